What follows belongs to an exercise in optimizing a design on an open flow for small area; a production flow would make more cautious choices.
RTL that was checked went through simulation tests only; none was proved equivalent to the original.
Runs are listed by start time; runs that overlapped did not see each other's results, and the first one shown may already differ from the original design.
Some runs may be left out. An edit can pass the tests and still lose a function that they never use.
No functional check of the RTL was part of runs 2 to 9.
Power is estimated from default activity; no workload was simulated.

==> flow/design.v <==
module half_clock(
    input logic oldclk,
    input logic rst,
    output logic newclk
);
logic count;
always_ff @(posedge oldclk)
    if (rst)
        begin
            newclk <= 0;
            count <= 0;
        end
    else if (count == 1)
        begin
            newclk <= 1;
            count <= 0;
        end
    else
        begin
            newclk <= 0;
            count <= count + 1;
        end
endmodule
module XYCounter(
    input logic clk,
    input logic rst,
    input logic en,
    output logic vs, hs,
    output logic[9:0] x, y
);
logic[9:0] xpos;
logic[9:0] ypos;
always_ff @(posedge clk)
    if (rst)
        begin
            hs <= 1;
            vs <= 1;
            xpos <= 0;
            ypos <= 0;
        end
    else if (en)
    begin
        hs <= ~((xpos >= 640 + 16) && (xpos < 640 + 16 + 96));
        vs <= ~((ypos >= 480 + 10) && (ypos < 480 + 10 + 2));
        if(xpos == 800 && ypos == 525)   
            begin
                ypos <= 0;
                xpos <= 0;
            end
        else if(xpos == 800)   
            begin
                ypos <= ypos + 1;
                xpos <= 0;
            end
        else   
            xpos <= xpos + 1;
    end
assign x = xpos;
assign y = ypos;
endmodule
module ps2 #(parameter
    UP = 8'h1D, DOWN = 8'h1B, LEFT = 8'h1C, RIGHT = 8'h23   
)(
    input logic sysclk, rst,
    input logic clk, data,
    output logic[1:0] dir_x, dir_y
);
logic[1:0] clk_sync;
logic[1:0] data_sync;
logic clk_prev;
logic fall;
logic bit_in;
always_ff @(posedge sysclk)
    if (rst)
        begin
            clk_sync <= 2'b11;
            data_sync <= 2'b11;
            clk_prev <= 1;
        end
    else
        begin
            clk_sync <= {clk_sync[0], clk};
            data_sync <= {data_sync[0], data};
            clk_prev <= clk_sync[1];
        end
assign fall = clk_prev & ~clk_sync[1];
assign bit_in = data_sync[1];
logic[7:0] bits;
logic[3:0] count;
logic[3:0] even_odd;
logic[1:0] x;
logic[1:0] y;
logic valid;
logic fo;
always_ff @(posedge sysclk)
    if (rst)
        begin
            bits <= 8'b0;
            count <= 0;
            even_odd <= 0;
            x <= 2;
            y <= 2;
            valid <= 0;
            fo <= 0;
        end
    else if (fall)
    begin
        if (count == 10)  
            begin
                if (valid)
                    begin
                        if (~fo && y == 2 && bits == UP) y <= 0;
                        else if (fo && y == 0 && bits == UP) y <= 2;
                        else if (~fo && y == 2 && bits == DOWN) y <= 1;
                        else if (fo && y == 1 && bits == DOWN) y <= 2;
                        if (~fo && x == 2 && bits == LEFT) x <= 0;
                        else if (fo && x == 0 && bits == LEFT) x <= 2;
                        else if (~fo && x == 2 && bits == RIGHT) x <= 1;
                        else if (fo && x == 1 && bits == RIGHT) x <= 2;
                        if (bits == 8'hF0) fo <= 1;
                        else fo <= 0;
                    end
                even_odd <= 0;
                count <= 0;
                bits <= 8'd0;
                valid <= 0;
            end
        else if (count == 9)   
            begin
                count <= count + 1;
                valid <= even_odd[0] == ~bit_in;
            end
        else if (count == 0)   
            count <= count + 1;
        else
            begin
                even_odd <= even_odd + bit_in;
                count <= count + 1;
                bits <= (bits >> 1) + (bit_in * 128);
            end
    end
assign dir_x = x;
assign dir_y = y;
endmodule
module box_controller #(parameter
    SIZE = 40
)(
    input logic clk,
    input logic rst,
    input logic vs,
    input logic[1:0] dir_x, dir_y,
    output logic[3:0] box_r, box_g, box_b,
    output logic[9:0] box_x, box_y, box_size
);
logic[9:0] xpos;
logic[9:0] ypos;
logic[3:0] r;
logic[3:0] g;
logic[3:0] b;
logic vs_q;
always_ff @(posedge clk)
    if (rst) vs_q <= 1;
    else vs_q <= vs;
always_ff @(posedge clk)
    if (rst)
    begin
        xpos <= 300;
        ypos <= 220;
        r <= 4'b1111;
        g <= 4'b0;
        b <= 4'b0;
    end
    else if (vs && ~vs_q)
    begin
        if(~(dir_x == 0 && xpos == 0) && ~(dir_x == 1 && xpos == 640 - SIZE))   
            begin
                if((xpos - 1 == 0 && dir_x == 0) || (xpos + 1 == 640 - SIZE && dir_x == 1))   
                    begin
                        r <= g;
                        g <= b;
                        b <= r;
                    end
                case(dir_x)
                    0: xpos <= xpos - 1;
                    1: xpos <= xpos + 1;
                endcase
            end
        if(~(dir_y == 0 && ypos == 0) && ~(dir_y == 1 && ypos == 480 - SIZE))   
            begin
                if((ypos - 1 == 0 && dir_y == 0) || (ypos + 1 == 480 - SIZE && dir_y == 1))   
                    begin
                        r <= g;
                        g <= b;
                        b <= r;
                    end
                case(dir_y)
                    0: ypos <= ypos - 1;
                    1: ypos <= ypos + 1;
                endcase
            end
    end
assign box_x = xpos;
assign box_y = ypos;
assign box_size = SIZE;
assign box_r = r;
assign box_g = g;
assign box_b = b;
endmodule
module Drawer(
    input logic clk,
    input logic rst,
    input logic en,
    input logic[3:0] box_r, box_g, box_b,
    input logic[9:0] x, y, box_x, box_y, box_size,
    output logic[3:0] r, g, b
);
always_ff @(posedge clk)
    if (rst)
        begin
            r <= 4'b0;
            g <= 4'b0;
            b <= 4'b0;
        end
    else if (en)
    if (x > 640 || y > 480 || x < box_x || y < box_y || x > box_x + box_size || y > box_y + box_size)
        begin
            r <= 4'b0;
            g <= 4'b0;
            b <= 4'b0;
        end
    else   
        begin
            r <= box_r;
            g <= box_g;
            b <= box_b;
        end
endmodule
module ps2_top_level(
    input logic clk, rst, psClk, data,
    output logic vs, hs,
    output logic[3:0] r, g, b
);
logic[9:0] xpos, ypos;
logic slowclk;
logic[1:0] dir_x, dir_y;
logic[3:0] box_r, box_g, box_b;
logic[9:0] box_x, box_y, box_size;
half_clock hc (
    .oldclk(clk),
    .rst(rst),
    .newclk(slowclk)
);
XYCounter c (
    .clk(clk),
    .rst(rst),
    .en(slowclk),
    .vs(vs),
    .hs(hs),
    .x(xpos),
    .y(ypos)
);
ps2 P (
    .sysclk(clk),
    .rst(rst),
    .clk(psClk),
    .data(data),
    .dir_x(dir_x),
    .dir_y(dir_y)
);
box_controller box (
    .clk(clk),
    .rst(rst),
    .vs(vs),
    .dir_x(dir_x),
    .dir_y(dir_y),
    .box_r(box_r),
    .box_g(box_g),
    .box_b(box_b),
    .box_x(box_x),
    .box_y(box_y),
    .box_size(box_size)
);
Drawer d (
    .clk(clk),
    .rst(rst),
    .en(slowclk),
    .box_r(box_r),
    .box_g(box_g),
    .box_b(box_b),
    .x(xpos),
    .y(ypos),
    .box_x(box_x),
    .box_y(box_y),
    .box_size(box_size),
    .r(r),
    .g(g),
    .b(b)
);
endmodule
==> flow/run.sh <==
#!/bin/bash
# synth_recipe.tcl (not shown) runs the flow's synth.tcl, then flattens the netlist and writes it again
# the make line also repeats each setting of config.mk as NAME=value (left out here)
make -C /OpenROAD-flow-scripts/flow DESIGN_CONFIG=/design/flow/config.mk WORK_HOME=/design/flow/orfs CLKGATE_MAP_FILE= SYNTH_SCRIPT=/design/flow/synth_recipe.tcl finish
==> flow/config.mk <==
export PLATFORM = sky130hd
export DESIGN_NAME = ps2_top_level
export DESIGN_NICKNAME = ps2_top_level
export VERILOG_FILES = /design/flow/design.v
export SDC_FILE = /design/flow/constraint.sdc
export NUM_CORES = 4
export LEC_CHECK = 0
export CAP_MARGIN = 20
export CORE_MARGIN = 2
export CORE_UTILIZATION = 40
export SLEW_MARGIN = 20
==> flow/constraint.sdc <==
create_clock -name core_clock -period 20.0 [get_ports {clk}]
set_input_delay 4.0000 -clock core_clock [delete_from_list [all_inputs] [get_ports {clk}]]
set_output_delay 4.0000 -clock core_clock [all_outputs]
set_load 0.01 [all_outputs]
==> results of run 1 <==
## through the flow
stage          instance area (sq um)   util  hold slack (ns)
3_5_place_dp                    6270  0.417            0.395
4_1_cts                         6560  0.436            0.409
5_1_grt                         6570  0.437            0.435
3_3_place_gp                    6270  0.417            0.392
2_1_floorplan                   6070      -            0.385
6_report                        6570  0.437            0.409
## cell families (layout without fill, tap and decap cells)
| logic type | after synthesis | count (layout) | share of synthesized area |
|---|---|---|---|
| buf+inv | 74 | 68 | 0.0559 |
| xor+xnor | 47 | 47 | 0.0678 |
| compound gates | 145 | 145 | 0.153 |
| simple gates | 321 | 321 | 0.283 |
| flops | 93 | 93 | 0.307 |
| mux | 15 | 15 | 0.0254 |
| fa+ha+maj | 52 | 52 | 0.107 |
## power by group
group	switching (uW)	internal [uW]
clock network	83.1	87.3
registers	1.45	186
logic	5.86	3.46
total	90.4	277
## synth_stat cells (2+ instances only)
cell type,instances
inv_1,28
a21oi_1,59
nand4_1,30
or4_1,2
clkbuf_1,26
mux2_2,3
nor4_1,9
nor4b_1,3
o32ai_1,2
or4b_1,2
a21o_1,6
nand2b_1,26
or3_1,10
nor3_2,2
xnor2_1,31
dfxtp_1,93
buf_6,3
o21bai_1,4
a211oi_1,2
or2_2,11
nand4b_1,3
nor3_1,19
a2111oi_0,2
nand3_1,32
and3_1,10
ha_1,52
a211o_1,5
o211ai_1,4
nand2_1,54
a31oi_1,6
o2111ai_1,6
nor2b_1,16
a22oi_1,3
mux2i_1,12
nor4b_2,2
o21ai_0,28
buf_4,5
buf_2,8
xor2_1,16
nor2_1,70
nand3b_1,4
o21a_1,3
nor3b_1,8
## sequential cells by signal, summed over array words and instances, names as in the netlist, 2 cells and up
| name | cells |
|---|---|
| P.bits | 8 |
| P.clk_sync | 2 |
| P.count | 4 |
| P.data_sync | 2 |
| P.x | 2 |
| P.y | 2 |
| box.b | 4 |
| box.g | 4 |
| box.r | 4 |
| box.xpos | 10 |
| box.ypos | 10 |
| c.xpos | 10 |
| c.ypos | 10 |
| d.b | 4 |
| d.g | 4 |
| d.r | 4 |
## worst max path at each step
stage          from           to  slack (ns)  depth (start not counted)
2_1_floorplan   rst  box.xpos[2]       15.29                          2
3_5_place_dp    rst    c.ypos[9]       14.44                          5
3_3_place_gp    rst    c.ypos[3]       14.52                          5
5_1_grt        c.vs           vs       14.63                          1
4_1_cts        c.vs           vs       14.66                          1
6_report       c.vs           vs       14.67                          1
## area by class of cell
class | instances | area share
multi-input cells | 580 | 0.589
flip-flops and latches | 93 | 0.283
well taps | 188 | 0.0358
clock buffers | 9 | 0.0343
repair buffers | 22 | 0.0309
inverters | 30 | 0.0171
clock inverters | 7 | 0.00990
## per-layer routing
layer,share of wire,wire length (um)
met1,0.49,6870
met3,0.025,358
met4,0.020,289
met2,0.47,6630
met5,0,0
## cells in the final DEF, fill, tap and decap left out, types with 12 or more instances in the layout
cell type         n
nand2_1          54
nand2b_1         26
ha_1             52
mux2i_1          12
nor2b_1          16
nand4_1          30
clkdlybuf4s50_1  16
xnor2_1          31
nor3_1           19
inv_1            28
o21ai_0          28
nand3_1          32
dfxtp_1          93
xor2_1           16
nor2_1           70
a21oi_1          59
==> flow_summary_export.csv, run 1 <==
group,metric,value,unit
outcome,outcome,"no timing/DRC/antenna violations",
logic_synthesis,syn_nets,803,
clock_network,post_cts_resized,0,
worst_setup_path,arrival,1.33,ns
worst_setup_path,worst_setup_path_end_kind,"primary output",
place,globalplace.congestion,0.878,
global_routing,gr-total-overflow,0,
timing,finalWorstSetupSlack,14.67,ns
power,power_density,55.9,nW/um^2
clock_network,post_cts_buffers,0,
cells_and_area,syn_to_final_growth,8.27,%
worst_setup_path,crit_chain,"clkdlybuf4s50_1",
min_path,min_from,"hc.count",
worst_setup_path,r2r_cells,11,
worst_setup_path,r2r_start,"box.ypos[3]",
timing,fin_crit,5.33,ns
global_routing,grt_pass1_wl,24000,um
place,dpl.cell_count,912,
cells_and_area,layout-drive-gt1-share,0.0648,
global_routing,top_usage_layer,"met2",
logic_synthesis,synth.avg_cell_area,8.12,sq um
floorplan,die_x,127,um
power,power.leakage,0.00241,uW
logic_synthesis,syn-cell-area,6070,sq um
drt,wirelength,14100,um
cells_and_area,num-fill-cells,1468,
floorplan,die_h,127,um
logic_synthesis,synthFlopType,"dfxtp_1",
cells_and_area,fin_cells,929,
logic_synthesis,yosysTopAreaCell,"dfxtp_1",
drt,drt_iter0_markers,295,
drt,dr.pass1.iters,4,
clock_network,clockBufferDepth,2,
logic_synthesis,synthCells,747,
global_routing,use_met2,0.299,
clock_network,h-tree-depth,3,
drt,post_drt_wl_per_cell,15.2,um
logic_synthesis,synth.top_cell.area_share,0.307,
global_routing,met3_usage,0.0402,
drt,via_per_inst,5.58,
worst_setup_path,cp_num_buf_inv,1,
drt,drc,0,
timing,max_slew_margin,0.433,
place,dp.final_hpwl,10100,um
timing,fmax,187,MHz
timing,rsz0062_at_grt,"false",
global_routing,grtUsageTotal,0.180,
clock_network,cts_tree,"yes",
drt,final_antenna_net_count,0,
worst_setup_path,crit_required,16.00,ns
timing,finalCritPeriodShare,0.267,
timing,setup_violations,0,
global_routing,antenna_found_initial,0,
global_routing,grt_max_degree,77,
worst_setup_path,crit_type,"flip-flop to primary output",
clock_network,numCtsBuffers,9,
cells_and_area,n_antenna_cell,0,
worst_setup_path,critPathLaunchType,"flip-flop",
cells_and_area,multi_input_area,3870,sq um
min_path,hold_path_depth,1,
worst_setup_path,crit_family,"buffers and inverters",
worst_setup_path,rr_endpoint,"d.b[0]",
clock_network,ctsHoldBuffers,0,
place,portBuffers,17,
drt,vias,5185,
cells_and_area,regArea,1860,sq um
timing,finalSetupTns,0,ns
clock_network,cts_root_buffer,"clkbuf_16",
clock_network,clock-sinks,93,
floorplan,pin_count,18,
global_routing,grt_pass1_vias,5009,
floorplan,num_rows,45,
min_path,min_path_type,"flip-flop to flip-flop",
job,cap_violations,0,
worst_setup_path,cp_max_fo,4,
power,ir_worst_vdd,0.0000410,V
logic_synthesis,synth-edff-count,0,
cells_and_area,fin_nets,792,
timing,worst_pin_slew,0.848,ns
logic_synthesis,synthArstFlopShare,0,
timing,finalMaxSlewViolations,0,
logic_synthesis,ys_ff_latch,93,
global_routing,gr-usage-met1,0.229,
power,power,367,uW
timing,hold_viol_final,0,
worst_setup_path,slowest_delay,0.57,ns
worst_setup_path,crit_slowest_cell,"clkdlybuf4s50_1",
clock_network,clk_pin_slew,0.07,ns
place,pre_cts_slack,14.44,ns
floorplan,start_util,0.404,
floorplan,die_area,16200,sq um
logic_synthesis,synthTopCellsByArea,"dfxtp_1 31%, ha_1 11%, a21oi_1 4.9%, xnor2_1 4.5%, nor2_1 4.3%",
worst_setup_path,r2r_slack,16.54,ns
logic_synthesis,synthDistinctLibCells,70,
clock_network,insertion_delay,0.35,ns
timing,finClkSkew,0.0120,ns
logic_synthesis,yosysSeqAreaShare,0.307,
min_path,holdPathEnd,"hc.count",
floorplan,core,15000,sq um
logic_synthesis,yosysWarnings,5,
==> run 2, diff against run 1 <==
==> flow/design.v (replaced) <==
module half_clock(
    input  logic oldclk,
    input  logic rst,
    output logic newclk,    
    output logic odd        
);
always_ff @(posedge oldclk) begin
    odd    <= ~rst & ~odd;
    newclk <= ~rst & odd;
end
endmodule
module XYCounter(
    input  logic clk,
    input  logic rst,
    input  logic en,
    output logic vs, hs,
    output logic yinc,      
    output logic upd,       
    output logic[9:0] x, y
);
wire xend = x[9] & x[8] & x[5];                   
wire yend = y[9] & y[3] & y[2] & y[0];            
assign yinc = en & xend;
wire clrx = rst | yinc;
wire clry = rst | (yinc & yend);
wire[10:0] cx, cy;
assign cx[0] = en;
assign cy[0] = yinc;
genvar i;
for (i = 0; i < 10; i++) begin : g
    assign cx[i+1] = cx[i] & x[i];
    assign cy[i+1] = cy[i] & y[i];
    always_ff @(posedge clk) begin
        x[i] <= ~clrx & (x[i] ^ cx[i]);
        y[i] <= ~clry & (y[i] ^ cy[i]);
    end
end
wire hsl = x[9] & ~x[8] & x[7] & ~(x[6] & x[5] & x[4]) & (x[6] | x[5] | x[4]);
wire vsl = y[8] & y[7] & y[6] & y[5] & ~y[4] & y[3] & ~y[2] & y[1];
logic vs_q;
always_ff @(posedge clk) begin
    vs_q <= rst | vs;
    if (rst | en) begin
        hs <= rst | ~hsl;
        vs <= rst | ~vsl;
    end
end
assign upd = vs & ~vs_q;
endmodule
module ps2 #(parameter
    UP = 8'h1D, DOWN = 8'h1B, LEFT = 8'h1C, RIGHT = 8'h23
)(
    input  logic sysclk, rst,
    input  logic clk, data,
    output logic L, R, U, D      
);
logic[1:0] lo;
always_ff @(posedge sysclk) begin
    lo[1] <= ~(rst | clk) & (lo[1] | lo[0]);
    lo[0] <= ~(rst | clk) & (lo[1] | ~lo[0]);
end
wire fall = lo[1] & ~lo[0];
logic[3:0] count;        
logic[7:0] bits;
logic par;
logic fo;
wire c0  = ~(count[3] | count[2] | count[1] | count[0]);
wire c9  = count[3] & count[0];
wire c10 = count[3] & count[1];
wire clrc = rst | (fall & c10);
wire[4:0] cc;
assign cc[0] = fall;
genvar i;
for (i = 0; i < 4; i++) begin : g
    assign cc[i+1] = cc[i] & count[i];
    always_ff @(posedge sysclk) count[i] <= ~clrc & (count[i] ^ cc[i]);
end
always_ff @(posedge sysclk)
    if (fall & ~c9) bits <= {data, bits[7:1]};
always_ff @(posedge sysclk)
    if (fall) par <= ~c0 & (par ^ data);
wire act = fall & c10 & par;
wire isU = bits == UP, isD = bits == DOWN, isL = bits == LEFT, isR = bits == RIGHT;
always_ff @(posedge sysclk)
    if (rst | act) begin
        U  <= ~rst & (U ? ~(fo & isU) : (~D & ~fo & isU));
        D  <= ~rst & (D ? ~(fo & isD) : (~U & ~fo & isD));
        L  <= ~rst & (L ? ~(fo & isL) : (~R & ~fo & isL));
        R  <= ~rst & (R ? ~(fo & isR) : (~L & ~fo & isR));
        fo <= ~rst & (bits == 8'hF0);
    end
endmodule
module box_controller(
    input  logic clk,
    input  logic rst,
    input  logic odd,
    input  logic yinc,
    input  logic upd,
    input  logic L, R, U, D,
    output logic[9:0] u, v,
    output logic[1:0] col      
);
wire bx0   = u[9] & u[7] & u[6];                                         
wire bx1   = u[9] & u[7] & u[5] & u[4] & u[3] & u[2] & u[1] & u[0];      
wire ulo   = ~u[9] & ~u[8] & ~u[7] & ~u[4] & ~u[2] & ~u[1];
wire bx600 = ulo & ~u[0];                                                
wire bx599 = ulo & u[0];                                                 
wire vhi   = v[8] & v[7] & v[6] & v[5] & v[3];
wire by0   = vhi & v[2];                                                 
wire by1   = vhi & v[1] & v[0];                                          
wire vlo   = ~v[9] & ~v[8] & ~v[7] & ~v[6] & ~v[3] & ~v[1];
wire by440 = vlo & ~v[0];                                                
wire by439 = vlo & v[0];                                                 
wire mvl = L & ~bx0, mvr = R & ~bx600;
wire mvu = U & ~by0, mvd = D & ~by440;
wire rot = upd & ((L & bx1) | (R & bx599) | (U & by1) | (D & by439));
wire uwrap = u[9] & u[8] & u[5];             
wire vwrap = v[9] & v[3] & v[2] & v[1];      
localparam logic[9:0] U0 = 10'd403, V0 = 10'd307;
wire ua0 = odd & ~(upd & (mvl | mvr));
wire ua1 = upd & mvl;
wire va0 = yinc | (upd & ~(mvu | mvd));
wire va1 = upd & mvu;
wire clru = odd & uwrap;
wire clrv = yinc & vwrap;
wire[10:0] cu, cv;
assign cu[0] = ua0;
assign cv[0] = va0;
assign cu[1] = (u[0] & ua0) | ua1;
assign cv[1] = (v[0] & va0) | va1;
genvar i;
for (i = 0; i < 10; i++) begin : g
    if (i > 0) begin : c
        assign cu[i+1] = cu[i] & u[i];
        assign cv[i+1] = cv[i] & v[i];
    end
    always_ff @(posedge clk) begin
        u[i] <= rst ? U0[i] : ~clru & (u[i] ^ cu[i]);
        v[i] <= rst ? V0[i] : ~clrv & (v[i] ^ cv[i]);
    end
end
always_ff @(posedge clk)
    if (rst | rot) col <= {~rst & col[0], ~rst & ~col[1] & ~col[0]};
endmodule
module Drawer(
    input  logic clk,
    input  logic rst,
    input  logic en,
    input  logic[9:0] u, v,
    input  logic[1:0] col,
    output logic[3:0] r, g, b
);
wire inx = u[9] & u[7] & u[6] & (~u[5] | (~u[4] & (~u[3] | ~(u[2] | u[1] | u[0]))));
wire iny = ~(v[9] | v[8] | v[7] | v[6]) & (~v[5] | (~v[4] & (~v[3] | ~(v[2] | v[1] | v[0]))));
logic on;
always_ff @(posedge clk)
    if (rst | en) on <= ~rst & inx & iny;
assign r = {4{on & ~col[1] & ~col[0]}};
assign g = {4{on & col[1]}};
assign b = {4{on & col[0]}};
endmodule
module ps2_top_level(
    input logic clk, rst, psClk, data,
    output logic vs, hs,
    output logic[3:0] r, g, b
);
logic en, odd, yinc, upd;
logic[9:0] x, y, u, v;
logic L, R, U, D;
logic[1:0] col;
half_clock hc (.oldclk(clk), .rst(rst), .newclk(en), .odd(odd));
XYCounter c (.clk(clk), .rst(rst), .en(en), .vs(vs), .hs(hs),
             .yinc(yinc), .upd(upd), .x(x), .y(y));
ps2 P (.sysclk(clk), .rst(rst), .clk(psClk), .data(data),
       .L(L), .R(R), .U(U), .D(D));
box_controller box (.clk(clk), .rst(rst), .odd(odd), .yinc(yinc), .upd(upd),
                    .L(L), .R(R), .U(U), .D(D), .u(u), .v(v), .col(col));
Drawer d (.clk(clk), .rst(rst), .en(en), .u(u), .v(v), .col(col),
          .r(r), .g(g), .b(b));
endmodule
==> run 2 against run 1 <==
  * Cell count decreased by 58%
  * Via count decreased by 61%
  * Sequential power decreased by 22%
  * Flip-flop and latch count decreased by 25
  * Maximum frequency decreased by 8.3%
  * Critical path type is now primary input to flip-flop
  * Synthesized cell count decreased by 63%
  * Worst hold slack improved by 0.071 ns
  * Die area decreased by 49%
  * Worst setup slack got worse by 0.49 ns
  * Total power decreased by 31%
==> flow_summary_export.csv, run 2 <==
group,metric,value,unit
min_path,min_from,"P.bits[3]",
drt,wirelength,5000,um
logic_synthesis,synthFlopType,"dfxtp_1",
place,globalplace.congestion,0.804,
clock_network,post_cts_buffers,0,
worst_setup_path,r2r_cells,14,
drt,final_antenna_net_count,0,
cells_and_area,num-fill-cells,722,
clock_network,clk_pin_slew,0.07,ns
drt,drc,0,
logic_synthesis,synth-edff-count,19,
clock_network,clock-sinks,68,
power,ir_worst_vdd,0.0000334,V
timing,setup_violations,0,
global_routing,antenna_found_initial,0,
logic_synthesis,synthTopCellsByArea,"dfxtp_1 32%, edfxtp_1 19%, ha_1 16%, and3_1 3.9%, nand2_1 3.3%",
cells_and_area,postLayoutCellArea,3420,sq um
cells_and_area,syn_to_final_growth,12.3,%
logic_synthesis,yosys.cell_count.top_type,"dfxtp_1",
place,dpl.cell_count,375,
floorplan,core,7290,sq um
job,cap_violations,0,
logic_synthesis,synthArstFlopShare,0,
floorplan,num_rows,31,
clock_network,insertion_delay,0.34,ns
place,dp.final_hpwl,3620,um
logic_synthesis,ys_ff_latch,68,
timing,worst_pin_slew,0.814,ns
power,swShare,0.226,
logic_synthesis,synthCells,274,
worst_setup_path,crit_family,"buffers and inverters",
worst_setup_path,cp_num_buf_inv,2,
timing,fin_crit,5.82,ns
clock_network,post_cts_resized,0,
floorplan,die_h,91.2,um
worst_setup_path,crit_required,20.16,ns
place,place_area,3250,sq um
drt,via_per_inst,5.15,
power,combinationalPowerShare,0.040,
worst_setup_path,path_depth,4,
global_routing,grt_pass1_wl,8840,um
global_routing,grtUsageTotal,0.135,
worst_setup_path,r2r_start,"c.x[5]",
timing,rsz0062_at_grt,"false",
timing,hold_viol_final,0,
worst_setup_path,crit_chain,"clkdlybuf4s50_1 > inv_1 > nand4_1 > nor4_1",
timing,finalCritPeriodShare,0.291,
logic_synthesis,synth.avg_cell_area,11.1,sq um
worst_setup_path,worst_setup_path_end_kind,"flip-flop",
clock_network,cts_root_buffer,"clkbuf_8",
worst_setup_path,crit_path_start,"rst",
clock_network,cts_tree,"yes",
cells_and_area,layout_common_cells,"49 x dfxtp_1, 39 x ha_1, 27 x nand2_1",
drt,vias,2013,
power,internal_power,197,uW
power,switchingPower,57.4,uW
floorplan,die_area,8320,sq um
timing,finalMaxSlewViolations,0,
drt,drt_iter0_markers,88,
worst_setup_path,crit_type,"primary input to flip-flop",
cells_and_area,layout_commonest_cell,"dfxtp_1",
global_routing,grt_pass1_vias,1882,
global_routing,gr-total-overflow,0,
cells_and_area,layout-drive-gt1-share,0.0788,
clock_network,clockBufferDepth,2,
logic_synthesis,yosysSeqAreaShare,0.510,
cells_and_area,fin_cells,391,
logic_synthesis,yosysWarnings,5,
cells_and_area,n_antenna_cell,0,
min_path,hold_path_depth,0,
clock_network,ctsHoldBuffers,0,
logic_synthesis,yosysTopAreaCell,"dfxtp_1",
timing,fmax,172,MHz
worst_setup_path,critPathLaunchType,"primary input",
timing,finalSetupTns,0,ns
worst_setup_path,crit_slowest_cell,"inv_1",
floorplan,start_util,0.417,
power,power.leakage,0.00154,uW
floorplan,die_x,91.2,um
timing,finClkSkew,0.00969,ns
logic_synthesis,syn_nets,317,
logic_synthesis,synth_common_cells,"49 x dfxtp_1, 39 x ha_1, 27 x nand2_1",
power,power_density,74.4,nW/um^2
drt,dr.pass1.iters,4,
cells_and_area,fin_nets,330,
worst_setup_path,slowest_delay,0.79,ns
drt,post_drt_wl_per_cell,12.8,um
floorplan,pin_count,18,
logic_synthesis,synthDistinctLibCells,40,
worst_setup_path,arrival,5.98,ns
logic_synthesis,synth.top_cell.area_share,0.322,
place,portBuffers,17,
outcome,outcome,"no timing/DRC/antenna violations",
worst_setup_path,cp_max_fo,31,
logic_synthesis,syn-cell-area,3040,sq um
clock_network,numCtsBuffers,9,
clock_network,h-tree-depth,3,
power,p_clk_frac,0.382,
global_routing,grt_max_degree,32,
power,p_seq_frac,0.579,
timing,max_slew_margin,0.457,
min_path,min_path_type,"flip-flop to flip-flop",
[run 2: cell type report]
cell class              instances  area [sq um]  share of cell area
well taps                      99           124              0.0363
clock inverters                 3          15.0             0.00440
flip-flops and latches         68          1550               0.454
inverters                       7          26.3             0.00769
multi-input cells             184          1380               0.404
clock buffers                  13           149              0.0436
repair buffers                 17           170              0.0498
[run 2: final timing paths]
kind                             endpoint  slack [ns]
worst max-delay path                 P.fo       14.18
worst min-delay path            P.bits[2]        0.48
worst max register to register   box.v[9]       16.81
worst min register to register  P.bits[2]        0.48
[run 2: through the flow]
stage	setup slack (ns)	power, uW	hold WS [ns]	util
after floorplan	14.79	157	0.402	-
after global placement	13.86	160	0.451	0.445
after detailed placement	13.81	161	0.461	0.445
after CTS	14.14	257	0.484	0.468
after global routing	14.00	264	0.501	0.468
final	14.18	254	0.479	0.468
[run 2: power groups by stage]
| stage | combinational, uW | sequential (uW) | clock (uW) |
|---|---|---|---|
| after global routing | 11.7 | 148 | 105 |
| after CTS | 10.3 | 147 | 99.3 |
| after global placement | 9.98 | 150 | 0 |
| after floorplan | 7.42 | 149 | 0 |
| after detailed placement | 10.3 | 150 | 0 |
| final | 10.1 | 147 | 97.0 |
[run 2: routing by layer]
metal / track usage / share of wire / up-vias
met5: 0 / 0 / -
met4: 0.0909 / 0.033 / 0
met3: 0.0299 / 0.033 / 13
met2: 0.199 / 0.43 / 37
met1: 0.178 / 0.50 / 946
li1: - / - / 1017
[run 2: cells by family (layout without fill, tap and decap cells)]
logic type      Yosys count  after routing  share of synthesized area
compound gates           21             21                     0.0514
buf+inv                  22             40                     0.0382
simple gates            118            118                      0.223
fa+ha+maj                39             39                      0.160
xor+xnor                  6              6                     0.0173
flops                    68             68                      0.510
==> run 3, diff against run 2 <==
--- a/flow/config.mk
+++ b/flow/config.mk
@@ -10,2 +10,3 @@
 export CORE_UTILIZATION = 40
+export CTS_BUF_LIST = sky130_fd_sc_hd__clkbuf_4
 export SLEW_MARGIN = 20
==> run 3 against run 2 <==
  * First-iteration DRC count increased by 28%
  * Synthesized cell count unchanged
  * Worst setup slack lost 0.045 ns
  * Maximum frequency fell by 0.76%
  * Via count down 0.75%
  * Clock skew grew 0.0082 ns
  * Critical endpoint is now r[0]
==> flow_summary_export.csv, run 3 <==
group,metric,value,unit
clock_network,post_cts_buffers,0,
global_routing,gr-total-overflow,0,
logic_synthesis,yosys.cell_count.top_type,"dfxtp_1",
logic_synthesis,syn_nets,317,
cells_and_area,layout_commonest_cell,"dfxtp_1",
min_path,min_path_type,"flip-flop to flip-flop",
clock_network,ctsHoldBuffers,0,
cells_and_area,syn_to_final_growth,10.4,%
worst_setup_path,slowest_delay,0.63,ns
timing,max_slew_margin,0.459,
global_routing,grtUsageTotal,0.133,
clock_network,clockBufferDepth,2,
worst_setup_path,crit_type,"flip-flop to primary output",
cells_and_area,layout_common_cells,"49 x dfxtp_1, 39 x ha_1, 27 x nand2_1",
timing,rsz0062_at_grt,"false",
drt,vias,1998,
drt,drt_iter0_markers,113,
logic_synthesis,yosysTopAreaCell,"dfxtp_1",
timing,finalMaxSlewViolations,0,
global_routing,grt_pass1_wl,8820,um
worst_setup_path,cp_max_fo,4,
power,power_density,68.8,nW/um^2
cells_and_area,fin_cells,391,
place,portBuffers,17,
logic_synthesis,synthDistinctLibCells,40,
clock_network,cts_tree,"yes",
outcome,outcome,"no timing/DRC/antenna violations",
floorplan,die_h,91.2,um
logic_synthesis,synth-edff-count,19,
power,switchingPower,53.6,uW
logic_synthesis,synthArstFlopShare,0,
timing,fmax,171,MHz
power,p_seq_frac,0.636,
worst_setup_path,crit_required,16.00,ns
floorplan,die_area,8320,sq um
floorplan,start_util,0.417,
power,power.leakage,0.00152,uW
cells_and_area,n_antenna_cell,0,
drt,dr.pass1.iters,4,
clock_network,clk_pin_slew,0.10,ns
logic_synthesis,synth.avg_cell_area,11.1,sq um
logic_synthesis,synthCells,274,
worst_setup_path,critPathLaunchType,"flip-flop",
timing,fin_crit,5.86,ns
timing,worst_pin_slew,0.810,ns
clock_network,numCtsBuffers,9,
cells_and_area,layout-drive-gt1-share,0.0856,
clock_network,post_cts_resized,0,
logic_synthesis,synthTopCellsByArea,"dfxtp_1 32%, edfxtp_1 19%, ha_1 16%, and3_1 3.9%, nand2_1 3.3%",
timing,finClkSkew,0.0179,ns
floorplan,core,7290,sq um
floorplan,num_rows,31,
timing,hold_viol_final,0,
timing,setup_violations,0,
power,ir_worst_vdd,0.0000338,V
timing,finalCritPeriodShare,0.293,
worst_setup_path,crit_slowest_cell,"clkdlybuf4s50_1",
logic_synthesis,ys_ff_latch,68,
worst_setup_path,r2r_start,"c.x[5]",
cells_and_area,utilization,0.461,
drt,via_per_inst,5.11,
logic_synthesis,synth_common_cells,"49 x dfxtp_1, 39 x ha_1, 27 x nand2_1",
logic_synthesis,synth.top_cell.area_share,0.322,
power,internal_power,178,uW
drt,wirelength,4950,um
logic_synthesis,yosysSeqAreaShare,0.510,
place,dp.final_hpwl,3620,um
power,p_clk_frac,0.321,
job,cap_violations,0,
min_path,holdPathEnd,"P.bits[2]",
min_path,hold_path_depth,0,
global_routing,antenna_found_initial,0,
clock_network,insertion_delay,0.40,ns
worst_setup_path,r2r_cells,14,
drt,drc,0,
worst_setup_path,arrival,1.86,ns
logic_synthesis,yosysWarnings,5,
floorplan,die_x,91.2,um
worst_setup_path,r2r_slack,16.81,ns
global_routing,grt_max_degree,32,
clock_network,clock-sinks,68,
worst_setup_path,worst_setup_path_end_kind,"primary output",
timing,finalSetupTns,0,ns
place,dpl.cell_count,375,
worst_setup_path,rr_endpoint,"box.v[9]",
min_path,min_from,"P.bits[3]",
worst_setup_path,crit_chain,"nor3b_1 > clkdlybuf4s50_1",
drt,post_drt_wl_per_cell,12.6,um
cells_and_area,fin_nets,330,
floorplan,pin_count,18,
logic_synthesis,syn-cell-area,3040,sq um
place,globalplace.congestion,0.804,
global_routing,grt_pass1_vias,1888,
drt,final_antenna_net_count,0,
logic_synthesis,synthFlopType,"dfxtp_1",
clock_network,cts_root_buffer,"clkbuf_4",
cells_and_area,num-fill-cells,735,
clock_network,h-tree-depth,3,
power,swShare,0.232,
power,combinationalPowerShare,0.044,
## run 3: per-layer routing
metal	GRT usage	part of all wire	up-vias
met3	0.0274	0.037	9
met2	0.201	0.44	41
met5	0	0	-
li1	-	-	1016
met4	0.0720	0.022	0
met1	0.178	0.50	932
## run 3: area by class of cell
class | count | area [sq um] | share of cell area
Clock buffer | 12 | 90.1 | 0.0268
Clock inverter | 4 | 18.8 | 0.00558
Inverter | 7 | 26.3 | 0.00782
Multi-Input combinational cell | 184 | 1380 | 0.411
Sequential cell | 68 | 1550 | 0.462
Tap cell | 99 | 124 | 0.0369
Timing Repair Buffer | 17 | 170 | 0.0506
## run 3: logic make-up after synthesis
group,count (synthesis),share of synthesized area
buffers and inverters,22,0.0382
flip-flops,68,0.510
AO/OA/AOI/OAI,21,0.0514
AND/OR/NAND/NOR,118,0.223
XOR/XNOR,6,0.0173
adder cells (fa/ha/maj),39,0.160
## run 3: critical path, delay by kind of cell, from the launching register on
kind                   cells  cell delay (ns)
DFF                        1             0.43
and+or+nand+nor            1             0.41
buffers and inverters      1             0.63
## run 3: worst max path at each step
stage | from | end | slack (ns) | depth (start not counted)
floorplan | rst | P.D | 14.79 | 4
global placement | rst | box.col[0] | 13.86 | 3
detailed placement | rst | box.col[0] | 13.81 | 3
CTS | box.col[0] | r[0] | 14.08 | 2
global route | box.col[0] | r[0] | 13.92 | 2
finish | box.col[0] | r[0] | 14.14 | 2
## run 3: metrics by stage
stage / area, sq um / setup slack (ns) / hold WS, ns / total power, uW
after floorplan: 3040 / 14.79 / 0.402 / 157
after global placement: 3250 / 13.86 / 0.451 / 160
after detailed placement: 3250 / 13.81 / 0.461 / 161
after CTS: 3360 / 14.08 / 0.491 / 234
after global routing: 3360 / 13.92 / 0.512 / 242
final: 3360 / 14.14 / 0.485 / 231
## run 3: power by group through the flow
stage	clock network, uW	registers [uW]	logic, uW
detailed placement	0	150	10.3
CTS	76.6	147	10.3
global route	82.5	148	11.7
floorplan	0	149	7.42
finish	74.2	147	10.1
global placement	0	150	9.98
==> run 4, diff against run 3 <==
--- a/flow/design.v
+++ b/flow/design.v
@@ -15,5 +15,6 @@
     input  logic en,
+    input  logic odd,
     output logic vs, hs,
     output logic yinc,      
-    output logic upd,       
+    output logic upd,
     output logic[9:0] x, y
@@ -25,2 +26,3 @@
 wire clry = rst | (yinc & yend);
+localparam logic[9:0] Y0 = 10'd22;
 wire[10:0] cx, cy;
@@ -34,16 +36,13 @@
         x[i] <= ~clrx & (x[i] ^ cx[i]);
-        y[i] <= ~clry & (y[i] ^ cy[i]);
+        y[i] <= rst ? Y0[i] : ~clry & (y[i] ^ cy[i]);
     end
 end
-wire hsl = x[9] & ~x[8] & x[7] & ~(x[6] & x[5] & x[4]) & (x[6] | x[5] | x[4]);
-wire vsl = y[8] & y[7] & y[6] & y[5] & ~y[4] & y[3] & ~y[2] & y[1];
-logic vs_q;
-always_ff @(posedge clk) begin
-    vs_q <= rst | vs;
-    if (rst | en) begin
-        hs <= rst | ~hsl;
-        vs <= rst | ~vsl;
-    end
-end
-assign upd = vs & ~vs_q;
+wire x01 = ~(x[9] | x[8] | x[7] | x[6] | x[5] | x[4] | x[3] | x[2] | x[1]);    
+wire nz  = x[3] | x[2] | x[1] | x[0];
+wire hsl = x[9] & ~x[8] & x[7] & (x[6] | x[5] | (x[4] & nz)) & ~(x[6] & x[5] & x[4] & nz);
+wire y51x = y[9] & ~y[3] & ~y[2];
+wire vsl = (x01 & ~x[0]) ? y51x & (y[1] ^ y[0]) : y51x & ~y[1];
+assign hs  = ~hsl;
+assign vs  = ~vsl;
+assign upd = odd & x01 & x[0] & y51x & y[1] & ~y[0];
 endmodule
@@ -171,3 +170,3 @@
 half_clock hc (.oldclk(clk), .rst(rst), .newclk(en), .odd(odd));
-XYCounter c (.clk(clk), .rst(rst), .en(en), .vs(vs), .hs(hs),
+XYCounter c (.clk(clk), .rst(rst), .en(en), .odd(odd), .vs(vs), .hs(hs),
              .yinc(yinc), .upd(upd), .x(x), .y(y));
--- a/flow/config.mk
+++ b/flow/config.mk
@@ -10,3 +10,5 @@
 export CORE_UTILIZATION = 40
-export CTS_BUF_LIST = sky130_fd_sc_hd__clkbuf_4
+export CTS_BUF_LIST = sky130_fd_sc_hd__clkbuf_8
+export CTS_CLUSTER_DIAMETER = 200
+export CTS_CLUSTER_SIZE = 35
 export SLEW_MARGIN = 20
==> run 4 against run 3 <==
  * Still clean on timing, DRC and antenna
  * Die area decreased by 1.3%
  * Combinational power up 12%
  * Core utilization is 0.57 points higher
  * Synthesized area shrank 1.3%
  * Maximum frequency shrank 5.3%
  * Worst hold slack got worse by 0.022 ns
  * Wire length grew 7.4%
  * Cell count down 0.51%
  * Register-to-register slack got worse by 0.74 ns
  * Via count up 1.3%
  * Sequential power decreased by 5%
  * Clock-buffer cell count fell by 2
  * Largest power group unchanged
  * Highest routed layer unchanged
==> flow_summary_export.csv, run 4 <==
group,metric,value,unit
outcome,outcome,"no timing/DRC/antenna violations",
power,power,245,uW
worst_setup_path,slowest_delay,0.57,ns
power,ir_worst_vdd,0.0000291,V
place,globalplace.congestion,0.767,
timing,finalSetupTns,0,ns
clock_network,clk_pin_slew,0.07,ns
logic_synthesis,synth-edff-count,17,
clock_network,post_cts_buffers,0,
worst_setup_path,r2r_start,"c.y[0]",
worst_setup_path,cp_num_buf_inv,1,
global_routing,gr-total-overflow,0,
logic_synthesis,synthTopCellsByArea,"dfxtp_1 32%, edfxtp_1 17%, ha_1 16%, and3_1 5.8%, buf_4 2.3%",
floorplan,die_x,90.6,um
worst_setup_path,crit_type,"flip-flop to primary output",
drt,vias,2023,
logic_synthesis,synth.top_cell.area_share,0.320,
clock_network,numCtsBuffers,9,
floorplan,core,7250,sq um
drt,drc,0,
clock_network,cts_tree,"yes",
cells_and_area,n_antenna_cell,0,
place,portBuffers,17,
global_routing,antenna_found_initial,0,
worst_setup_path,critPathLaunchType,"flip-flop",
drt,dr.pass1.iters,4,
floorplan,start_util,0.414,
floorplan,pin_count,18,
min_path,hold_path_depth,0,
clock_network,cts_root_buffer,"clkbuf_8",
logic_synthesis,yosysSeqAreaShare,0.490,
drt,drt_iter0_markers,78,
worst_setup_path,crit_family,"simple AND/OR/NAND/NOR gates",
place,dp.final_hpwl,3770,um
worst_setup_path,worst_setup_path_end_kind,"primary output",
logic_synthesis,synth_common_cells,"48 x dfxtp_1, 39 x ha_1, 28 x and3_1",
drt,wirelength,5310,um
clock_network,clock-sinks,65,
timing,rsz0062_at_grt,"false",
logic_synthesis,syn-cell-area,3000,sq um
global_routing,grt_max_degree,34,
logic_synthesis,yosysTopAreaCell,"dfxtp_1",
timing,max_slew_margin,0.425,
worst_setup_path,crit_path_start,"c.y[0]",
timing,hold_viol_final,0,
job,cap_violations,0,
worst_setup_path,r2r_slack,16.07,ns
power,power_density,72.4,nW/um^2
timing,finalCritPeriodShare,0.310,
place,dpl.cell_count,373,
drt,via_per_inst,5.20,
timing,fin_crit,6.19,ns
timing,setup_violations,0,
floorplan,num_rows,31,
min_path,holdPathEnd,"P.bits[4]",
cells_and_area,fin_cells,389,
drt,final_antenna_net_count,0,
global_routing,grt_pass1_wl,9240,um
worst_setup_path,crit_slowest_cell,"or4_4",
timing,hold_ws,0.463,ns
timing,fmax,161,MHz
timing,finalMaxSlewViolations,0,
global_routing,grtUsageTotal,0.142,
timing,finClkSkew,0.0114,ns
power,power.leakage,0.00156,uW
logic_synthesis,synthCells,271,
drt,post_drt_wl_per_cell,13.7,um
floorplan,die_area,8220,sq um
logic_synthesis,yosysWarnings,5,
worst_setup_path,crit_required,16.00,ns
worst_setup_path,crit_chain,"or4_4 > nor4_4 > xnor2_1 > nand3_1 > clkdlybuf4s50_1",
clock_network,h-tree-depth,3,
logic_synthesis,synthArstFlopShare,0,
logic_synthesis,synthFlopType,"dfxtp_1",
logic_synthesis,yosys.cell_count.top_type,"dfxtp_1",
logic_synthesis,synth.avg_cell_area,11.1,sq um
clock_network,clockBufferDepth,2,
min_path,min_from,"P.bits[5]",
logic_synthesis,ys_ff_latch,65,
cells_and_area,fin_nets,328,
logic_synthesis,syn_nets,314,
worst_setup_path,rr_endpoint,"box.u[9]",
global_routing,grt_pass1_vias,1944,
cells_and_area,layout-drive-gt1-share,0.0862,
floorplan,die_h,90.6,um
clock_network,ctsHoldBuffers,0,
worst_setup_path,arrival,2.19,ns
clock_network,post_cts_resized,0,
clock_network,insertion_delay,0.33,ns
cells_and_area,syn_to_final_growth,12.7,%
cells_and_area,layout_common_cells,"48 x dfxtp_1, 39 x ha_1, 28 x and3_1",
timing,worst_pin_slew,0.861,ns
min_path,min_path_type,"flip-flop to flip-flop",
logic_synthesis,synthDistinctLibCells,48,
worst_setup_path,r2r_cells,16,
cells_and_area,layout_commonest_cell,"dfxtp_1",
worst_setup_path,cp_max_fo,3,
run 4: changes by cell type in the layout (fill, tap and decap cells not counted), sizes merged, moves of 3 or more:
cell   change
a21o       +8
and2       -9
and3       +9
nand2      -9
o21ai      +3
run 4: routing by layer:
metal | track usage | routed length [um] | up-vias
met5 | 0 | 0 | -
met4 | 0.0615 | 91 | 0
met3 | 0.0417 | 176 | 7
met2 | 0.215 | 2360 | 26
met1 | 0.189 | 2690 | 959
li1 | - | - | 1031
run 4: cell type report:
cell class              count  area (sq um)
well taps                  99           124
inverters                   7          26.3
flip-flops and latches     65          1470
multi-input cells         184          1420
fillers                   699          3870
clock inverters             6          27.5
clock buffers              10           138
repair buffers             18           178
run 4: how the worst max path moves through the flow:
stage,endpoint,cells after the start
final,vs,5
after global routing,vs,5
after CTS,vs,5
after detailed placement,box.col[0],4
after global placement,vs,5
after floorplan,vs,4
run 4: stage by stage:
step | setup WS [ns] | util | instance area (sq um)
after global placement | 14.14 | 0.443 | 3210
after floorplan | 14.64 | - | 3000
final | 13.81 | 0.467 | 3380
after detailed placement | 14.10 | 0.443 | 3210
after global routing | 13.67 | 0.467 | 3380
after CTS | 13.76 | 0.466 | 3380
run 4: power breakdown:
group / switching, uW / total [uW] / internal, uW
registers: 2.61 / 140 / 138
logic: 5.85 / 11.3 / 5.47
clock network: 46.8 / 93.3 / 46.6
run 4: cell families (layout without fill, tap and decap cells):
| kind of cell | count (synthesis) | in the layout | synth area share |
|---|---|---|---|
| compound gates | 33 | 33 | 0.0783 |
| simple gates | 105 | 105 | 0.210 |
| buf+inv | 22 | 41 | 0.0387 |
| flops | 65 | 65 | 0.490 |
| fa+ha+maj | 39 | 39 | 0.163 |
| xor+xnor | 7 | 7 | 0.0204 |
==> run 5, diff against run 4 <==
--- a/flow/config.mk
+++ b/flow/config.mk
@@ -10,5 +10,5 @@
 export CORE_UTILIZATION = 40
-export CTS_BUF_LIST = sky130_fd_sc_hd__clkbuf_8
+export CTS_BUF_LIST = sky130_fd_sc_hd__clkbuf_4
 export CTS_CLUSTER_DIAMETER = 200
-export CTS_CLUSTER_SIZE = 35
+export CTS_CLUSTER_SIZE = 25
 export SLEW_MARGIN = 20
==> run 5 against run 4 <==
  * Critical path depth stayed put
  * Still clean on timing, DRC and antenna
  * Maximum frequency is 1.3% lower
  * Core utilization is 0.78 points lower
  * Clock-buffer cell count is 1 higher
  * Sequential share of layout area is 0.74 points higher
  * Die area stayed put
  * Critical path type unchanged
  * Synthesized cell count stayed put
  * Clock skew is 0.0036 ns higher
  * Worst setup slack worse by 0.081 ns
==> flow_summary_export.csv, run 5 <==
group,metric,value,unit
clock_network,post_cts_buffers,0,
clock_network,clk_pin_slew,0.11,ns
timing,rsz0062_at_grt,"false",
global_routing,grt_max_degree,34,
worst_setup_path,endpoint,"vs",
drt,drt_iter0_markers,111,
global_routing,grt_pass1_vias,1965,
place,globalplace.congestion,0.767,
worst_setup_path,critPathLaunchType,"flip-flop",
drt,post_drt_wl_per_cell,13.7,um
logic_synthesis,synth-edff-count,17,
clock_network,numCtsBuffers,9,
logic_synthesis,synthArstFlopShare,0,
worst_setup_path,worst_setup_path_end_kind,"primary output",
logic_synthesis,ys_ff_latch,65,
timing,finalMaxSlewViolations,0,
power,power_density,67.1,nW/um^2
place,dp.final_hpwl,3770,um
logic_synthesis,synthCells,271,
clock_network,clockBufferDepth,2,
logic_synthesis,synth_compound_area_frac,0.0783,
floorplan,num_rows,31,
drt,vias,2035,
floorplan,start_util,0.414,
logic_synthesis,syn-cell-area,3000,sq um
logic_synthesis,yosysSeqAreaShare,0.490,
logic_synthesis,synthMuxAreaShare,0,
min_path,min_path_type,"flip-flop to flip-flop",
clock_network,ctsHoldBuffers,0,
global_routing,gr-total-overflow,0,
logic_synthesis,synth_common_cells,"48 x dfxtp_1, 39 x ha_1, 28 x and3_1",
clock_network,clock-sinks,65,
drt,dr.pass1.iters,4,
logic_synthesis,yosysTopAreaCell,"dfxtp_1",
logic_synthesis,synthTopCellsByArea,"dfxtp_1 32%, edfxtp_1 17%, ha_1 16%, and3_1 5.8%, buf_4 2.3%",
floorplan,die_x,90.6,um
floorplan,die_area,8220,sq um
job,cap_violations,0,
timing,hold_viol_final,0,
timing,max_slew_margin,0.418,
worst_setup_path,crit_chain,"or4_4 > nor4_4 > xnor2_1 > nand3_1 > clkdlybuf4s50_1",
logic_synthesis,synth-xor-area-share,0.0204,
global_routing,grt_pass1_wl,9250,um
drt,via_per_inst,5.22,
floorplan,pin_count,18,
cells_and_area,fin_cells,390,
worst_setup_path,cp_num_buf_inv,1,
global_routing,antenna_found_initial,1,
worst_setup_path,crit_type,"flip-flop to primary output",
power,ir_worst_vdd,0.0000224,V
place,portBuffers,17,
clock_network,h-tree-depth,3,
worst_setup_path,arrival,2.28,ns
worst_setup_path,crit_family,"simple AND/OR/NAND/NOR gates",
logic_synthesis,yosysWarnings,5,
worst_setup_path,crit_required,16.00,ns
worst_setup_path,path_depth,5,
logic_synthesis,yosys.cell_count.top_type,"dfxtp_1",
logic_synthesis,synth.top_cell.area_share,0.320,
clock_network,cts_tree,"yes",
clock_network,post_cts_resized,0,
global_routing,grtUsageTotal,0.143,
clock_network,cts_root_buffer,"clkbuf_4",
worst_setup_path,cp_max_fo,3,
drt,drc,0,
worst_setup_path,rr_endpoint,"box.u[9]",
worst_setup_path,slowest_delay,0.58,ns
outcome,outcome,"no timing/DRC/antenna violations",
logic_synthesis,synth_top_family_by_area,"simple AND/OR/NAND/NOR gates",
worst_setup_path,r2r_cells,16,
cells_and_area,syn_to_final_growth,10.8,%
cells_and_area,layout_common_cells,"48 x dfxtp_1, 39 x ha_1, 28 x and3_1",
drt,final_antenna_net_count,0,
cells_and_area,fin_nets,328,
timing,fmax,159,MHz
cells_and_area,layout-drive-gt1-share,0.0897,
worst_setup_path,crit_path_start,"c.y[0]",
worst_setup_path,crit_slowest_cell,"or4_4",
logic_synthesis,synth_fa_ha_area_frac,0.163,
cells_and_area,layout_commonest_cell,"dfxtp_1",
logic_synthesis,yosys.area_share.simple,0.210,
logic_synthesis,syn_nets,314,
place,dpl.cell_count,373,
timing,finalSetupTns,0,ns
logic_synthesis,synthFlopType,"dfxtp_1",
worst_setup_path,r2r_slack,16.06,ns
timing,worst_pin_slew,0.872,ns
floorplan,core,7250,sq um
worst_setup_path,r2r_start,"c.y[0]",
logic_synthesis,synthDistinctLibCells,48,
timing,setup_violations,0,
drt,wirelength,5330,um
clock_network,insertion_delay,0.40,ns
timing,fin_crit,6.28,ns
floorplan,die_h,90.6,um
timing,finalCritPeriodShare,0.314,
timing,hold_ws,0.471,ns
timing,finClkSkew,0.0149,ns
power,power.leakage,0.00153,uW
logic_synthesis,synth.avg_cell_area,11.1,sq um
==> run 5: cell counts after synthesis <==
No cell type changed its count.
==> run 5: final cells by class <==
class / count / area (sq um)
inverter: 7 / 26.3
antenna: 1 / 2.50
clock buffer: 11 / 82.6
fill: 712 / 3930
tap: 99 / 124
timing repair buffer: 18 / 178
sequential: 65 / 1470
multi-input combinational: 184 / 1420
clock inverter: 5 / 23.8
==> run 5: routing by layer <==
metal / vias to the layer above / GRT usage / routed length, um
met5: - / 0 / 0
met1: 965 / 0.188 / 2570
li1: 1030 / - / -
met2: 36 / 0.216 / 2470
met4: 0 / 0.0731 / 65
met3: 4 / 0.0392 / 219
==> run 5: kinds of logic after synthesis <==
kind of cell	after synthesis
simple gates	105
compound gates	33
fa+ha+maj	39
buf+inv	22
xor+xnor	7
flops	65
==> run 5: power breakdown <==
group          switching (uW)  internal [uW]
Clock                    44.5           27.2
Sequential               2.61            138
Combinational            5.89           5.48
Total                    53.0            170
==> run 5: how the worst min path moves through the flow <==
stage / to / cells after the start / startpoint / slack (ns)
global route: P.bits[4] / 0 / P.bits[5] / 0.49
floorplan: hc.odd / 1 / hc.odd / 0.41
global placement: P.bits[4] / 0 / P.bits[5] / 0.45
finish: P.bits[4] / 0 / P.bits[5] / 0.47
CTS: P.bits[4] / 0 / P.bits[5] / 0.47
detailed placement: P.bits[4] / 0 / P.bits[5] / 0.45
==> run 5: per-stage QoR <==
step                      instance area (sq um)  total power [uW]  setup slack, ns  utilization
after floorplan                            3000               151            14.64            -
after global placement                     3210               154            14.14        0.443
after detailed placement                   3210               155            14.10        0.443
after CTS                                  3320               226            13.67        0.458
after global routing                       3330               234            13.59        0.459
final                                      3330               223            13.72        0.459
==> run 5: worst reg2reg max path: cells and delay by family, from the launching register on <==
| kind | cells | cell delay [ns] |
|---|---|---|
| AOI/OAI and AO/OA | 2 | 0.43 |
| xor gates and xnor gates | 1 | 0.14 |
| adders and majority gates | 9 | 1.78 |
| DFF | 1 | 0.34 |
| and+or+nand+nor | 4 | 1.15 |
==> run 6, diff against run 5 <==
--- a/flow/design.v
+++ b/flow/design.v
@@ -48,5 +48,3 @@
 endmodule
-module ps2 #(parameter
-    UP = 8'h1D, DOWN = 8'h1B, LEFT = 8'h1C, RIGHT = 8'h23
-)(
+module ps2(
     input  logic sysclk, rst,
@@ -62,3 +60,2 @@
 logic[3:0] count;        
-logic[7:0] bits;
 logic par;
@@ -66,4 +63,4 @@
 wire c0  = ~(count[3] | count[2] | count[1] | count[0]);
+wire c10 = count[3] & count[1];
 wire c9  = count[3] & count[0];
-wire c10 = count[3] & count[1];
 wire clrc = rst | (fall & c10);
@@ -77,7 +74,21 @@
 always_ff @(posedge sysclk)
-    if (fall & ~c9) bits <= {data, bits[7:1]};
+    if (fall) par <= ~c0 & (par ^ data);
+logic[2:0] s;
+logic e;             
+logic[2:0] alt;      
+always_comb
+    case (count[2:0])
+        3'd1: begin e = 1'b1;                        alt = 3'b110; end
+        3'd2: begin e = 1'b0;                        alt = s[0] ? 3'b101 : 3'b000; end
+        3'd3: begin e = s[1];                        alt = ~s[0] ? 3'b100 : 3'b000; end
+        3'd4: begin e = s[1] | s[0];                 alt = (~s[1] & s[0]) ? 3'b001 : 3'b000; end
+        3'd5: begin e = s[2];                        alt = 3'b000; end
+        3'd6: begin e = s[2] ? ~(s[1] | s[0]) : s[0]; alt = 3'b000; end
+        default: begin e = s[2] & ~s[1] & ~s[0];     alt = 3'b000; end    
+    endcase
 always_ff @(posedge sysclk)
-    if (fall) par <= ~c0 & (par ^ data);
+    if (fall & ~c9 & ~c10) s <= c0 ? 3'b111 : (data == e) ? s : alt;
+wire isU = s == 3'b111, isD = s == 3'b101, isL = s == 3'b110, isF = s == 3'b100;
+wire isR = ~s[2] & s[0];
 wire act = fall & c10 & par;
-wire isU = bits == UP, isD = bits == DOWN, isL = bits == LEFT, isR = bits == RIGHT;
 always_ff @(posedge sysclk)
@@ -88,3 +99,3 @@
         R  <= ~rst & (R ? ~(fo & isR) : (~L & ~fo & isR));
-        fo <= ~rst & (bits == 8'hF0);
+        fo <= ~rst & isF;
     end
==> flow/flow/run.sh (new file) <==
#!/bin/bash
# Layout flow: the standard flow (standard.sh), with two changes:
#  - synthesis maps the logic with an area-oriented ABC script and lets ABC
#    map the adders too (no separate half-adder mapping); the registers are
#    the standard synthesis's, as dfflibmap makes them before ABC runs;
#  - the port buffers are sky130_fd_sc_hd__buf_1.
# Each step's full output goes to a log file in the work folder.
set -euo pipefail
W=$PWD
cp -r "$FLOW_HOME/scripts" "$W/scripts_area"
printf '&get -n\n&st\n&dch -f\n&nf -a\n&put\ntopo\n' > "$W/scripts_area/abc_speed.script"
bash standard.sh SCRIPTS_DIR="$W/scripts_area" ADDER_MAP_FILE= synth > "$W/flow_synth.log" 2>&1
bash standard.sh BUFFER_PORTS_ARGS="-buffer_cell sky130_fd_sc_hd__buf_1" finish > "$W/flow_layout.log" 2>&1
==> flow/standard.sh (new file) <==
#!/bin/bash
# synth_recipe.tcl (not shown) runs the flow's synth.tcl, then flattens the netlist and writes it again
# the make line also repeats each setting of config.mk as NAME=value (left out here)
make -C /OpenROAD-flow-scripts/flow DESIGN_CONFIG=/design/flow/config.mk WORK_HOME=/design/flow/orfs CLKGATE_MAP_FILE= SYNTH_SCRIPT=/design/flow/synth_recipe.tcl "${@:-finish}"
removed: flow/run.sh
==> run 6 against run 5 <==
  * Critical path depth is 1 higher
  * Sequential share of layout area about the same
  * Non-clock buffer count decreased by 1
  * Worst hold slack got worse by 0.028 ns
  * Clock skew decreased by 0.0029 ns
  * Sequential power decreased by 7%
  * Critical path type unchanged
  * Largest cell class is now multi-input combinational cells
  * Largest power group unchanged
==> flow_summary_export.csv, run 6 <==
group,metric,value,unit
cells_and_area,fin_cells,412,
floorplan,start_util,0.409,
job,cap_violations,0,
cells_and_area,postLayoutCellArea,2990,sq um
timing,finalSetupTns,0,ns
cells_and_area,layout-drive-gt1-share,0.0361,
drt,drc,0,
power,power_density,73.7,nW/um^2
logic_synthesis,synthDistinctLibCells,43,
floorplan,core,6760,sq um
cells_and_area,utilization,0.442,
logic_synthesis,yosysWarnings,5,
timing,worst_pin_slew,0.895,ns
place,dp.final_hpwl,3740,um
global_routing,grtUsageTotal,0.158,
floorplan,pin_count,18,
power,internal_power,170,uW
timing,hold_viol_final,0,
timing,setup_violations,0,
logic_synthesis,yosysSeqAreaShare,0.478,
clock_network,post_cts_resized,0,
drt,final_antenna_net_count,0,
global_routing,antenna_found_initial,0,
clock_network,h-tree-depth,3,
worst_setup_path,rr_endpoint,"box.v[9]",
worst_setup_path,r2r_slack,16.50,ns
floorplan,die_area,7590,sq um
logic_synthesis,synth.top_cell.area_share,0.348,
cells_and_area,syn_to_final_growth,7.96,%
outcome,outcome,"no timing/DRC/antenna violations",
logic_synthesis,synth.avg_cell_area,8.95,sq um
timing,finClkSkew,0.0121,ns
cells_and_area,fin_nets,332,
logic_synthesis,syn_nets,313,
global_routing,grt_pass1_wl,9540,um
clock_network,cts_tree,"yes",
logic_synthesis,synth_common_cells,"48 x dfxtp_1, 35 x nor2_1, 26 x nor3_1",
worst_setup_path,cp_max_fo,6,
worst_setup_path,slowest_delay,0.69,ns
global_routing,gr-total-overflow,0,
clock_network,clockBufferDepth,2,
clock_network,numCtsBuffers,9,
logic_synthesis,synth_top_family_by_area,"simple AND/OR/NAND/NOR gates",
place,place_area,2860,sq um
power,p_seq_frac,0.590,
logic_synthesis,synthCells,309,
min_path,min_path_type,"flip-flop to flip-flop",
cells_and_area,regArea,1320,sq um
logic_synthesis,syn-cell-area,2770,sq um
clock_network,post_cts_buffers,0,
timing,finalMaxSlewViolations,0,
logic_synthesis,yosys.area_share.simple,0.252,
cells_and_area,n_antenna_cell,0,
power,p_clk_frac,0.361,
worst_setup_path,r2r_cells,8,
logic_synthesis,synth-edff-count,12,
drt,via_per_inst,5.51,
worst_setup_path,arrival,2.63,ns
worst_setup_path,crit_chain,"or4_1 > nor4_1 > nor3b_1 > xnor2_1 > nand2_1 > buf_1",
cells_and_area,layout_commonest_cell,"dfxtp_1",
logic_synthesis,synth-xor-area-share,0.0570,
cells_and_area,num-fill-cells,688,
timing,max_slew_margin,0.398,
logic_synthesis,synth_compound_area_frac,0.173,
clock_network,cts_root_buffer,"clkbuf_4",
worst_setup_path,endpoint,"vs",
floorplan,num_rows,30,
power,power.leakage,0.00100,uW
place,dpl.cell_count,397,
cells_and_area,layout_common_cells,"48 x dfxtp_1, 35 x nor2_1, 26 x nor3_1",
worst_setup_path,crit_required,16.00,ns
power,swShare,0.229,
drt,wirelength,5230,um
power,combinationalPowerShare,0.049,
logic_synthesis,ys_ff_latch,60,
drt,post_drt_wl_per_cell,12.7,um
timing,finalCritPeriodShare,0.332,
floorplan,die_x,87.1,um
clock_network,clock-sinks,60,
timing,fin_crit,6.63,ns
logic_synthesis,yosys.cell_count.top_type,"dfxtp_1",
place,globalplace.congestion,0.776,
cells_and_area,multi_input_area,1340,sq um
power,switchingPower,50.3,uW
worst_setup_path,r2r_start,"c.x[8]",
worst_setup_path,crit_type,"flip-flop to primary output",
drt,vias,2271,
clock_network,clk_pin_slew,0.10,ns
clock_network,ctsHoldBuffers,0,
logic_synthesis,yosysTopAreaCell,"dfxtp_1",
timing,fmax,151,MHz
power,ir_worst_vdd,0.0000232,V
drt,dr.pass1.iters,4,
logic_synthesis,synthFlopType,"dfxtp_1",
logic_synthesis,synthArstFlopShare,0,
drt,drt_iter0_markers,73,
worst_setup_path,worst_setup_path_end_kind,"primary output",
place,portBuffers,17,
logic_synthesis,synthMuxAreaShare,0,
logic_synthesis,synthTopCellsByArea,"dfxtp_1 35%, edfxtp_1 13%, nor2_1 4.8%, nor3_1 4.7%, xnor2_1 4.4%",
clock_network,insertion_delay,0.40,ns
logic_synthesis,synth_fa_ha_area_frac,0,
worst_setup_path,critPathLaunchType,"flip-flop",
worst_setup_path,crit_slowest_cell,"nor4_1",
timing,rsz0062_at_grt,"false",
global_routing,grt_pass1_vias,2076,
global_routing,grt_max_degree,22,
worst_setup_path,crit_path_start,"c.x[8]",
floorplan,die_h,87.1,um
[run 6: routing by layer]
layer | routed length [um] | part of all wire | track usage
met1 | 2640 | 0.50 | 0.211
met2 | 2320 | 0.44 | 0.242
met3 | 132 | 0.025 | 0.0341
met4 | 132 | 0.025 | 0.0797
met5 | 0 | 0 | 0
[run 6: power by group through the flow]
stage | logic [uW] | clock network [uW] | registers, uW
detailed placement | 10.9 | 0 | 133
global placement | 10.7 | 0 | 132
floorplan | 8.86 | 0 | 132
CTS | 11.0 | 82.8 | 130
global route | 12.7 | 87.7 | 130
finish | 10.7 | 79.5 | 130
[run 6: cells by family (layout without fill, tap and decap cells)]
| family | count (synthesis) | in the layout |
|---|---|---|
| buf+inv | 20 | 43 |
| flops | 60 | 60 |
| xor+xnor | 18 | 18 |
| compound gates | 75 | 75 |
| simple gates | 136 | 136 |
[run 6: stage by stage]
| stage | power (uW) | hold slack (ns) | worst slack (ns) |
|---|---|---|---|
| 5_1_grt | 231 | 0.488 | 13.13 |
| 6_report | 220 | 0.443 | 13.37 |
| 2_1_floorplan | 140 | 0.402 | 14.23 |
| 3_3_place_gp | 143 | 0.412 | 13.76 |
| 4_1_cts | 223 | 0.448 | 13.29 |
| 3_5_place_dp | 143 | 0.424 | 13.70 |
[run 6: worst min path at each step]
stage	startpoint	cells past startpoint	slack [ns]	to
floorplan	hc.odd	1	0.40	hc.odd
global placement	hc.odd	1	0.41	hc.odd
detailed placement	hc.odd	1	0.42	hc.odd
CTS	hc.odd	1	0.45	hc.odd
global route	hc.odd	1	0.49	hc.odd
finish	hc.odd	1	0.44	hc.odd
[run 6: area by class of cell]
cell class | instances | share of cell area
Clock buffer | 11 | 0.0277
Clock inverter | 4 | 0.0138
Tap cell | 80 | 0.0335
Inverter | 11 | 0.0138
Timing Repair Buffer | 17 | 0.0214
Sequential cell | 60 | 0.443
Multi-Input combinational cell | 229 | 0.447
[run 6: worst max-delay path: cells and delay by family (launching register included)]
family,cells,cell delay [ns]
XOR/XNOR,1,0.14
flip-flops,1,0.37
buffers and inverters,1,0.13
AND/OR/NAND/NOR,4,1.58
==> run 7, diff against run 6 <==
--- a/flow/flow/run.sh
+++ b/flow/flow/run.sh
@@ -12,2 +12,2 @@
 bash standard.sh SCRIPTS_DIR="$W/scripts_area" ADDER_MAP_FILE= synth > "$W/flow_synth.log" 2>&1
-bash standard.sh BUFFER_PORTS_ARGS="-buffer_cell sky130_fd_sc_hd__buf_1" finish > "$W/flow_layout.log" 2>&1
+bash standard.sh BUFFER_PORTS_ARGS="-buffer_cell sky130_fd_sc_hd__buf_1" CTS_ARGS="-sink_clustering_enable -repair_clock_nets -buf_list sky130_fd_sc_hd__clkbuf_4 -sink_clustering_size 25 -sink_clustering_max_diameter 200 -dont_use_dummy_load" finish > "$W/flow_layout.log" 2>&1
==> run 7 against run 6 <==
  * Still clean on timing, DRC and antenna
  * Clock-buffer cell count decreased by 2
  * Design area decreased by 1.9%
  * Die area unchanged
  * Global-route usage increased by 0.22 points
  * Wire length increased by 0.61%
  * Combinational power about the same
  * Clock skew increased by 0.014 ns
  * Critical endpoint unchanged
  * Largest cell class unchanged
==> flow_summary_export.csv, run 7 <==
group,metric,value,unit
power,internal_power,151,uW
clock_network,h-tree-depth,3,
floorplan,core,6760,sq um
logic_synthesis,synth-edff-count,12,
drt,met1_length,2660,um
drt,met2WireLength,2310,um
clock_network,numCtsBuffers,9,
global_routing,grt_pass1_wl,9560,um
min_path,min_from,"hc.odd",
floorplan,num_rows,30,
drt,drt_iter0_markers,87,
cells_and_area,n_antenna_cell,0,
place,globalplace.congestion,0.776,
floorplan,start_util,0.409,
power,p_clk_frac,0.291,
logic_synthesis,ys_ff_latch,60,
logic_synthesis,yosys.cell_count.top_type,"dfxtp_1",
logic_synthesis,synth.avg_cell_area,8.95,sq um
worst_setup_path,crit_required,16.00,ns
timing,max_slew_margin,0.412,
clock_network,clk_pin_slew,0.09,ns
logic_synthesis,synth_common_cells,"48 x dfxtp_1, 35 x nor2_1, 26 x nor3_1",
power,switchingPower,46.8,uW
global_routing,grtUsageTotal,0.161,
timing,finalSetupTns,0,ns
job,cap_violations,0,
min_path,holdPathEnd,"hc.odd",
timing,finalMaxSlewViolations,0,
logic_synthesis,yosysWarnings,5,
place,portBuffers,17,
worst_setup_path,r2r_slack,16.46,ns
power,power_density,67.6,nW/um^2
timing,finClkSkew,0.0262,ns
global_routing,grt_max_degree,22,
drt,via_per_inst,5.58,
global_routing,antenna_found_initial,0,
drt,topRoutingLayerUsed,"met4",
cells_and_area,syn_to_final_growth,5.93,%
worst_setup_path,crit_type,"flip-flop to primary output",
worst_setup_path,rr_endpoint,"box.v[9]",
min_path,min_path_type,"flip-flop to flip-flop",
cells_and_area,utilization,0.434,
global_routing,gr-total-overflow,0,
place,dp.final_hpwl,3740,um
logic_synthesis,synthTopCellsByArea,"dfxtp_1 35%, edfxtp_1 13%, nor2_1 4.8%, nor3_1 4.7%, xnor2_1 4.4%",
logic_synthesis,yosysSeqAreaShare,0.478,
drt,dr_wl_met3,174,um
worst_setup_path,worst_setup_path_end_kind,"primary output",
logic_synthesis,synthDistinctLibCells,43,
logic_synthesis,synthArstFlopShare,0,
clock_network,clock-sinks,60,
drt,final_antenna_net_count,0,
cells_and_area,fin_nets,332,
timing,setup_violations,0,
cells_and_area,layout-drive-gt1-share,0.0276,
power,p_seq_frac,0.655,
power,power.leakage,0.000974,uW
clock_network,post_cts_resized,0,
worst_setup_path,critPathLaunchType,"flip-flop",
power,power,198,uW
floorplan,pin_count,18,
drt,post_drt_wl_per_cell,13.0,um
clock_network,ctsHoldBuffers,0,
worst_setup_path,cp_max_fo,6,
clock_network,clockBufferDepth,2,
logic_synthesis,yosysTopAreaCell,"dfxtp_1",
worst_setup_path,arrival,2.62,ns
logic_synthesis,synth.top_cell.area_share,0.348,
timing,finalCritPeriodShare,0.331,
clock_network,insertion_delay,0.40,ns
logic_synthesis,synthCells,309,
logic_synthesis,syn-cell-area,2770,sq um
drt,vias,2265,
cells_and_area,layout_commonest_cell,"dfxtp_1",
timing,fin_crit,6.62,ns
global_routing,grt_pass1_vias,2079,
logic_synthesis,syn_nets,313,
floorplan,die_h,87.1,um
outcome,outcome,"no timing/DRC/antenna violations",
timing,rsz0062_at_grt,"false",
floorplan,die_x,87.1,um
clock_network,post_cts_buffers,0,
timing,hold_viol_final,0,
timing,fmax,151,MHz
drt,wirelength,5260,um
power,ir_worst_vdd,0.0000228,V
drt,dr.pass1.iters,4,
worst_setup_path,r2r_cells,8,
logic_synthesis,synthFlopType,"dfxtp_1",
drt,drc,0,
worst_setup_path,crit_path_start,"c.x[8]",
worst_setup_path,r2r_start,"c.x[8]",
cells_and_area,layout_common_cells,"48 x dfxtp_1, 35 x nor2_1, 26 x nor3_1",
timing,worst_pin_slew,0.873,ns
clock_network,cts_tree,"yes",
min_path,hold_path_depth,1,
power,combinationalPowerShare,0.054,
floorplan,die_area,7590,sq um
power,swShare,0.236,
clock_network,cts_root_buffer,"clkbuf_4",
==> run 7: how the worst max path moves through the flow <==
stage	end	cells past startpoint
after floorplan	vs	5
after global placement	P.D	4
after detailed placement	P.D	4
after CTS	vs	6
after global routing	vs	6
final	vs	6
==> run 7: cell families (layout without fill, tap and decap cells) <==
| family | count (synthesis) | in the layout | synth area share |
|---|---|---|---|
| simple gates | 136 | 136 | 0.252 |
| compound gates | 75 | 75 | 0.173 |
| flops | 60 | 60 | 0.478 |
| buf+inv | 20 | 37 | 0.0394 |
| xor+xnor | 18 | 18 | 0.0570 |
==> run 7: power groups by stage <==
stage / registers (uW) / logic, uW / clock network [uW]
floorplan: 132 / 8.86 / 0
global placement: 132 / 10.7 / 0
detailed placement: 133 / 10.9 / 0
CTS: 130 / 11.0 / 60.9
global route: 130 / 12.7 / 66.0
finish: 130 / 10.7 / 57.6
==> run 7: final cells by class <==
type	count	area [sq um]
timing repair buffer	17	63.8
sequential	60	1320
multi-input combinational	229	1340
fill	685	3830
clock buffer	9	67.6
tap	80	100
inverter	11	41.3
==> run 7: per-layer routing <==
metal | up-vias | track usage
met5 | - | 0
met4 | 0 | 0.0797
met3 | 10 | 0.0455
met2 | 32 | 0.241
met1 | 1047 | 0.211
li1 | 1176 | -
==> run 7: worst max-delay path: stages (launching register included) <==
cell and delay, ns:
dfxtp_1 0.37, or4_1 0.52, nor4_1 0.68, nor3b_1 0.31, xnor2_1 0.14, nand2_1 0.06
buf_1 0.13
==> run 7: per-stage QoR <==
step | setup WS, ns | hold WS (ns) | cell area (sq um) | instances
floorplan | 14.23 | 0.402 | 2770 | 309
CTS | 13.28 | 0.445 | 2930 | 406
global placement | 13.76 | 0.412 | 2860 | 397
finish | 13.38 | 0.441 | 2930 | 406
global route | 13.11 | 0.486 | 2930 | 406
detailed placement | 13.70 | 0.424 | 2860 | 397
==> run 8, diff against run 7 <==
--- a/flow/flow/run.sh
+++ b/flow/flow/run.sh
@@ -12,2 +12,2 @@
 bash standard.sh SCRIPTS_DIR="$W/scripts_area" ADDER_MAP_FILE= synth > "$W/flow_synth.log" 2>&1
-bash standard.sh BUFFER_PORTS_ARGS="-buffer_cell sky130_fd_sc_hd__buf_1" CTS_ARGS="-sink_clustering_enable -repair_clock_nets -buf_list sky130_fd_sc_hd__clkbuf_4 -sink_clustering_size 25 -sink_clustering_max_diameter 200 -dont_use_dummy_load" finish > "$W/flow_layout.log" 2>&1
+bash standard.sh BUFFER_PORTS_ARGS="-buffer_cell sky130_fd_sc_hd__buf_1" CTS_ARGS="-sink_clustering_enable -repair_clock_nets -buf_list sky130_fd_sc_hd__clkbuf_8 -sink_clustering_size 30 -sink_clustering_max_diameter 500 -dont_use_dummy_load" finish > "$W/flow_layout.log" 2>&1
==> run 8 against run 7 <==
  * Worst setup slack better by 0.079 ns
  * Combinational power about the same
  * Highest routed layer unchanged
  * Still clean on timing, DRC and antenna
  * Total power up 11%
  * Largest power group unchanged
  * Via count down 0.40%
==> flow_summary_export.csv, run 8 <==
group,metric,value,unit
timing,setup_violations,0,
timing,finalMaxSlewViolations,0,
timing,hold_viol_final,0,
drt,dr.pass1.iters,4,
cells_and_area,layout-drive-gt1-share,0.0276,
floorplan,core,6760,sq um
worst_setup_path,r2r_slack,16.48,ns
worst_setup_path,crit_path_start,"c.x[8]",
timing,worst_pin_slew,0.873,ns
drt,vias,2256,
floorplan,start_util,0.409,
timing,finalSetupTns,0,ns
logic_synthesis,synth.avg_cell_area,8.95,sq um
logic_synthesis,synth-edff-count,12,
power,p_seq_frac,0.592,
cells_and_area,utilization,0.442,
timing,fmax,153,MHz
cells_and_area,fin_nets,332,
power,combinationalPowerShare,0.049,
cells_and_area,n_antenna_cell,0,
logic_synthesis,yosysWarnings,5,
min_path,hold_path_depth,1,
logic_synthesis,ys_ff_latch,60,
worst_setup_path,cp_max_fo,6,
logic_synthesis,synthTopCellsByArea,"dfxtp_1 35%, edfxtp_1 13%, nor2_1 4.8%, nor3_1 4.7%, xnor2_1 4.4%",
floorplan,die_h,87.1,um
clock_network,post_cts_buffers,0,
logic_synthesis,synth-xor-area-share,0.0570,
timing,hold_ws,0.434,ns
timing,max_slew_margin,0.413,
clock_network,clk_pin_slew,0.06,ns
clock_network,clock-sinks,60,
cells_and_area,layout_common_cells,"48 x dfxtp_1, 35 x nor2_1, 26 x nor3_1",
place,portBuffers,17,
clock_network,post_cts_resized,0,
drt,final_antenna_net_count,0,
floorplan,die_x,87.1,um
drt,wirelength,5260,um
global_routing,gr-total-overflow,0,
place,globalplace.congestion,0.776,
logic_synthesis,synthFlopType,"dfxtp_1",
worst_setup_path,slowest_delay,0.68,ns
logic_synthesis,yosys.area_share.simple,0.252,
clock_network,cts_tree,"yes",
timing,rsz0062_at_grt,"false",
worst_setup_path,critPathLaunchType,"flip-flop",
power,swShare,0.223,
place,dp.final_hpwl,3740,um
clock_network,h-tree-depth,3,
worst_setup_path,crit_required,16.00,ns
logic_synthesis,synth_compound_area_frac,0.173,
logic_synthesis,syn_nets,313,
logic_synthesis,synth.top_cell.area_share,0.348,
clock_network,ctsHoldBuffers,0,
clock_network,clockBufferDepth,2,
logic_synthesis,yosys.cell_count.top_type,"dfxtp_1",
global_routing,grt_max_degree,22,
logic_synthesis,yosysSeqAreaShare,0.478,
logic_synthesis,yosysTopAreaCell,"dfxtp_1",
timing,finalCritPeriodShare,0.327,
min_path,min_path_type,"flip-flop to flip-flop",
power,switchingPower,48.9,uW
timing,finClkSkew,0.0191,ns
outcome,outcome,"no timing/DRC/antenna violations",
worst_setup_path,rr_endpoint,"box.v[9]",
logic_synthesis,synthArstFlopShare,0,
power,power_density,73.5,nW/um^2
min_path,holdPathEnd,"hc.odd",
logic_synthesis,synthMuxAreaShare,0,
floorplan,die_area,7590,sq um
drt,post_drt_wl_per_cell,13.0,um
worst_setup_path,crit_slowest_cell,"nor4_1",
clock_network,insertion_delay,0.33,ns
clock_network,numCtsBuffers,9,
power,ir_worst_vdd,0.0000282,V
global_routing,grt_pass1_vias,2088,
logic_synthesis,synthCells,309,
logic_synthesis,synth_fa_ha_area_frac,0,
worst_setup_path,r2r_start,"c.x[8]",
global_routing,grt_pass1_wl,9580,um
worst_setup_path,worst_setup_path_end_kind,"primary output",
timing,fin_crit,6.54,ns
logic_synthesis,synth_common_cells,"48 x dfxtp_1, 35 x nor2_1, 26 x nor3_1",
drt,drt_iter0_markers,109,
power,power.leakage,0.000997,uW
cells_and_area,layout_commonest_cell,"dfxtp_1",
clock_network,cts_root_buffer,"clkbuf_8",
drt,drc,0,
worst_setup_path,crit_type,"flip-flop to primary output",
min_path,min_from,"hc.odd",
floorplan,pin_count,18,
worst_setup_path,r2r_cells,8,
cells_and_area,syn_to_final_growth,7.96,%
logic_synthesis,synth_top_family_by_area,"simple AND/OR/NAND/NOR gates",
power,p_clk_frac,0.359,
logic_synthesis,synthDistinctLibCells,43,
job,cap_violations,0,
logic_synthesis,syn-cell-area,2770,sq um
worst_setup_path,crit_chain,"or4_1 > nor4_1 > nor3b_1 > xnor2_1 > nand2_1 > buf_1",
drt,via_per_inst,5.56,
worst_setup_path,arrival,2.54,ns
floorplan,num_rows,30,
power,internal_power,171,uW
global_routing,grtUsageTotal,0.160,
cells_and_area,num-fill-cells,685,
global_routing,antenna_found_initial,0,
-- run 8: cell counts after synthesis --
No cell type changed its count.
-- run 8: kinds of logic (layout without fill, tap and decap cells) --
logic type / Yosys count / after routing
buf+inv: 20 / 37
xor+xnor: 18 / 18
compound gates: 75 / 75
simple gates: 136 / 136
flops: 60 / 60
-- run 8: metal layers --
metal | track usage | vias to the layer above | wire (um) | share of wire
li1 | - | 1171 | - | -
met1 | 0.212 | 1048 | 2660 | 0.51
met2 | 0.242 | 26 | 2330 | 0.44
met3 | 0.0398 | 11 | 155 | 0.029
met4 | 0.0797 | 0 | 111 | 0.021
met5 | 0 | - | 0 | 0
-- run 8: through the flow --
step,instances,total power (uW),area (sq um),setup slack [ns]
after floorplan,309,140,2770,14.23
after global placement,397,143,2860,13.76
after detailed placement,397,143,2860,13.70
after CTS,406,223,2990,13.37
after global routing,406,230,2990,13.21
final,406,219,2990,13.46
-- run 8: power groups by stage --
stage	logic [uW]	clock network [uW]	registers [uW]
floorplan	8.86	0	132
global placement	10.7	0	132
detailed placement	10.9	0	133
CTS	11.0	82.5	130
global route	12.7	87.3	131
finish	10.8	78.7	130
-- run 8: area by class of cell --
| cell class | count | area, sq um | area share |
|---|---|---|---|
| Inverter | 11 | 41.3 | 0.0138 |
| Multi-Input combinational cell | 229 | 1340 | 0.447 |
| Tap cell | 80 | 100 | 0.0335 |
| Clock buffer | 9 | 124 | 0.0415 |
| Sequential cell | 60 | 1320 | 0.443 |
| Timing Repair Buffer | 17 | 63.8 | 0.0214 |
-- run 8: worst max-delay path by stage --
| stage | endpoint | slack [ns] | cells past startpoint |
|---|---|---|---|
| 2_1_floorplan | vs | 14.23 | 5 |
| 3_3_place_gp | P.D | 13.76 | 4 |
| 3_5_place_dp | P.D | 13.70 | 4 |
| 4_1_cts | vs | 13.37 | 6 |
| 5_1_grt | vs | 13.21 | 6 |
| 6_report | vs | 13.46 | 6 |
-- run 8: critical path: cells and delay by family, from the launching register on --
kind,cells,cell delay [ns]
xor gates and xnor gates,1,0.14
DFF,1,0.36
buffers and inverters,1,0.13
and+or+nand+nor,4,1.57
==> run 9, diff against run 8 <==
--- a/flow/design.v
+++ b/flow/design.v
@@ -19,2 +19,3 @@
     output logic upd,
+    output logic vstall,    
     output logic[9:0] x, y
@@ -46,2 +47,3 @@
 assign vs  = ~vsl;
+assign vstall = ~(y[9] | y[8] | y[7] | y[6] | y[5] | y[4]);
 assign upd = odd & x01 & x[0] & y51x & y[1] & ~y[0];
@@ -108,4 +110,6 @@
     input  logic upd,
+    input  logic vstall,
     input  logic L, R, U, D,
-    output logic[9:0] u, v,
+    output logic[9:0] u,
+    output logic[8:0] v,
     output logic[1:0] col      
@@ -120,3 +124,3 @@
 wire by1   = vhi & v[1] & v[0];                                          
-wire vlo   = ~v[9] & ~v[8] & ~v[7] & ~v[6] & ~v[3] & ~v[1];
+wire vlo   = ~v[8] & ~v[7] & ~v[6] & ~v[3] & ~v[1];
 wire by440 = vlo & ~v[0];                                                
@@ -127,15 +131,12 @@
 wire uwrap = u[9] & u[8] & u[5];             
-wire vwrap = v[9] & v[3] & v[2] & v[1];      
-localparam logic[9:0] U0 = 10'd403, V0 = 10'd307;
+localparam logic[9:0] U0 = 10'd403;
+localparam logic[8:0] V0 = 9'd292;
 wire ua0 = odd & ~(upd & (mvl | mvr));
 wire ua1 = upd & mvl;
-wire va0 = yinc | (upd & ~(mvu | mvd));
-wire va1 = upd & mvu;
+wire va0 = (yinc & ~vstall) | (upd & (mvu | mvd));
+wire va1 = upd & ~mvd;
 wire clru = odd & uwrap;
-wire clrv = yinc & vwrap;
-wire[10:0] cu, cv;
+wire[10:0] cu;
 assign cu[0] = ua0;
-assign cv[0] = va0;
 assign cu[1] = (u[0] & ua0) | ua1;
-assign cv[1] = (v[0] & va0) | va1;
 genvar i;
@@ -144,8 +145,16 @@
         assign cu[i+1] = cu[i] & u[i];
+    end
+    always_ff @(posedge clk)
+        u[i] <= rst ? U0[i] : ~clru & (u[i] ^ cu[i]);
+end
+wire[9:0] cv;
+assign cv[0] = va0;
+assign cv[1] = v[0] & va0;
+assign cv[2] = (v[1] & (cv[1] | va1)) | (cv[1] & va1);
+for (i = 0; i < 9; i++) begin : gv
+    if (i > 1) begin : c
         assign cv[i+1] = cv[i] & v[i];
     end
-    always_ff @(posedge clk) begin
-        u[i] <= rst ? U0[i] : ~clru & (u[i] ^ cu[i]);
-        v[i] <= rst ? V0[i] : ~clrv & (v[i] ^ cv[i]);
-    end
+    always_ff @(posedge clk)
+        v[i] <= rst ? V0[i] : v[i] ^ cv[i] ^ (i == 1 ? va1 : 1'b0);
 end
@@ -158,3 +167,4 @@
     input  logic en,
-    input  logic[9:0] u, v,
+    input  logic[9:0] u,
+    input  logic[8:0] v,
     input  logic[1:0] col,
@@ -163,3 +173,3 @@
 wire inx = u[9] & u[7] & u[6] & (~u[5] | (~u[4] & (~u[3] | ~(u[2] | u[1] | u[0]))));
-wire iny = ~(v[9] | v[8] | v[7] | v[6]) & (~v[5] | (~v[4] & (~v[3] | ~(v[2] | v[1] | v[0]))));
+wire iny = ~(v[8] | v[7] | v[6]) & (~v[5] | (~v[4] & (~v[3] | ~(v[2] | v[1] | v[0]))));
 logic on;
@@ -176,4 +186,5 @@
 );
-logic en, odd, yinc, upd;
-logic[9:0] x, y, u, v;
+logic en, odd, yinc, upd, vstall;
+logic[9:0] x, y, u;
+logic[8:0] v;
 logic L, R, U, D;
@@ -182,6 +193,6 @@
 XYCounter c (.clk(clk), .rst(rst), .en(en), .odd(odd), .vs(vs), .hs(hs),
-             .yinc(yinc), .upd(upd), .x(x), .y(y));
+             .yinc(yinc), .upd(upd), .vstall(vstall), .x(x), .y(y));
 ps2 P (.sysclk(clk), .rst(rst), .clk(psClk), .data(data),
        .L(L), .R(R), .U(U), .D(D));
-box_controller box (.clk(clk), .rst(rst), .odd(odd), .yinc(yinc), .upd(upd),
+box_controller box (.clk(clk), .rst(rst), .odd(odd), .yinc(yinc), .upd(upd), .vstall(vstall),
                     .L(L), .R(R), .U(U), .D(D), .u(u), .v(v), .col(col));
==> flow/flow/run.sh (replaced) <==
#!/bin/bash
# Layout flow: the standard flow (standard.sh), with these changes:
#  - synthesis maps the logic with area-oriented ABC scripts and lets ABC
#    map the adders too (no separate half-adder mapping).  A few ABC scripts
#    are tried and the one giving the smallest cell area is used.  The
#    registers are the standard synthesis's: dfflibmap makes them before ABC
#    runs, and ABC only maps the logic between them;
#  - the port buffers are sky130_fd_sc_hd__buf_1;
#  - clock tree synthesis uses clkbuf_4 and no dummy loads.
# Each step's full output goes to a log file in the work folder.
set -euo pipefail
W=$PWD
declare -A ABC
ABC[a]='&get -n\n&st\n&dch -f\n&nf -a\n&put\ntopo\n'
ABC[b]='&get -n\n&st\n&dch -f\n&nf -a -F 20 -A 20\n&put\ntopo\n'
ABC[c]='strash\ndc2\ndch -f\namap -m\ntopo\n'
ABC[d]='&get -n\n&st\n&dch\n&nf -a\n&put\ntopo\n'
best=""
best_area=""
for k in a b c d; do
  T="$W/try_$k"
  mkdir -p "$T"
  cp -r "$FLOW_HOME/scripts" "$T/scripts"
  printf "${ABC[$k]}" > "$T/scripts/abc_speed.script"
  if bash standard.sh WORK_HOME="$T/orfs" SCRIPTS_DIR="$T/scripts" ADDER_MAP_FILE= synth > "$W/flow_synth_try_$k.log" 2>&1; then
    a=$(awk '/Chip area for module/ {print $NF; exit}' "$T"/orfs/reports/*/ps2_top_level/base/synth_stat.txt)
    echo "ABC script $k: area $a" >> "$W/flow_choice.log"
    if [[ -n "$a" ]] && { [[ -z "$best_area" ]] || awk -v x="$a" -v y="$best_area" 'BEGIN{exit !(x < y)}'; }; then
      best=$k; best_area=$a
    fi
  fi
done
echo "chosen: $best ($best_area)" >> "$W/flow_choice.log"
bash standard.sh SCRIPTS_DIR="$W/try_$best/scripts" ADDER_MAP_FILE= synth > "$W/flow_synth.log" 2>&1
rm -rf "$W"/try_*/orfs
bash standard.sh BUFFER_PORTS_ARGS="-buffer_cell sky130_fd_sc_hd__buf_1" \
  CTS_ARGS="-sink_clustering_enable -repair_clock_nets -buf_list sky130_fd_sc_hd__clkbuf_4 -sink_clustering_size 25 -sink_clustering_max_diameter 200 -dont_use_dummy_load" \
  finish > "$W/flow_layout.log" 2>&1
==> run 9 against run 8 <==
  * Core utilization fell by 0.87 points
  * Clock-buffer cell count did not move
  * Global-route usage down 0.39 points
  * First-iteration DRC count fell by 20%
  * Register-to-register slack improved by 0.81 ns
  * Total power shrank 11%
  * Worst setup slack improved by 0.52 ns
  * Largest cell class unchanged
==> flow_summary_export.csv, run 9 <==
group,metric,value,unit
clock_network,clockBufferDepth,2,
cells_and_area,layout_commonest_cell,"dfxtp_1",
cells_and_area,syn_to_final_growth,6.30,%
logic_synthesis,yosys.cell_count.top_type,"dfxtp_1",
drt,wirelength,5220,um
clock_network,cts_root_buffer,"clkbuf_4",
floorplan,die_h,86.5,um
power,power_density,67.7,nW/um^2
logic_synthesis,synthArstFlopShare,0,
outcome,outcome,"no timing/DRC/antenna violations",
timing,max_slew_margin,0.624,
worst_setup_path,arrival,2.02,ns
floorplan,die_area,7480,sq um
cells_and_area,fin_cells,405,
drt,dr.pass1.iters,4,
drt,final_antenna_net_count,0,
min_path,min_path_type,"flip-flop to flip-flop",
floorplan,core,6680,sq um
timing,rsz0062_at_grt,"false",
logic_synthesis,yosysSeqAreaShare,0.478,
timing,worst_pin_slew,0.560,ns
clock_network,clk_pin_slew,0.09,ns
drt,drc,0,
logic_synthesis,synth.avg_cell_area,8.87,sq um
logic_synthesis,yosysWarnings,5,
logic_synthesis,synthTopCellsByArea,"dfxtp_1 35%, edfxtp_1 13%, xnor2_1 4.8%, nor2_1 4.5%, nor3_1 4.4%",
cells_and_area,layout-drive-gt1-share,0.0308,
place,globalplace.congestion,0.789,
cells_and_area,n_antenna_cell,0,
drt,post_drt_wl_per_cell,12.9,um
global_routing,antenna_found_initial,0,
drt,drt_iter0_markers,87,
global_routing,grt_pass1_vias,2070,
place,place_area,2830,sq um
logic_synthesis,syn_nets,311,
worst_setup_path,crit_slowest_cell,"or3_1",
timing,fmax,166,MHz
worst_setup_path,r2r_slack,17.29,ns
cells_and_area,top_regs,"box.u x10, c.x x10, c.y x10",
clock_network,post_cts_buffers,0,
logic_synthesis,synthCells,307,
clock_network,h-tree-depth,3,
clock_network,numCtsBuffers,9,
floorplan,die_x,86.5,um
timing,hold_viol_final,0,
place,portBuffers,17,
power,power.leakage,0.000991,uW
drt,via_per_inst,5.49,
worst_setup_path,crit_type,"flip-flop to primary output",
timing,finalCritPeriodShare,0.301,
global_routing,grt_pass1_wl,9220,um
timing,finalSetupTns,0,ns
worst_setup_path,slowest_delay,0.36,ns
power,ir_worst_vdd,0.0000362,V
logic_synthesis,synth_common_cells,"47 x dfxtp_1, 33 x nor2_1, 24 x nor3_1",
cells_and_area,regArea,1300,sq um
timing,hold_ws,0.467,ns
global_routing,grt_max_degree,21,
place,dpl.cell_count,396,
global_routing,grtUsageTotal,0.156,
global_routing,gr-total-overflow,0,
logic_synthesis,synthFlopType,"dfxtp_1",
floorplan,pin_count,18,
timing,finalMaxSlewViolations,0,
worst_setup_path,critPathLaunchType,"flip-flop",
worst_setup_path,worst_setup_path_end_kind,"primary output",
logic_synthesis,yosysTopAreaCell,"dfxtp_1",
cells_and_area,layout_common_cells,"47 x dfxtp_1, 33 x nor2_1, 24 x nor3_1",
drt,vias,2224,
worst_setup_path,cp_max_fo,5,
job,cap_violations,0,
floorplan,num_rows,30,
logic_synthesis,ys_ff_latch,59,
cells_and_area,multi_input_area,1310,sq um
worst_setup_path,crit_chain,"nor4_1 > nand3_1 > or3_1 > a21oi_1 > o21ai_0 > buf_1",
clock_network,ctsHoldBuffers,0,
clock_network,clock-sinks,59,
cells_and_area,postLayoutCellArea,2890,sq um
timing,finClkSkew,0.0285,ns
logic_synthesis,syn-cell-area,2720,sq um
cells_and_area,utilization,0.433,
floorplan,start_util,0.407,
cells_and_area,num-fill-cells,687,
clock_network,post_cts_resized,0,
timing,fin_crit,6.02,ns
worst_setup_path,crit_required,16.00,ns
cells_and_area,fin_nets,331,
logic_synthesis,synthDistinctLibCells,41,
place,dp.final_hpwl,3650,um
logic_synthesis,synth-edff-count,12,
clock_network,insertion_delay,0.40,ns
logic_synthesis,synth.top_cell.area_share,0.346,
clock_network,cts_tree,"yes",
timing,setup_violations,0,
[run 9: cell type report]
type / count / share of cell area
multi-input cells: 227 / 0.452
flip-flops and latches: 59 / 0.450
well taps: 80 / 0.0346
repair buffers: 18 / 0.0246
clock buffers: 9 / 0.0233
inverters: 12 / 0.0156
[run 9: metrics by stage]
stage	total power, uW	worst slack [ns]
after floorplan	139	14.60
after global placement	142	14.30
after detailed placement	142	14.22
after CTS	200	13.94
after global routing	207	13.81
final	196	13.98
[run 9: layer usage]
layer  vias to the layer above  GRT usage  wire (um)
met2                        41      0.237       2290
met3                        12     0.0429        209
met1                      1010      0.200       2600
met5                         -          0          0
met4                         0     0.0852        117
li1                       1161          -          -
[run 9: cell families (layout without fill, tap and decap cells)]
logic type / Yosys count / count (layout) / share of synthesized area
buffers and inverters: 21 / 39 / 0.0414
flip-flops: 59 / 59 / 0.478
adder cells (fa/ha/maj): 1 / 1 / 0.00368
XOR/XNOR: 18 / 18 / 0.0579
AND/OR/NAND/NOR: 140 / 140 / 0.263
AO/OA/AOI/OAI: 68 / 68 / 0.156
[run 9: worst paths after layout]
| path | from | end | cells past startpoint |
|---|---|---|---|
| max reg2reg | box.v[6] | box.v[8] | 8 |
| min | P.lo[1] | P.lo[0] | 2 |
| min reg2reg | P.lo[1] | P.lo[0] | 2 |
| max | c.x[8] | vs | 6 |
[run 9: critical path: cells and delay by family, from the launching register on]
| kind | cells | cell delay, ns |
|---|---|---|
| and+or+nand+nor | 3 | 0.92 |
| AOI/OAI and AO/OA | 2 | 0.22 |
| DFF | 1 | 0.34 |
| buffers and inverters | 1 | 0.14 |
[run 9: report_power, final]
| part | total, uW | internal, uW | switching [uW] |
|---|---|---|---|
| Clock | 56.3 | 20.8 | 35.5 |
| Combinational | 11.2 | 4.52 | 6.69 |
| Sequential | 128 | 124 | 3.88 |
==> run 10, diff against run 9 <==
--- a/flow/design.v
+++ b/flow/design.v
@@ -57,6 +57,7 @@
 always_ff @(posedge sysclk) begin
-    lo[1] <= ~(rst | clk) & (lo[1] | lo[0]);
-    lo[0] <= ~(rst | clk) & (lo[1] | ~lo[0]);
-end
-wire fall = lo[1] & ~lo[0];
+    lo[1] <= ~rst & ((~lo[1] & lo[0]) | (~clk & (lo[1] | lo[0])));
+    lo[0] <= ~rst & ~clk & (lo[1] | ~lo[0]);
+end
+wire first = ~lo[1] & ~lo[0] & ~clk;
+wire fall  = lo[1] & ~lo[0];
 logic[3:0] count;        
@@ -65,7 +66,8 @@
 wire c0  = ~(count[3] | count[2] | count[1] | count[0]);
-wire c10 = count[3] & count[1];
-wire c9  = count[3] & count[0];
-wire clrc = rst | (fall & c10);
+wire c9  = count[3] & ~count[1] & count[0];
+wire c10 = count[3] & count[1] & ~count[0];
+wire c11 = count[3] & count[1] & count[0];
+wire clrc = rst | (fall & c11);
 wire[4:0] cc;
-assign cc[0] = fall;
+assign cc[0] = first;
 genvar i;
@@ -76,3 +78,3 @@
 always_ff @(posedge sysclk)
-    if (fall) par <= ~c0 & (par ^ data);
+    if (first & ~c10) par <= ~c0 & (par ^ data);
 logic[2:0] s;
@@ -84,3 +86,3 @@
         3'd2: begin e = 1'b0;                        alt = s[0] ? 3'b101 : 3'b000; end
-        3'd3: begin e = s[1];                        alt = ~s[0] ? 3'b100 : 3'b000; end
+        3'd3: begin e = s[1];                        alt = (s[1] & ~s[0]) ? 3'b100 : 3'b000; end
         3'd4: begin e = s[1] | s[0];                 alt = (~s[1] & s[0]) ? 3'b001 : 3'b000; end
@@ -91,6 +93,6 @@
 always_ff @(posedge sysclk)
-    if (fall & ~c9 & ~c10) s <= c0 ? 3'b111 : (data == e) ? s : alt;
+    if (first & ~c9 & ~c10) s <= c0 ? 3'b111 : (data == e) ? s : alt;
 wire isU = s == 3'b111, isD = s == 3'b101, isL = s == 3'b110, isF = s == 3'b100;
 wire isR = ~s[2] & s[0];
-wire act = fall & c10 & par;
+wire act = fall & c11 & par;
 always_ff @(posedge sysclk)
==> run 10 against run 9 <==
  * Worst hold slack better by 0.0026 ns
  * Sequential share of layout area about the same
  * Combinational power is 38% higher
  * Largest power group unchanged
  * Clock-buffer cell count unchanged
  * Register-to-register slack worse by 0.73 ns
  * Critical path type unchanged
  * Synthesized cell count rose by 8.8%
==> flow_summary_export.csv, run 10 <==
group,metric,value,unit
logic_synthesis,synth.avg_cell_area,8.15,sq um
drt,via_per_inst,5.27,
clock_network,h-tree-depth,3,
global_routing,grt_pass1_vias,2042,
timing,finalSetupTns,0,ns
clock_network,insertion_delay,0.39,ns
clock_network,clk_pin_slew,0.10,ns
cells_and_area,syn_to_final_growth,6.30,%
power,power_density,69.9,nW/um^2
drt,dr.pass1.iters,6,
floorplan,die_h,86.5,um
clock_network,post_cts_buffers,0,
logic_synthesis,yosysTopAreaCell,"dfxtp_1",
timing,setup_violations,0,
global_routing,gr-total-overflow,0,
outcome,outcome,"no timing/DRC/antenna violations",
cells_and_area,fin_nets,358,
cells_and_area,layout-drive-gt1-share,0.0284,
place,pre_cts_slack,14.05,ns
cells_and_area,utilization,0.433,
logic_synthesis,synthTopCellsByArea,"dfxtp_1 35%, edfxtp_1 13%, nor2_1 8.1%, clkinv_1 6.2%, a211oi_1 4.7%",
place,globalplace.congestion,0.791,
logic_synthesis,syn_nets,338,
drt,drt_iter0_markers,68,
timing,rsz0062_at_grt,"false",
logic_synthesis,yosys.cell_count.top_type,"nor2_1",
timing,fin_crit,5.80,ns
clock_network,clock-sinks,59,
logic_synthesis,synth_common_cells,"59 x nor2_1, 47 x dfxtp_1, 45 x clkinv_1",
logic_synthesis,synth.top_cell.area_share,0.346,
worst_setup_path,r2r_start,"c.x[3]",
logic_synthesis,synthArstFlopShare,0,
logic_synthesis,ys_ff_latch,59,
drt,wirelength,5230,um
min_path,holdPathEnd,"c.x[1]",
logic_synthesis,synth-edff-count,12,
logic_synthesis,syn-cell-area,2720,sq um
timing,fmax,172,MHz
worst_setup_path,r2r_slack,16.56,ns
logic_synthesis,yosysSeqAreaShare,0.478,
cells_and_area,n_antenna_cell,0,
cells_and_area,top_regs,"box.u x10, c.x x10, c.y x10",
worst_setup_path,worst_setup_path_end_kind,"primary output",
floorplan,die_x,86.5,um
cells_and_area,layout_common_cells,"59 x nor2_1, 47 x dfxtp_1, 45 x clkinv_1",
min_path,hold_path_depth,2,
global_routing,grt_pass1_wl,8840,um
clock_network,cts_root_buffer,"clkbuf_4",
worst_setup_path,cp_max_fo,2,
floorplan,core,6680,sq um
place,dp.final_hpwl,3810,um
drt,post_drt_wl_per_cell,12.1,um
min_path,min_from,"c.x[1]",
global_routing,grtUsageTotal,0.150,
timing,finClkSkew,0.0314,ns
clock_network,numCtsBuffers,9,
timing,worst_pin_slew,0.755,ns
worst_setup_path,crit_type,"flip-flop to primary output",
power,ir_worst_vdd,0.0000376,V
cells_and_area,layout_commonest_cell,"nor2_1",
drt,drc,0,
clock_network,ctsHoldBuffers,0,
logic_synthesis,yosysWarnings,5,
worst_setup_path,arrival,1.80,ns
floorplan,num_rows,30,
logic_synthesis,synthDistinctLibCells,37,
power,power.leakage,0.000952,uW
timing,finalCritPeriodShare,0.290,
floorplan,start_util,0.407,
worst_setup_path,critPathLaunchType,"flip-flop",
place,portBuffers,17,
drt,vias,2276,
logic_synthesis,synthCells,334,
global_routing,antenna_found_initial,0,
worst_setup_path,crit_required,16.00,ns
clock_network,post_cts_resized,0,
worst_setup_path,rr_endpoint,"box.u[8]",
timing,finalMaxSlewViolations,0,
clock_network,cts_tree,"yes",
timing,max_slew_margin,0.490,
drt,final_antenna_net_count,0,
clock_network,clockBufferDepth,2,
worst_setup_path,r2r_cells,19,
timing,hold_viol_final,0,
global_routing,grt_max_degree,23,
logic_synthesis,synthFlopType,"dfxtp_1",
job,cap_violations,0,
floorplan,pin_count,18,
min_path,min_path_type,"flip-flop to flip-flop",
floorplan,die_area,7480,sq um
timing,finalWorstSetupSlack,14.20,ns
## run 10: cell types whose count changed in the layout (fill, tap and decap cells not counted), moves of 4 or more
| cell | change |
|---|---|
| a211oi_1 | +13 |
| a21oi_1 | -14 |
| and3_1 | -9 |
| clkinv_1 | +33 |
| nand2_1 | +11 |
| nor2_1 | +26 |
| nor3_1 | -6 |
| o2111a_1 | +4 |
| o211ai_1 | +5 |
| o21ai_0 | -5 |
| xnor2_1 | -15 |
## run 10: how the worst max path moves through the flow
stage	endpoint	start	slack [ns]
finish	vs	c.x[3]	14.20
global route	hs	c.x[3]	14.06
CTS	vs	c.x[3]	14.16
detailed placement	P.L	rst	14.05
global placement	P.fo	rst	14.06
floorplan	hs	c.x[3]	14.80
## run 10: critical path: stages, from the launching register on
cell and delay [ns]:
dfxtp_1 0.32, or3_1 0.40, nor2_1 0.12, nand3_1 0.12, nor2_1 0.13, a21oi_1 0.08
o21ai_0 0.07, buf_1 0.17
## run 10: layout make-up
class,instances,area (sq um)
timing repair buffer,18,71.3
sequential,59,1300
tap,80,100
fill,688,3790
inverter,45,169
multi-input combinational,221,1180
clock buffer,9,67.6
## run 10: cells by family after synthesis
| logic type | after synthesis | share of synthesized area |
|---|---|---|
| AND/OR/NAND/NOR | 151 | 0.251 |
| buffers and inverters | 54 | 0.0869 |
| AO/OA/AOI/OAI | 70 | 0.184 |
| flip-flops | 59 | 0.478 |
## run 10: per-layer routing
metal	up-vias	part of all wire	GRT usage
met5	-	0	0
met2	45	0.46	0.241
li1	1216	-	-
met1	1008	0.49	0.188
met3	7	0.038	0.0543
met4	0	0.012	0.0469
## run 10: per-stage QoR
stage	instance area (sq um)	cells	total power, uW	hold slack (ns)
after floorplan	2720	334	143	0.414
after global routing	2890	432	212	0.499
after detailed placement	2830	423	148	0.457
after global placement	2830	423	147	0.455
final	2890	432	202	0.470
after CTS	2890	432	205	0.473
## run 10: power by group
part	switching, uW	leakage (uW)	total (uW)	internal, uW
Clock	36.6	0.0000414	57.5	20.9
Sequential	3.74	0.000498	129	126
Combinational	10.1	0.000413	15.5	5.41
Total	50.4	0.000952	202	152
==> run 11, diff against run 10 <==
==> flow/run.sh (new file) <==
#!/bin/bash
# synth_recipe.tcl (not shown) runs the flow's synth.tcl, then flattens the netlist and writes it again
# the make line also repeats each setting of config.mk as NAME=value (left out here)
make -C /OpenROAD-flow-scripts/flow DESIGN_CONFIG=/design/flow/config.mk WORK_HOME=/design/flow/orfs CLKGATE_MAP_FILE= SYNTH_SCRIPT=/design/flow/synth_recipe.tcl finish
removed: flow/flow/run.sh
removed: flow/standard.sh
==> run 11 against run 10 <==
  * Largest cell class is now multi-input combinational cells
  * Combinational power increased by 14%
  * Synthesized area up 9.3%
  * Worst setup slack lost 0.33 ns
  * Cell count shrank 5.6%
  * Sequential share of layout area is 5.5 points lower
  * Critical path depth shrank 3
==> flow_summary_export.csv, run 11 <==
group,metric,value,unit
cells_and_area,layout_common_cells,"47 x dfxtp_1, 37 x ha_1, 26 x and2_1",
timing,finalSetupTns,0,ns
logic_synthesis,synthFlopType,"dfxtp_1",
drt,final_antenna_net_count,0,
logic_synthesis,yosysWarnings,5,
logic_synthesis,synth.avg_cell_area,10.2,sq um
min_path,min_path_type,"flip-flop to flip-flop",
worst_setup_path,cp_max_fo,5,
clock_network,clockBufferDepth,2,
power,ir_worst_vdd,0.0000306,V
worst_setup_path,arrival,2.14,ns
clock_network,cts_root_buffer,"clkbuf_4",
worst_setup_path,endpoint,"hs",
timing,finClkSkew,0.0184,ns
logic_synthesis,syn_nets,335,
worst_setup_path,cp_num_buf_inv,1,
worst_setup_path,worst_setup_path_end_kind,"primary output",
drt,wirelength,5110,um
clock_network,ctsHoldBuffers,0,
worst_setup_path,crit_required,16.00,ns
floorplan,die_h,90.2,um
timing,fin_crit,6.14,ns
floorplan,die_x,90.2,um
global_routing,gr-total-overflow,0,
drt,drc,0,
cells_and_area,num-fill-cells,735,
logic_synthesis,synthArstFlopShare,0,
floorplan,num_rows,31,
drt,post_drt_wl_per_cell,12.5,um
global_routing,antenna_found_initial,0,
drt,via_per_inst,4.98,
worst_setup_path,slowest_delay,0.48,ns
global_routing,grt_pass1_wl,9140,um
worst_setup_path,crit_family,"compound AO/OA/AOI/OAI gates",
logic_synthesis,syn-cell-area,2980,sq um
clock_network,post_cts_buffers,0,
job,cap_violations,0,
clock_network,clock-sinks,59,
logic_synthesis,ys_ff_latch,59,
floorplan,start_util,0.412,
logic_synthesis,synth.top_cell.area_share,0.316,
cells_and_area,regArea,1300,sq um
clock_network,cts_tree,"yes",
power,power,232,uW
logic_synthesis,yosysTopAreaCell,"dfxtp_1",
cells_and_area,top_regs,"box.u x10, c.x x10, c.y x10",
drt,drt_iter0_markers,96,
logic_synthesis,synthCells,293,
floorplan,die_area,8140,sq um
worst_setup_path,crit_chain,"o41ai_1 > nor2_1 > a2111o_1 > clkdlybuf4s50_1",
worst_setup_path,path_depth,4,
timing,fmax,163,MHz
worst_setup_path,r2r_slack,16.32,ns
cells_and_area,n_antenna_cell,0,
floorplan,core,7210,sq um
timing,max_slew_margin,0.709,
global_routing,grtUsageTotal,0.140,
timing,finalCritPeriodShare,0.307,
cells_and_area,layout_commonest_cell,"dfxtp_1",
clock_network,clk_pin_slew,0.09,ns
timing,finalMaxSlewViolations,0,
worst_setup_path,crit_path_start,"c.x[0]",
timing,rsz0062_at_grt,"false",
power,power.leakage,0.00140,uW
clock_network,numCtsBuffers,9,
clock_network,h-tree-depth,3,
logic_synthesis,synth_common_cells,"47 x dfxtp_1, 37 x ha_1, 26 x and2_1",
global_routing,grt_max_degree,39,
timing,hold_viol_final,0,
worst_setup_path,critPathLaunchType,"flip-flop",
logic_synthesis,yosysSeqAreaShare,0.437,
logic_synthesis,yosys.cell_count.top_type,"dfxtp_1",
clock_network,insertion_delay,0.40,ns
clock_network,post_cts_resized,0,
place,portBuffers,17,
worst_setup_path,r2r_cells,15,
place,dp.final_hpwl,3650,um
timing,setup_violations,0,
outcome,outcome,"no timing/DRC/antenna violations",
power,power_density,70.3,nW/um^2
timing,worst_pin_slew,0.437,ns
cells_and_area,fin_nets,346,
floorplan,pin_count,18,
logic_synthesis,synthDistinctLibCells,53,
global_routing,grt_pass1_vias,1963,
logic_synthesis,synth-edff-count,12,
worst_setup_path,r2r_start,"c.y[9]",
worst_setup_path,crit_slowest_cell,"clkdlybuf4s50_1",
place,globalplace.congestion,0.756,
drt,dr.pass1.iters,4,
drt,vias,2031,
cells_and_area,multi_input_area,1530,sq um
logic_synthesis,synthTopCellsByArea,"dfxtp_1 32%, ha_1 16%, edfxtp_1 12%, and2_1 5.5%, a21o_1 2.5%",
worst_setup_path,crit_type,"flip-flop to primary output",
cells_and_area,syn_to_final_growth,10.8,%
cells_and_area,layout-drive-gt1-share,0.0744,
worst_setup_path,rr_endpoint,"box.u[9]",
## run 11: changes by cell type in the layout (fill, tap and decap cells not counted), sizes merged, moves of 9 or more
cell | previous run | this run
and2 | 3 | 27
a21o | 0 | 10
clkinv | 45 | 3
clkdlybuf4s50 | 0 | 17
a211oi | 17 | 3
nand2 | 34 | 18
ha | 0 | 37
nor2 | 59 | 17
nor2b | 2 | 11
buf | 18 | 1
inv | 0 | 9
## run 11: power by group
part | switching [uW] | leakage [uW] | total [uW] | internal, uW
Combinational | 8.68 | 0.000825 | 17.6 | 8.95
Clock | 41.9 | 0.0000764 | 83.3 | 41.5
Sequential | 5.00 | 0.000495 | 131 | 126
Total | 55.5 | 0.00140 | 232 | 176
## run 11: cell type report
cell class | count | share of cell area
Multi-Input combinational cell | 207 | 0.463
Sequential cell | 59 | 0.395
Timing Repair Buffer | 18 | 0.0539
Tap cell | 99 | 0.0376
Clock buffer | 12 | 0.0273
Clock inverter | 4 | 0.0129
Inverter | 9 | 0.0103
## run 11: routing by layer
metal  vias to the layer above  GRT usage  share of wire
met5                         -          0              0
met3                        10     0.0352          0.034
met4                         0     0.0731          0.022
met2                        35      0.211           0.43
li1                       1064          -              -
met1                       922      0.184           0.52
## run 11: through the flow
| step | instances | hold slack, ns | setup slack, ns | util | cell area [sq um] |
|---|---|---|---|---|---|
| floorplan | 293 | 0.415 | 14.78 | - | 2980 |
| global placement | 392 | 0.479 | 14.31 | 0.438 | 3160 |
| detailed placement | 392 | 0.488 | 14.28 | 0.438 | 3160 |
| CTS | 408 | 0.504 | 13.82 | 0.457 | 3300 |
| global route | 408 | 0.528 | 13.72 | 0.457 | 3300 |
| finish | 408 | 0.497 | 13.86 | 0.457 | 3300 |
## run 11: kinds of logic after synthesis
| logic type | Yosys count | synth area share |
|---|---|---|
| simple gates | 115 | 0.217 |
| fa+ha+maj | 38 | 0.162 |
| buf+inv | 27 | 0.0496 |
| xor+xnor | 7 | 0.0206 |
| flops | 59 | 0.437 |
| compound gates | 47 | 0.114 |
## run 11: worst min path at each step
stage          cells past startpoint  startpoint      end  slack [ns]
5_1_grt                            1     P.lo[1]  P.lo[1]        0.53
2_1_floorplan                      1      hc.odd   hc.odd        0.41
3_5_place_dp                       1      hc.odd   hc.odd        0.49
3_3_place_gp                       1     P.lo[1]  P.lo[1]        0.48
4_1_cts                            1     P.lo[1]  P.lo[1]        0.50
6_report                           1     P.lo[1]  P.lo[1]        0.50
==> run 12, diff against run 11 <==
--- a/flow/design.v
+++ b/flow/design.v
@@ -178,3 +178,3 @@
 always_ff @(posedge clk)
-    if (rst | en) on <= ~rst & inx & iny;
+    on <= ~rst & inx & iny;
 assign r = {4{on & ~col[1] & ~col[0]}};
==> flow/flow/run.sh (new file) <==
#!/bin/bash
# Layout flow: the standard flow (standard.sh), with these changes:
#  - synthesis maps the logic with area-oriented ABC scripts and lets ABC
#    map the adders too (no separate half-adder mapping).  A few ABC scripts
#    are tried and the one giving the smallest cell area is used.  The
#    registers are the standard synthesis's: dfflibmap makes them before ABC
#    runs, and ABC only maps the logic between them;
#  - the port buffers are sky130_fd_sc_hd__buf_1;
#  - clock tree synthesis uses clkbuf_4 and no dummy loads.
# Each step's full output goes to a log file in the work folder.
set -euo pipefail
W=$PWD
declare -A ABC
ABC[a]='&get -n\n&st\n&dch -f\n&nf -a\n&put\ntopo\n'
ABC[b]='&get -n\n&st\n&dch -f\n&nf -a -F 20 -A 20\n&put\ntopo\n'
ABC[c]='strash\ndc2\ndch -f\namap -m\ntopo\n'
ABC[d]='&get -n\n&st\n&dch\n&nf -a\n&put\ntopo\n'
best=""
best_area=""
for k in a b c d; do
  T="$W/try_$k"
  mkdir -p "$T"
  cp -r "$FLOW_HOME/scripts" "$T/scripts"
  printf "${ABC[$k]}" > "$T/scripts/abc_speed.script"
  if bash standard.sh WORK_HOME="$T/orfs" SCRIPTS_DIR="$T/scripts" ADDER_MAP_FILE= synth > "$W/flow_synth_try_$k.log" 2>&1; then
    a=$(awk '/Chip area for module/ {print $NF; exit}' "$T"/orfs/reports/*/ps2_top_level/base/synth_stat.txt)
    echo "ABC script $k: area $a" >> "$W/flow_choice.log"
    if [[ -n "$a" ]] && { [[ -z "$best_area" ]] || awk -v x="$a" -v y="$best_area" 'BEGIN{exit !(x < y)}'; }; then
      best=$k; best_area=$a
    fi
  fi
done
echo "chosen: $best ($best_area)" >> "$W/flow_choice.log"
bash standard.sh SCRIPTS_DIR="$W/try_$best/scripts" ADDER_MAP_FILE= synth > "$W/flow_synth.log" 2>&1
rm -rf "$W"/try_*/orfs
bash standard.sh BUFFER_PORTS_ARGS="-buffer_cell sky130_fd_sc_hd__buf_1" \
  CTS_ARGS="-sink_clustering_enable -repair_clock_nets -buf_list sky130_fd_sc_hd__clkbuf_4 -sink_clustering_size 25 -sink_clustering_max_diameter 200 -dont_use_dummy_load" \
  finish > "$W/flow_layout.log" 2>&1
==> flow/standard.sh (new file) <==
#!/bin/bash
# synth_recipe.tcl (not shown) runs the flow's synth.tcl, then flattens the netlist and writes it again
# the make line also repeats each setting of config.mk as NAME=value (left out here)
make -C /OpenROAD-flow-scripts/flow DESIGN_CONFIG=/design/flow/config.mk WORK_HOME=/design/flow/orfs CLKGATE_MAP_FILE= SYNTH_SCRIPT=/design/flow/synth_recipe.tcl "${@:-finish}"
removed: flow/run.sh
==> run 12 against run 11 <==
  * Clock skew increased by 0.0033 ns
  * Wire length increased by 3.3%
  * Total power decreased by 13%
  * Non-clock buffer count is 1 lower
  * Via count rose by 14%
  * Clock power down about 30%
  * Clock-buffer cell count shrank 3
  * Critical path type is now primary input to flip-flop
==> flow_summary_export.csv, run 12 <==
group,metric,value,unit
outcome,outcome,"no timing/DRC/antenna violations",
timing,finalCritPeriodShare,0.304,
clock_network,clk_pin_slew,0.08,ns
worst_setup_path,arrival,6.36,ns
place,place_area,2820,sq um
power,ir_worst_vdd,0.0000251,V
cells_and_area,postLayoutCellArea,2890,sq um
worst_setup_path,critPathLaunchType,"primary input",
global_routing,grt_max_degree,24,
clock_network,insertion_delay,0.40,ns
logic_synthesis,yosys.cell_count.top_type,"nor2_1",
timing,fmax,164,MHz
job,cap_violations,0,
clock_network,cts_tree,"yes",
worst_setup_path,worst_setup_path_end_kind,"flip-flop",
timing,finalMaxSlewViolations,0,
global_routing,grt_pass1_wl,9270,um
timing,hold_viol_final,0,
power,power_density,69.6,nW/um^2
floorplan,num_rows,30,
logic_synthesis,synth-edff-count,11,
clock_network,h-tree-depth,3,
clock_network,cts_root_buffer,"clkbuf_4",
place,dp.final_hpwl,3900,um
logic_synthesis,syn_nets,344,
floorplan,die_x,86.5,um
floorplan,die_area,7480,sq um
drt,dr.pass1.iters,4,
clock_network,clock-sinks,59,
timing,worst_pin_slew,0.783,ns
cells_and_area,utilization,0.432,
global_routing,antenna_found_initial,0,
min_path,min_path_type,"flip-flop to flip-flop",
logic_synthesis,yosysWarnings,5,
worst_setup_path,crit_required,20.28,ns
cells_and_area,layout_commonest_cell,"nor2_1",
timing,rsz0062_at_grt,"false",
logic_synthesis,synthArstFlopShare,0,
cells_and_area,top_regs,"box.u x10, c.x x10, c.y x10",
cells_and_area,fin_nets,363,
logic_synthesis,synthTopCellsByArea,"dfxtp_1 35%, edfxtp_1 12%, nor2_1 8.7%, clkinv_1 6.9%, a211oi_1 5.8%",
clock_network,post_cts_resized,0,
place,globalplace.congestion,0.847,
drt,vias,2311,
logic_synthesis,synthDistinctLibCells,34,
drt,final_antenna_net_count,0,
floorplan,start_util,0.407,
timing,setup_violations,0,
floorplan,pin_count,18,
clock_network,post_cts_buffers,0,
floorplan,die_h,86.5,um
logic_synthesis,synthFlopType,"dfxtp_1",
place,portBuffers,17,
drt,wirelength,5280,um
drt,drt_iter0_markers,99,
cells_and_area,layout-drive-gt1-share,0.0252,
timing,finClkSkew,0.0217,ns
logic_synthesis,synth.avg_cell_area,8.00,sq um
floorplan,core,6680,sq um
logic_synthesis,syn-cell-area,2720,sq um
power,power.leakage,0.000942,uW
clock_network,ctsHoldBuffers,0,
global_routing,gr-total-overflow,0,
drt,post_drt_wl_per_cell,12.1,um
global_routing,grtUsageTotal,0.160,
logic_synthesis,synth.top_cell.area_share,0.353,
global_routing,grt_pass1_vias,2091,
timing,fin_crit,6.08,ns
logic_synthesis,yosysTopAreaCell,"dfxtp_1",
clock_network,numCtsBuffers,9,
logic_synthesis,synth_common_cells,"63 x nor2_1, 50 x clkinv_1, 48 x dfxtp_1",
cells_and_area,syn_to_final_growth,6.02,%
logic_synthesis,ys_ff_latch,59,
drt,drc,0,
cells_and_area,n_antenna_cell,0,
drt,via_per_inst,5.29,
logic_synthesis,synthCells,340,
timing,finalSetupTns,0,ns
timing,max_slew_margin,0.478,
clock_network,clockBufferDepth,2,
worst_setup_path,cp_max_fo,23,
logic_synthesis,yosysSeqAreaShare,0.474,
cells_and_area,layout_common_cells,"63 x nor2_1, 50 x clkinv_1, 48 x dfxtp_1",
worst_setup_path,crit_type,"primary input to flip-flop",
## run 12: cell type report
cell class / count / area, sq um
sequential: 59 / 1290
tap: 80 / 100
timing repair buffer: 17 / 63.8
multi-input combinational: 222 / 1170
clock buffer: 9 / 67.6
fill: 710 / 3800
inverter: 50 / 188
## run 12: logic make-up after synthesis
kind of cell	synth area share
simple gates	0.240
compound gates	0.191
flops	0.474
buf+inv	0.0938
## run 12: power by group
group | total, uW | leakage (uW) | internal (uW) | switching [uW]
registers | 129 | 0.000496 | 125 | 3.48
logic | 14.3 | 0.000405 | 4.90 | 9.38
clock network | 57.9 | 0.0000414 | 20.8 | 37.1
## run 12: worst paths after layout
| check | from | endpoint | slack (ns) | cells after the start |
|---|---|---|---|---|
| worst max-delay path | rst | c.y[4] | 13.92 | 6 |
| worst min-delay path | hc.odd | hc.odd | 0.45 | 1 |
| worst max register to register | hc.odd | box.u[8] | 16.78 | 15 |
| worst min register to register | hc.odd | hc.odd | 0.45 | 1 |
## run 12: worst max-delay path: stages
cell	delay [ns]
buf_1	0.57
clkinv_1	0.81
o21ai_0	0.55
clkinv_1	0.22
o211ai_1	0.14
nand2_1	0.06
## run 12: per-stage QoR
stage | power [uW] | cells | hold WS (ns) | worst slack (ns)
floorplan | 141 | 340 | 0.402 | 14.63
global placement | 146 | 428 | 0.420 | 13.49
detailed placement | 146 | 428 | 0.433 | 13.41
CTS | 203 | 437 | 0.453 | 13.87
global route | 212 | 437 | 0.472 | 13.49
finish | 201 | 437 | 0.450 | 13.92
## run 12: routing by layer
metal  vias up  share of wire  GRT usage
li1       1232              -          -
met1      1033           0.50      0.207
met2        36           0.44      0.244
met3        10          0.039     0.0571
met4         0          0.017     0.0639
met5         -              0          0
==> run 13, diff against run 12 <==
--- a/flow/flow/run.sh
+++ b/flow/flow/run.sh
@@ -17,5 +17,6 @@
 ABC[d]='&get -n\n&st\n&dch\n&nf -a\n&put\ntopo\n'
+ABC[e]='&get -n\n&st\n&dch -f\n&nf -a -F 20 -A 20\n&put\nstrash\ndch -f\namap -m\ntopo\n'
 best=""
 best_area=""
-for k in a b c d; do
+for k in a b c d e; do
   T="$W/try_$k"
==> run 13 against run 12 <==
  * Flip-flop and latch count is the same
  * Maximum frequency is 1.6% higher
  * Core utilization increased by 1.3 points
  * Die area is 1.0% lower
  * Wire length is 2.5% lower
  * Design area down 0.91%
  * Sequential share of layout area grew 0.41 points
  * Synthesized area down 1.1%
  * Non-clock buffer count is 1 higher
  * Highest routed layer unchanged
==> flow_summary_export.csv, run 13 <==
group,metric,value,unit
worst_setup_path,crit_type,"flip-flop to primary output",
logic_synthesis,synth_top_family_by_area,"simple AND/OR/NAND/NOR gates",
logic_synthesis,synth.avg_cell_area,7.96,sq um
global_routing,grt_max_degree,22,
drt,final_antenna_net_count,0,
logic_synthesis,yosysWarnings,5,
logic_synthesis,yosys.area_share.simple,0.243,
global_routing,grtUsageTotal,0.153,
clock_network,cts_root_buffer,"clkbuf_4",
clock_network,h-tree-depth,3,
place,place_area,2790,sq um
cells_and_area,fin_nets,362,
drt,drt_iter0_markers,68,
cells_and_area,utilization,0.445,
worst_setup_path,cp_max_fo,2,
floorplan,die_area,7400,sq um
power,power.leakage,0.000939,uW
cells_and_area,syn_to_final_growth,6.23,%
outcome,outcome,"no timing/DRC/antenna violations",
logic_synthesis,synth.top_cell.area_share,0.357,
logic_synthesis,yosysTopAreaCell,"dfxtp_1",
cells_and_area,num-fill-cells,638,
floorplan,pin_count,18,
cells_and_area,top_regs,"box.u x10, c.x x10, c.y x10",
timing,finalMaxSlewViolations,0,
power,ir_worst_vdd,0.0000474,V
timing,fin_crit,5.99,ns
timing,worst_pin_slew,0.751,ns
logic_synthesis,synthDistinctLibCells,34,
logic_synthesis,synthCells,338,
timing,finalCritPeriodShare,0.299,
logic_synthesis,synth_compound_area_frac,0.190,
timing,fmax,167,MHz
cells_and_area,n_antenna_cell,0,
cells_and_area,layout_commonest_cell,"nor2_1",
global_routing,gr-total-overflow,0,
timing,hold_viol_final,0,
floorplan,die_h,86.0,um
floorplan,core,6420,sq um
logic_synthesis,yosys.cell_count.top_type,"nor2_1",
global_routing,grt_pass1_wl,8910,um
floorplan,num_rows,29,
global_routing,antenna_found_initial,0,
drt,vias,2304,
logic_synthesis,synth-edff-count,11,
floorplan,start_util,0.419,
timing,rsz0062_at_grt,"false",
logic_synthesis,syn_nets,342,
clock_network,post_cts_buffers,0,
clock_network,clockBufferDepth,2,
worst_setup_path,arrival,1.99,ns
drt,via_per_inst,5.32,
job,cap_violations,0,
drt,wirelength,5150,um
clock_network,cts_tree,"yes",
drt,post_drt_wl_per_cell,11.9,um
cells_and_area,regArea,1290,sq um
timing,max_slew_margin,0.493,
drt,dr.pass1.iters,4,
min_path,min_path_type,"flip-flop to flip-flop",
logic_synthesis,yosysSeqAreaShare,0.480,
timing,finalSetupTns,0,ns
timing,finClkSkew,0.0278,ns
worst_setup_path,worst_setup_path_end_kind,"primary output",
logic_synthesis,syn-cell-area,2690,sq um
cells_and_area,postLayoutCellArea,2860,sq um
place,globalplace.congestion,0.791,
logic_synthesis,synth_common_cells,"64 x nor2_1, 48 x dfxtp_1, 45 x clkinv_1",
logic_synthesis,synthArstFlopShare,0,
timing,setup_violations,0,
cells_and_area,layout_common_cells,"64 x nor2_1, 48 x dfxtp_1, 45 x clkinv_1",
logic_synthesis,synthMuxAreaShare,0,
cells_and_area,multi_input_area,1160,sq um
logic_synthesis,synth_fa_ha_area_frac,0,
clock_network,clock-sinks,59,
logic_synthesis,ys_ff_latch,59,
clock_network,ctsHoldBuffers,0,
drt,drc,0,
place,portBuffers,17,
global_routing,grt_pass1_vias,1998,
cells_and_area,layout-drive-gt1-share,0.0281,
power,power_density,70.4,nW/um^2
worst_setup_path,crit_required,16.00,ns
logic_synthesis,synth-xor-area-share,0,
worst_setup_path,critPathLaunchType,"flip-flop",
logic_synthesis,synthFlopType,"dfxtp_1",
logic_synthesis,synthTopCellsByArea,"dfxtp_1 36%, edfxtp_1 12%, nor2_1 8.9%, clkinv_1 6.3%, a211oi_1 5.3%",
floorplan,die_x,86.0,um
place,dp.final_hpwl,3820,um
clock_network,numCtsBuffers,9,
clock_network,clk_pin_slew,0.10,ns
clock_network,insertion_delay,0.40,ns
clock_network,post_cts_resized,0,
-- run 13: path summary, 6_finish.rpt --
check	cells after the start	from	slack (ns)	endpoint
worst min-delay path	1	hc.odd	0.44	hc.odd
worst max-delay path	6	c.x[3]	14.01	vs
worst min register to register	1	hc.odd	0.44	hc.odd
worst max register to register	11	c.x[3]	16.90	box.u[8]
-- run 13: cell families (layout without fill, tap and decap cells) --
family | count (synthesis) | after routing
AOI/OAI and AO/OA | 77 | 77
buffers and inverters | 54 | 72
and+or+nand+nor | 148 | 148
DFF | 59 | 59
-- run 13: layout make-up --
type	instances	area share
flip-flops and latches	59	0.452
multi-input cells	225	0.407
inverters	45	0.0591
well taps	77	0.0337
repair buffers	18	0.0249
clock buffers	9	0.0236
-- run 13: critical path, stage by stage (launching register included) --
cell and delay, ns:
dfxtp_1 0.33, or3_1 0.38, nand4b_1 0.21, nor3_1 0.23
nor2_1 0.06, a211o_1 0.26, buf_1 0.12
-- run 13: stage by stage --
stage | hold WS, ns | total power (uW) | cells | setup WS, ns
detailed placement | 0.425 | 147 | 424 | 14.18
finish | 0.435 | 201 | 433 | 14.01
CTS | 0.441 | 204 | 433 | 13.97
floorplan | 0.398 | 142 | 338 | 14.63
global placement | 0.412 | 147 | 424 | 14.20
global route | 0.482 | 212 | 433 | 13.77
-- run 13: power breakdown --
group          total (uW)  internal (uW)  switching [uW]  leakage, uW
clock                57.0           20.9            36.1    0.0000414
combinational        15.2           5.31            9.89     0.000402
sequential            129            125            3.63     0.000496
total                 201            152            49.6     0.000939
-- run 13: per-layer routing --
layer / track usage / routed length, um / share of wire / vias up
met5: 0 / 0 / 0 / -
met4: 0.0491 / 60 / 0.012 / 0
met3: 0.0587 / 243 / 0.047 / 6
met2: 0.239 / 2220 / 0.43 / 38
met1: 0.196 / 2630 / 0.51 / 1024
li1: - / - / - / 1236

port drivers added, routing unchanged:
Ports are ideal in the flow. The routed layouts listed here were re-timed in OpenROAD.
Step 1, drivers: a clkbuf_16 drives clk and a buf_2 each remaining input, both assumed.
Step 2 adds t to the input delays and takes it off the output delays; t is the mean of the earliest and latest rising clock arrival at the registers after step 1. Input paths then give back, and output paths get back, about the clock's delay inside the block.
Slacks: no drivers / after step 1 / after step 2; pairs: no drivers / after step 1.
run | t (ns) | setup slack, ns | worst register clock-pin slew, ns | worst data-port slew with drivers (ns)
run 1 | 0.390 | 14.666 / 14.624 / 14.471 | 0.07 / 0.07 | 0.03
run 2 | 0.368 | 14.181 / 14.166 / 13.822 | 0.07 / 0.07 | 0.03
run 3 | 0.418 | 14.137 / 14.109 / 13.818 | 0.11 / 0.11 | 0.03
run 4 | 0.354 | 13.806 / 13.776 / 14.112 | 0.07 / 0.07 | 0.03
run 5 | 0.423 | 13.725 / 13.694 / 14.102 | 0.11 / 0.11 | 0.03
run 6 | 0.415 | 13.369 / 13.344 / 13.759 | 0.10 / 0.10 | 0.03
run 7 | 0.416 | 13.379 / 13.352 / 13.768 | 0.09 / 0.09 | 0.03
run 8 | 0.351 | 13.458 / 13.430 / 13.764 | 0.06 / 0.06 | 0.03
run 9 | 0.410 | 13.979 / 13.953 / 14.228 | 0.09 / 0.09 | 0.03
run 10 | 0.405 | 14.198 / 14.173 / 14.043 | 0.10 / 0.10 | 0.03
run 11 | 0.421 | 13.864 / 13.836 / 14.257 | 0.11 / 0.11 | 0.03
run 12 | 0.419 | 13.915 / 13.915 / 13.496 | 0.09 / 0.09 | 0.03
run 13 | 0.409 | 14.010 / 13.983 / 14.217 | 0.10 / 0.10 | 0.03
After both steps every run listed still meets setup and hold. For run 12, which loses most, drivers alone change the setup slack by 0.000 ns; drivers and shift together by -0.419 ns.
